Source: an optimization exercise on an open RTL-to-GDS flow (aim: small area). Production flows keep margins and buffers that such runs may drop. The RTL was checked by simulation tests, not by an equivalence proof against the original design. Runs are listed by start time; runs that overlapped did not see each other's results, and the first one shown may already differ from the original design. Some runs may be left out. An edit can pass the tests and still lose a function that they never use. No driver is modelled on the clock port, so clocking that relies on it looks cheaper here than on a real chip. Power and IR drop assume default switching activity.

File: flow/design.v
module baud_gen #(parameter DVSR = 326)(
    input wire clk,
    input wire reset,
    output reg tick
);
    reg [8:0] count;   
    always @(posedge clk or posedge reset) begin
        if (reset) begin
            count <= 0;
            tick <= 0;
        end else if (count == DVSR - 1) begin
            count <= 0;
            tick <= 1;  
        end else begin
            count <= count + 1;
            tick <= 0;
        end
    end
endmodule
module uart_rx (
    input wire clk,
    input wire reset,
    input wire rx,  
    input wire s_tick,   
    output reg rx_done_tick,  
    output reg [7:0] dout  
);
    reg [3:0] s_reg;  
    reg [2:0] n_reg;  
    reg [7:0] b_reg;  
    reg [1:0] state;  
    localparam [1:0]
        idle  = 2'b00,
        start = 2'b01,
        data  = 2'b10,
        stop  = 2'b11;
    always @(posedge clk or posedge reset) begin
        if (reset) begin
            state <= idle;
            s_reg <= 0;
            n_reg <= 0;
            b_reg <= 0;
            rx_done_tick <= 0;
        end else begin
            rx_done_tick <= 0;
            case (state)
                idle:
                    if (~rx) begin  
                        state <= start;
                        s_reg <= 0;
                    end
                start:
                    if (s_tick) begin
                        s_reg <= s_reg + 1;
                        if (s_reg == 7) begin  
                            state <= data;
                            s_reg <= 0;
                            n_reg <= 0;
                        end
                    end
                data:
                    if (s_tick) begin
                        s_reg <= s_reg + 1;
                        if (s_reg == 15) begin  
                            s_reg <= 0;
                            b_reg <= {rx, b_reg[7:1]};
                            if (n_reg == 7)
                                state <= stop;  
                            else
                                n_reg <= n_reg + 1;
                        end
                    end
                stop:
                    if (s_tick) begin
                        if (s_reg == 15) begin
                            state <= idle;
                            rx_done_tick <= 1;
                            dout <= b_reg;
                        end else
                            s_reg <= s_reg + 1;
                    end
            endcase
        end
    end
endmodule
module uart_tx (
    input wire clk,
    input wire reset,
    input wire tx_start,  
    input wire s_tick,  
    input wire [7:0] din,  
    output reg tx_done_tick,  
    output reg tx  
);
    reg [3:0] s_reg;  
    reg [2:0] n_reg;  
    reg [7:0] b_reg;  
    reg [1:0] state;  
    localparam [1:0]
        idle  = 2'b00,
        start = 2'b01,
        data  = 2'b10,
        stop  = 2'b11;
    always @(posedge clk or posedge reset) begin
        if (reset) begin
            state <= idle;
            tx <= 1'b1;
            tx_done_tick <= 0;
        end else begin
            tx_done_tick <= 0;
            case (state)
                idle:
                    if (tx_start) begin  
                        state <= start;
                        b_reg <= din;
                        s_reg <= 0;
                        tx <= 0;
                    end
                start:
                    if (s_tick) begin
                        if (s_reg == 15) begin
                            s_reg <= 0;
                            n_reg <= 0;
                            state <= data;
                            tx <= b_reg[0];  
                            b_reg <= b_reg >> 1;
                        end else
                            s_reg <= s_reg + 1;
                    end
                data:
                    if (s_tick) begin
                        if (s_reg == 15) begin
                            s_reg <= 0;
                            if (n_reg == 7) begin
                                state <= stop;  
                                tx <= 1;  
                            end else begin
                                n_reg <= n_reg + 1;
                                tx <= b_reg[0];  
                                b_reg <= b_reg >> 1;
                            end
                        end else
                            s_reg <= s_reg + 1;
                    end
                stop:
                    if (s_tick) begin
                        if (s_reg == 15) begin
                            state <= idle;
                            tx <= 1;
                            tx_done_tick <= 1;  
                        end else
                            s_reg <= s_reg + 1;
                    end
            endcase
        end
    end
endmodule
module fifo #(
    parameter DATA_WIDTH = 8,
    parameter ADDR_WIDTH = 4
)(
    input wire clk,
    input wire reset,
    input wire wr,  
    input wire rd,  
    input wire [DATA_WIDTH-1:0] w_data,  
    output wire [DATA_WIDTH-1:0] r_data,  
    output wire empty,  
    output wire full  
);
    reg [DATA_WIDTH-1:0] mem[2**ADDR_WIDTH-1:0];  
    reg [ADDR_WIDTH-1:0] w_ptr, r_ptr;  
    reg [ADDR_WIDTH:0] count;  
    assign full = (count == 2**ADDR_WIDTH);
    assign empty = (count == 0);
    assign r_data = mem[r_ptr];
    always @(posedge clk or posedge reset) begin
        if (reset) begin
            w_ptr <= 0; r_ptr <= 0; count <= 0;
        end else begin
            if (wr && !full) begin  
                mem[w_ptr] <= w_data;
                w_ptr <= w_ptr + 1;
            end
            if (rd && !empty) begin  
                r_ptr <= r_ptr + 1;
            end
            if ((wr && !full) && !(rd && !empty))
                count <= count + 1;
            else if (!(wr && !full) && (rd && !empty))
                count <= count - 1;
        end
    end
endmodule
`timescale 1ns / 1ps
module top_uart (
    input wire clk,
    input wire reset,
    input wire rx,  
    output wire tx,  
    output wire rx_done_tick,  
    output wire tx_done_tick,  
    output wire fifo_full,  
    output wire fifo_empty  
);
    wire tick;  
    wire [7:0] rx_data;  
    wire [7:0] tx_data;  
    wire wr_en;  
    wire rd_en;  
    baud_gen #(27) baud_unit (
        .clk(clk),
        .reset(reset),
        .tick(tick)
    );
    uart_rx rx_unit (
        .clk(clk),
        .reset(reset),
        .rx(rx),
        .s_tick(tick),
        .rx_done_tick(rx_done_tick),
        .dout(rx_data)
    );
    fifo #(8, 4) fifo_unit (
        .clk(clk),
        .reset(reset),
        .wr(rx_done_tick),          
        .rd(rd_en),                 
        .w_data(rx_data),
        .r_data(tx_data),
        .empty(fifo_empty),
        .full(fifo_full)
    );
    reg tx_start_reg;
    reg [1:0] tx_state;
    assign rd_en = tx_start_reg;
    uart_tx tx_unit (
        .clk(clk),
        .reset(reset),
        .tx_start(tx_start_reg),
        .s_tick(tick),
        .din(tx_data),
        .tx_done_tick(tx_done_tick),
        .tx(tx)
    );
    always @(posedge clk or posedge reset) begin
        if (reset) begin
            tx_start_reg <= 0;
            tx_state <= 0;
        end else begin
            case (tx_state)
                0: if (!fifo_empty) tx_state <= 1;
                1: begin
                    tx_start_reg <= 1;
                    tx_state <= 2;
                end
                2: begin
                    tx_start_reg <= 0;
                    if (tx_done_tick)
                        tx_state <= 0;
                end
            endcase
        end
    end
endmodule
File: flow/run.sh
#!/bin/bash
# synth_recipe.tcl (not shown) runs the flow's synth.tcl, then flattens the netlist and writes it again
# the make line also repeats each setting of config.mk as NAME=value (left out here)
make -C /OpenROAD-flow-scripts/flow DESIGN_CONFIG=/design/flow/config.mk WORK_HOME=/design/flow/orfs CLKGATE_MAP_FILE= SYNTH_SCRIPT=/design/flow/synth_recipe.tcl finish
File: flow/config.mk
export PLATFORM = sky130hd
export DESIGN_NAME = top_uart
export DESIGN_NICKNAME = top_uart
export VERILOG_FILES = /design/flow/design.v
export SDC_FILE = /design/flow/constraint.sdc
export NUM_CORES = 4
export LEC_CHECK = 0
export CAP_MARGIN = 20
export CORE_MARGIN = 2
export CORE_UTILIZATION = 40
export SLEW_MARGIN = 20
File: flow/constraint.sdc
create_clock -name core_clock -period 10.0 [get_ports {clk}]
set_input_delay 2.0000 -clock core_clock [delete_from_list [all_inputs] [get_ports {clk}]]
set_output_delay 2.0000 -clock core_clock [all_outputs]
set_load 0.01 [all_outputs]
==> flow_summary_export.csv, run 1 <==
group,metric,value,unit
final_layout,largest_reg_flops,128,
die,die_h,149,um
die,io_pins,8,
clocking,clock_path_buffers,2,
route,drc,0,
route,drt_first_pass_iters,5,
clocking,clock-sinks,199,
sta,worstMarginPinSlew,1030,ps
sta,slew_violations,0,
final_layout,fin_nets,653,
synthesis,yosys-top-cells-area,"edfxtp_1, dfrtp_1, ha_1",
synthesis,async_reset_ff_frac,0.241,
synthesis,yosysUniqueCellTypes,50,
sta,layout_min_cycle_time,4210,ps
clocking,hold_buffers,0,
route,drt_iter0_markers,486,
sta,fin_crit_sh,0.421,
synthesis,synth_top_cell_by_area,"edfxtp_1",
worst_setup_path,crit_required,8000,ps
clocking,htree_levels,4,
worst_setup_path,criticalPathCategory,"reg -> out",
clocking,clkLatencyLatePin,440,ps
worst_setup_path,cp-start-kind,"flip-flop",
route,vias,4970,
worst_setup_path,path_max_fanout,4,
synthesis,ys_warn_count,6,
sta,max_slew_margin,0.310,
route,drt-total-wl,18000,um
worst_setup_path,reg2reg_depth,11,
worst_setup_path,worstSetupEndpointType,"output pin",
synthesis,yosys-top-cells-count,"edfxtp_1, dfrtp_1, nand2_1, nor2_1, a22oi_1",
placed_design,hpwlAfterDp,11900,um
sta,fin_skew,12.5,ps
clocking,cts_setup_buffers,0,
global_routing,grtUsageTotal,0.174,
clocking,cts_tree,"done",
final_layout,antennaDiodeCount,0,
synthesis,synth_area_per_cell,13.7,um^2
sta,rsz0062_at_grt,"false",
synthesis,synth_seq_area_share,0.681,
die,dieArea,22200,um^2
global_routing,grt_pass1_wl,28500,um
placed_design,globalplace.congestion,0.905,
synthesis,syn_nets,649,
synthesis,synth_flop_cell,"edfxtp_1",
sta,hold_violations,0,
global_routing,grt_pass1_vias,5151,
die,core_area,20800,um^2
final_layout,final_layout_size_suffix_gt1_frac,0.0905,
global_routing,grt.overflow.total,0,
job,max_cap_violations,0,
route,ant_nets,0,
clocking,numCtsBuffers,17,
min_path,hold_class,"reg -> reg",
final_layout,largest-register,"fifo_unit.mem",
outcome,run_status,"no timing/DRC/antenna violations",
final_layout,n_fill_cell,1871,
synthesis,netlist_area,8420,um^2
min_path,min_path_cells,0,
route,routedWlPerCell,19.9,um
worst_setup_path,crit_arrival,2210,ps
clocking,ctsResizeCount,0,
sta,setup_tns,0,ps
sta,maxClockFrequency,238,MHz
synthesis,netlist.area_leader.share,0.538,
final_layout,largestRegisters,"fifo_unit.mem: 128 flops, baud_unit.count: 9 flops",
clocking,cts-root-buf,"clkbuf_16",
die,die_x,149,um
die,rows,53,
placed_design,port_buffers,7,
global_routing,grt_start_max_net_pins,53,
sta,setup_viol,0,
synthesis,yosysMostFrequentCell,"edfxtp_1",
synthesis,synth_edf_count,151,
synthesis,ys_ff_latch,199,
route,viasPerCell,5.49,
global_routing,antenna_found_initial,0,
die,initial_core_util,0.404,
synthesis,syn_inst,613,
final_layout,area_delta_synth_final,11.1,%
clocking,cts.clk_slew.worst_paths,70,ps
area by class of cell:
class / count / area, um^2 / share of cell area
Clock buffer: 17 / 425 / 0.0455
Multi-Input combinational cell: 359 / 2460 / 0.263
Timing Repair Buffer: 13 / 115 / 0.0123
Tap cell: 275 / 344 / 0.0368
Sequential cell: 199 / 5740 / 0.613
Inverter: 27 / 101 / 0.0108
Clock inverter: 15 / 169 / 0.0181
worst paths after layout:
| kind | slack, ps | startpoint | end |
|---|---|---|---|
| worst min register to register | 440 | rx_unit.b_reg[0] | rx_unit.dout[0] |
| min in group asynchronous | 2220 | reset | tx_unit.state[0] |
| worst max register to register | 6990 | fifo_unit.count[0] | fifo_unit.count[4] |
| max in group asynchronous | 7310 | reset | fifo_unit.w_ptr[3] |
| worst min-delay path | 440 | rx_unit.b_reg[0] | rx_unit.dout[0] |
| worst max-delay path | 5790 | fifo_unit.count[0] | fifo_empty |
placed cells by master, fill, tap and decap left out, types with 7 or more instances in the layout:
master and n:
a221oi_1 8, xor2_1 8, nand2b_1 8, nor2_1 39, nor2b_1 8, nor3_1 15, nand2_1 44, edfxtp_1 151
nand3_1 13, a21oi_1 30, o21ai_0 21, ha_1 32, o22ai_1 8, inv_1 26, clkbuf_16 17, clkdlybuf4s50_1 7
xnor2_1 12, a22oi_1 33, dfrtp_1 47, mux2_2 12, mux2i_1 7
cell families (layout without fill, tap and decap cells):
kind of cell | after synthesis | after routing | share of synthesized area
XOR/XNOR | 20 | 20 | 0.0208
flip-flops | 199 | 199 | 0.681
adder cells (fa/ha/maj) | 33 | 33 | 0.0499
AND/OR/NAND/NOR | 151 | 151 | 0.0863
AO/OA/AOI/OAI | 136 | 136 | 0.111
multiplexers | 19 | 19 | 0.0244
buffers and inverters | 55 | 72 | 0.0266
per-layer routing:
metal	GRT usage	part of all wire	up-vias	routed length, um
met3	0.0495	0.063	27	1130
met2	0.271	0.47	148	8470
met5	0	0	-	0
met1	0.230	0.44	2482	7930
met4	0.0695	0.028	0	507
li1	-	-	2313	-
stage by stage:
step | hold WS (ps) | utilization | instances | cell area [um^2] | worst slack (ps)
after floorplan | 419 | - | 613 | 8420 | 5830
after global placement | 439 | 0.421 | 873 | 8760 | 5610
after detailed placement | 434 | 0.421 | 873 | 8760 | 5510
after CTS | 449 | 0.449 | 905 | 9350 | 5770
after global routing | 460 | 0.449 | 905 | 9350 | 5600
final | 444 | 0.449 | 905 | 9350 | 5790
critical path, stage by stage (launching register included):
cell and delay [ps]:
dfrtp_1 420, nor4_1 370, nor2b_1 370, clkdlybuf4s50_1 610
Power of run 1 is not shown: the default activity estimate is doubtful for this run.
==> run 2, diff against run 1 <==
==> flow/design.v (replaced) <==
`timescale 1ns / 1ps
module top_uart (
    input wire clk,
    input wire reset,
    input wire rx,  
    output wire tx,  
    output wire rx_done_tick,  
    output wire tx_done_tick,  
    output wire fifo_full,  
    output wire fifo_empty  
);
    reg [4:0] bc;
    wire tick = (bc == 5'd27);
    always @(posedge clk or posedge reset)
        if (reset) bc <= 5'd0;
        else bc <= tick ? 5'd1 : bc + 5'd1;
    reg [7:0] rc;
    reg [7:0] rb;
    wire r_data = rc[7];
    wire r_ctrl = ~rc[7] & ~rc[6] & rc[4];
    assign rx_done_tick = r_ctrl & ~rc[0];
    always @(posedge clk or posedge reset)
        if (reset) rc <= 8'h11;
        else if (r_ctrl) rc <= rx ? 8'h11 : 8'h78;
        else if (tick) rc <= rc + 8'd1;
    always @(posedge clk)
        if (tick & r_data & (rc[3:0] == 4'hF)) rb <= {rx, rb[7:1]};
    reg [7:0] tc;
    reg [7:0] tb;
    wire t_ctrl = ~tc[7] & ~tc[6] & tc[4];
    wire t_start = ~tc[7] & tc[6];
    wire pop = t_ctrl & tc[1] & tc[0];
    assign tx_done_tick = t_ctrl & ~tc[1] & ~tc[0];
    assign tx = tc[7] ? tb[tc[6:4]] : ~tc[6];
    always @(posedge clk or posedge reset)
        if (reset) tc <= 8'h11;
        else if (t_ctrl) begin
            case (tc[1:0])
                2'd0: tc <= 8'h11;
                2'd1: if (!fifo_empty) tc <= 8'h12;
                2'd2: tc <= 8'h13;
                2'd3: tc <= 8'h70;
            endcase
        end else if (tick) tc <= tc + 8'd1;
    reg [4:0] wp, rp;      
    reg pend;              
    reg [7:0] ring [0:15];
    wire [4:0] diff = wp - rp;
    assign fifo_empty = (wp == rp);
    assign fifo_full = diff[4];
    wire wr = rx_done_tick & ~fifo_full;
    wire wr_now = pend & (wp[3:0] == 4'd1) & ~(fifo_full & t_start);
    wire [7:0] ring_in = wr_now ? rb : ring[0];
    always @(posedge clk or posedge reset)
        if (reset) begin
            wp <= 5'd0;
            rp <= 5'd0;
            pend <= 1'b0;
        end else begin
            wp <= wp - {4'd0, ~wr};
            rp <= rp - {4'd0, ~pop};
            pend <= wr | (pend & ~wr_now);
        end
    integer i;
    always @(posedge clk) begin
        for (i = 0; i < 15; i = i + 1) ring[i] <= ring[i + 1];
        ring[15] <= ring_in;
    end
    always @(posedge clk)
        if (t_start & (rp[3:0] == 4'd1)) tb <= ring_in;
endmodule
==> flow_summary_export.csv, run 2 <==
group,metric,value,unit
min_path,min-delay-start,"ring[6][3]",
worst_setup_path,path_max_fanout,4,
final_layout,design_area,5810,um^2
worst_setup_path,reg2reg_depth,7,
min_path,hold_class,"reg -> reg",
synthesis,netlist_area,4930,um^2
clocking,cts-root-buf,"clkbuf_16",
final_layout,area_delta_synth_final,17.8,%
sta,max_slew_margin,0.508,
synthesis,syn_nets,350,
placed_design,port_buffers,7,
die,die_x,115,um
route,drt-total-wl,6340,um
placed_design,place_area,5180,um^2
final_layout,layout_commonest_cell,"dfxtp_1",
die,die_h,115,um
worst_setup_path,crit_arrival,2330,ps
clocking,numCtsBuffers,17,
synthesis,yosysUniqueCellTypes,37,
synthesis,syn_inst,333,
die,io_pins,8,
worst_setup_path,cp_slowest_cell,"clkdlybuf4s50_1",
global_routing,use_met2,0.152,
sta,rsz0062_at_grt,"false",
global_routing,top_usage_layer,"met2",
route,viasPerCell,4.43,
global_routing,grtUsageTotal,0.110,
die,initial_core_util,0.410,
clocking,hold_buffers,0,
worst_setup_path,crit_required,8000,ps
final_layout,final_cell_mix,"dfxtp_1, dfrtp_1, nand2_1",
synthesis,yosys-top-cells-area,"dfxtp_1, dfrtp_1, edfxtp_1",
route,routedWlPerCell,12.2,um
sta,hold_violations,0,
placed_design,hpwlAfterDp,3900,um
final_layout,largest-register,"ring",
sta,worstMarginPinSlew,735,ps
global_routing,grt_pass1_vias,2226,
clocking,clock_path_buffers,2,
global_routing,met1_usage,0.141,
worst_setup_path,cp_top_family,"buffers and inverters",
route,drt_first_pass_iters,4,
die,rows,40,
final_layout,fin_nets,375,
clocking,cts_setup_buffers,0,
global_routing,use_met3,0.0490,
route,ant_nets,0,
sta,slew_violations,0,
worst_setup_path,r2r_slack,7700,ps
worst_setup_path,r2r-start,"wp[2]",
sta,maxClockFrequency,231,MHz
worst_setup_path,worst_r2r_endpoint,"tb[6]",
synthesis,synth_edf_count,16,
sta,fin_crit_sh,0.433,
route,drt_iter0_markers,100,
synthesis,ys_ff_latch,176,
clocking,clock-sinks,176,
final_layout,final_layout_size_suffix_gt1_frac,0.146,
synthesis,synth_flop_cell,"dfxtp_1",
job,max_cap_violations,0,
placed_design,globalplace.congestion,0.829,
route,vias,2297,
synthesis,yosysMostFrequentCell,"dfxtp_1",
global_routing,grt.overflow.total,0,
global_routing,grt_start_max_net_pins,33,
die,dieArea,13200,um^2
clocking,cts.clk_slew.worst_paths,60,ps
min_path,min_path_cells,0,
worst_setup_path,crit_chain,"ha_1 -> o21ai_0 -> a21oi_1 -> nor2_1 -> xor2_2 -> clkdlybuf4s50_1",
worst_setup_path,criticalPathCategory,"reg -> out",
synthesis,synth_seq_area_share,0.781,
sta,hold_ws,322,ps
sta,fin_skew,7.23,ps
synthesis,netlist.area_leader.share,0.520,
synthesis,ys_warn_count,2,
synthesis,async_reset_ff_frac,0.182,
worst_setup_path,cpPeakStageDelay,580,ps
final_layout,antennaDiodeCount,0,
sta,layout_min_cycle_time,4330,ps
synthesis,yosys-top-cells-count,"dfxtp_1, dfrtp_1, nand2_1, nor2_1, inv_1",
clocking,ctsResizeCount,0,
final_layout,largest_reg_flops,128,
min_path,worstHoldEndpoint,"ring[5][3]",
worst_setup_path,cp_num_cells,6,
outcome,run_status,"no timing/DRC/antenna violations",
worst_setup_path,cp_num_buf_inv,1,
worst_setup_path,cp-start-kind,"flip-flop",
sta,setup_tns,0,ps
die,core_area,12000,um^2
global_routing,grt_pass1_wl,10800,um
clocking,cts_tree,"done",
synthesis,synth_top_cell_by_area,"dfxtp_1",
global_routing,antenna_found_initial,0,
clocking,htree_levels,4,
clocking,clkLatencyLatePin,410,ps
worst_setup_path,worstSetupEndpointType,"output pin",
synthesis,synth_area_per_cell,14.8,um^2
route,drc,0,
sta,setup_viol,0,
## run 2: cell families (layout without fill, tap and decap cells)
logic type                 after synthesis  after routing  share of synthesized area
AOI/OAI and AO/OA                       21             21                     0.0300
and+or+nand+nor                         73             73                     0.0709
xor gates and xnor gates                17             17                     0.0333
adders and majority gates               14             14                     0.0356
buffers and inverters                   19             57                     0.0147
muxes                                   13             13                     0.0345
DFF                                    176            176                      0.781
## run 2: cell type report
cell class	instances	area, um^2
Sequential cell	176	3850
Clock inverter	11	139
Tap cell	147	184
Fill cell	1037	6210
Inverter	17	63.8
Timing Repair Buffer	8	77.6
Clock buffer	21	482
Multi-Input combinational cell	138	1010
## run 2: metrics by stage
step                      std cells  setup WS (ps)  utilization
after floorplan                 333           6500            -
after global placement          486           6100        0.431
after detailed placement        486           6100        0.431
after CTS                       518           5640        0.483
after global routing            518           5480        0.483
final                           518           5670        0.483
## run 2: worst max path at each step
| stage | startpoint | end | slack (ps) |
|---|---|---|---|
| floorplan | tc[4] | tx | 6500 |
| global placement | wp[2] | fifo_full | 6100 |
| detailed placement | wp[2] | fifo_full | 6100 |
| CTS | wp[2] | fifo_full | 5640 |
| global route | wp[2] | fifo_full | 5480 |
| finish | wp[2] | fifo_full | 5670 |
## run 2: metal layers
metal	part of all wire	vias up	routed length [um]
met5	0	-	0
met4	0.021	0	136
met3	0.043	13	270
met2	0.42	29	2630
met1	0.52	1101	3300
li1	-	1154	-
Power of run 2 is not shown: the default activity estimate is doubtful for this run.
==> run 3, diff against run 2 <==
--- a/flow/config.mk
+++ b/flow/config.mk
@@ -9,3 +9,6 @@
 export CORE_MARGIN = 2
 export CORE_UTILIZATION = 40
+export CTS_BUF_LIST = sky130_fd_sc_hd__clkbuf_8
+export CTS_CLUSTER_DIAMETER = 200
+export CTS_CLUSTER_SIZE = 40
 export SLEW_MARGIN = 20
==> flow_summary_export.csv, run 3 <==
group,metric,value,unit
synthesis,synth_compound_area_frac,0.0300,
synthesis,synth_top_family_by_area,"simple AND/OR/NAND/NOR gates",
final_layout,multi_input_comb_area,1010,um^2
die,die_x,115,um
sta,hold_violations,0,
placed_design,globalplace.congestion,0.829,
worst_setup_path,reg2reg_depth,7,
route,viasPerCell,4.45,
synthesis,syn_nets,350,
final_layout,antennaDiodeCount,0,
global_routing,grtUsageTotal,0.109,
synthesis,synth_top_cell_by_area,"dfxtp_1",
job,max_cap_violations,0,
synthesis,yosysMostFrequentCell,"dfxtp_1",
clocking,cts.clk_slew.worst_paths,90,ps
final_layout,fin_nets,375,
worst_setup_path,cp-start-kind,"flip-flop",
placed_design,port_buffers,7,
clocking,clock-sinks,176,
synthesis,yosysUniqueCellTypes,37,
synthesis,synth_flop_cell,"dfxtp_1",
sta,fin_crit_sh,0.437,
global_routing,grt_pass1_wl,10700,um
clocking,hold_buffers,0,
global_routing,grt.overflow.total,0,
clocking,cts_setup_buffers,0,
final_layout,layout_commonest_cell,"dfxtp_1",
die,dieArea,13200,um^2
route,routedWlPerCell,12.0,um
die,io_pins,8,
synthesis,yosys-top-cells-area,"dfxtp_1, dfrtp_1, edfxtp_1",
synthesis,ys_ff_latch,176,
final_layout,n_fill_cell,1061,
global_routing,antenna_found_initial,0,
synthesis,yosys.area_share.simple,0.0708,
clocking,clkLatencyLatePin,440,ps
synthesis,netlist_area,4930,um^2
worst_setup_path,crit_arrival,2370,ps
clocking,clock_path_buffers,2,
final_layout,regArea,3850,um^2
outcome,run_status,"no timing/DRC/antenna violations",
final_layout,final_layout_size_suffix_gt1_frac,0.146,
clocking,htree_levels,4,
synthesis,netlist.area_leader.share,0.520,
route,ant_nets,0,
clocking,ctsResizeCount,0,
worst_setup_path,path_max_fanout,4,
sta,max_slew_margin,0.512,
final_layout,final_cell_mix,"dfxtp_1, dfrtp_1, nand2_1",
global_routing,grt_pass1_vias,2212,
final_layout,largest-register,"ring",
synthesis,synthMuxAreaShare,0.0345,
sta,setup_tns,0,ps
worst_setup_path,worstSetupEndpointType,"output pin",
global_routing,grt_start_max_net_pins,33,
synthesis,synthXorXnorAreaFrac,0.0333,
route,drt-total-wl,6240,um
min_path,hold_class,"reg -> reg",
sta,rsz0062_at_grt,"false",
die,core_area,12000,um^2
sta,slew_violations,0,
sta,fin_skew,8.35,ps
sta,layout_min_cycle_time,4370,ps
sta,setup_viol,0,
route,drt_first_pass_iters,4,
die,initial_core_util,0.410,
route,drc,0,
final_layout,area_delta_synth_final,14.0,%
placed_design,hpwlAfterDp,3900,um
sta,maxClockFrequency,229,MHz
route,drt_iter0_markers,122,
die,die_h,115,um
synthesis,syn_inst,333,
synthesis,yosys-top-cells-count,"dfxtp_1, dfrtp_1, nand2_1, nor2_1, inv_1",
die,rows,40,
final_layout,largest_reg_flops,128,
min_path,min_path_cells,0,
worst_setup_path,crit_required,8000,ps
synthesis,async_reset_ff_frac,0.182,
synthesis,synth_edf_count,16,
synthesis,ys_warn_count,2,
route,vias,2307,
clocking,cts_tree,"done",
clocking,cts-root-buf,"clkbuf_8",
synthesis,synth_seq_area_share,0.781,
synthesis,synth_area_per_cell,14.8,um^2
synthesis,synth_fa_ha_area_frac,0.0356,
sta,worstMarginPinSlew,729,ps
worst_setup_path,criticalPathCategory,"reg -> out",
clocking,numCtsBuffers,17,
[run 3: cell count changes in the layout (fill, tap and decap cells not counted), sizes merged]
| cell | delta |
|---|---|
| inv | +1 |
| bufinv | +1 |
| clkbuf | -2 |
[run 3: stage by stage]
stage,instances,setup WS [ps],util,hold slack [ps],area (um^2)
floorplan,333,6500,-,310,4930
global placement,486,6100,0.431,310,5180
detailed placement,486,6100,0.431,312,5180
CTS,518,5590,0.467,330,5610
global route,518,5420,0.468,328,5620
finish,518,5630,0.468,325,5620
[run 3: logic make-up after synthesis]
group           after synthesis
buf+inv                      19
fa+ha+maj                    14
mux                          13
flops                       176
compound gates               21
simple gates                 73
xor+xnor                     17
[run 3: per-layer routing]
layer	GRT usage	wire length, um	vias up
met5	0	0	-
met4	0.0586	132	0
met3	0.0538	267	15
met2	0.149	2610	30
met1	0.142	3230	1108
li1	-	-	1154
[run 3: worst max-delay path, cell delays in order, from the launching register on]
cell and delay [ps]:
dfrtp_1 420, ha_1 320, o21ai_0 140, a21oi_1 50, nor2_1 160, xor2_2 250, clkdlybuf4s50_1 580
[run 3: worst paths after layout]
| kind | startpoint | to | slack, ps |
|---|---|---|---|
| worst min-delay path | ring[6][3] | ring[5][3] | 320 |
| worst max register to register | wp[2] | tb[6] | 7700 |
| worst max-delay path | wp[2] | fifo_full | 5630 |
| max in group asynchronous | reset | rc[0] | 7730 |
| min in group asynchronous | reset | bc[4] | 1930 |
| worst min register to register | ring[6][3] | ring[5][3] | 320 |
[run 3: area by class of cell]
| class | instances | share of cell area |
|---|---|---|
| clock inverters | 13 | 0.0307 |
| repair buffers | 8 | 0.0138 |
| multi-input cells | 138 | 0.180 |
| flip-flops and latches | 176 | 0.685 |
| clock buffers | 19 | 0.0465 |
| well taps | 147 | 0.0327 |
| inverters | 17 | 0.0114 |
Power of run 3 is not shown: the default activity estimate is doubtful for this run.
==> run 4, diff against run 3 <==
==> flow/flow/run.sh (new file) <==
#!/bin/bash
# Standard ORFS layout, with smaller port buffers and a clock tree without dummy loads.
set -euo pipefail
bash standard.sh \
  "BUFFER_PORTS_ARGS=-buffer_cell sky130_fd_sc_hd__buf_1" \
  "CTS_ARGS=-sink_clustering_enable -repair_clock_nets -buf_list sky130_fd_sc_hd__clkbuf_8 -dont_use_dummy_load" \
  finish > make_finish.log 2>&1
==> flow/standard.sh (new file) <==
#!/bin/bash
# synth_recipe.tcl (not shown) runs the flow's synth.tcl, then flattens the netlist and writes it again
# the make line also repeats each setting of config.mk as NAME=value (left out here)
make -C /OpenROAD-flow-scripts/flow DESIGN_CONFIG=/design/flow/config.mk WORK_HOME=/design/flow/orfs CLKGATE_MAP_FILE= SYNTH_SCRIPT=/design/flow/synth_recipe.tcl "${@:-finish}"
--- a/flow/config.mk
+++ b/flow/config.mk
@@ -9,6 +9,3 @@
 export CORE_MARGIN = 2
 export CORE_UTILIZATION = 40
-export CTS_BUF_LIST = sky130_fd_sc_hd__clkbuf_8
-export CTS_CLUSTER_DIAMETER = 200
-export CTS_CLUSTER_SIZE = 40
 export SLEW_MARGIN = 20
removed: flow/run.sh
==> flow_summary_export.csv, run 4 <==
group,metric,value,unit
clocking,clkLatencyLatePin,430,ps
clocking,htree_levels,4,
synthesis,netlist_area,4930,um^2
synthesis,async_reset_ff_frac,0.182,
synthesis,yosys-top-cells-area,"dfxtp_1, dfrtp_1, edfxtp_1",
worst_setup_path,crit_arrival,1970,ps
route,drc,0,
min_path,min-delay-start,"ring[7][3]",
final_layout,largest_reg_flops,128,
die,die_h,115,um
route,viasPerCell,4.44,
job,max_cap_violations,0,
final_layout,area_delta_synth_final,8.99,%
die,die_x,115,um
synthesis,synth_area_per_cell,14.8,um^2
die,initial_core_util,0.410,
sta,setup_viol,0,
clocking,cts_tree,"done",
synthesis,syn_inst,333,
global_routing,antenna_found_initial,0,
outcome,run_status,"no timing/DRC/antenna violations",
clocking,cts-root-buf,"clkbuf_8",
worst_setup_path,r2r-start,"wp[2]",
sta,worstMarginPinSlew,1010,ps
sta,rsz0062_at_grt,"false",
final_layout,antennaDiodeCount,0,
synthesis,synth_edf_count,16,
placed_design,globalplace.congestion,0.815,
clocking,hold_buffers,0,
synthesis,yosysMostFrequentCell,"dfxtp_1",
placed_design,hpwlAfterDp,3950,um
sta,fin_ws,6030,ps
die,rows,40,
placed_design,pre_cts_slack,6460,ps
final_layout,largest-register,"ring",
clocking,clock-sinks,176,
clocking,cts.clk_slew.worst_paths,90,ps
worst_setup_path,cpPeakStageDelay,420,ps
clocking,cts_setup_buffers,0,
sta,max_slew_margin,0.318,
route,vias,2233,
clocking,ctsResizeCount,0,
sta,hold_violations,0,
synthesis,yosysUniqueCellTypes,37,
sta,hold_ws,313,ps
worst_setup_path,cp_top_family,"flip-flops",
clocking,numCtsBuffers,17,
min_path,hold_class,"reg -> reg",
worst_setup_path,cp_slowest_cell,"dfrtp_1",
route,drt_iter0_markers,121,
worst_setup_path,worstSetupEndpointType,"output pin",
route,drt_first_pass_iters,4,
die,dieArea,13200,um^2
sta,setup_tns,0,ps
global_routing,grt_pass1_vias,2308,
worst_setup_path,crit_start,"wp[2]",
placed_design,port_buffers,7,
worst_setup_path,crit_chain,"ha_1 -> o21ai_0 -> a21oi_1 -> nor2_1 -> xor2_2 -> buf_1",
worst_setup_path,crit_required,8000,ps
sta,slew_violations,0,
synthesis,ys_warn_count,2,
sta,fin_crit_sh,0.397,
global_routing,grt_pass1_wl,10700,um
synthesis,synth_top_cell_by_area,"dfxtp_1",
die,core_area,12000,um^2
final_layout,n_fill_cell,1090,
worst_setup_path,criticalPathCategory,"reg -> out",
synthesis,ys_ff_latch,176,
worst_setup_path,path_max_fanout,4,
route,drt-total-wl,6240,um
synthesis,syn_nets,350,
sta,fin_skew,31.5,ps
final_layout,fin_nets,375,
final_layout,final_cell_mix,"dfxtp_1, dfrtp_1, nand2_1",
final_layout,final_layout_size_suffix_gt1_frac,0.110,
sta,layout_min_cycle_time,3970,ps
worst_setup_path,cp-start-kind,"flip-flop",
sta,maxClockFrequency,252,MHz
final_layout,layout_commonest_cell,"dfxtp_1",
synthesis,synth_flop_cell,"dfxtp_1",
synthesis,synth_seq_area_share,0.781,
global_routing,grt.overflow.total,0,
worst_setup_path,cp_num_buf_inv,1,
synthesis,netlist.area_leader.share,0.520,
global_routing,grt_start_max_net_pins,33,
clocking,clock_path_buffers,2,
global_routing,grtUsageTotal,0.109,
die,io_pins,8,
route,ant_nets,0,
route,routedWlPerCell,12.4,um
synthesis,yosys-top-cells-count,"dfxtp_1, dfrtp_1, nand2_1, nor2_1, inv_1",
## run 4: logic make-up after synthesis
family                   synth area share
AND/OR/NAND/NOR                    0.0709
AO/OA/AOI/OAI                      0.0300
flip-flops                          0.781
buffers and inverters              0.0147
adder cells (fa/ha/maj)            0.0356
XOR/XNOR                           0.0333
multiplexers                       0.0345
## run 4: area by class of cell
| cell class | count | area [um^2] | area share |
|---|---|---|---|
| tap | 147 | 184 | 0.0342 |
| multi-input combinational | 138 | 1010 | 0.187 |
| inverter | 17 | 63.8 | 0.0119 |
| sequential | 176 | 3850 | 0.717 |
| timing repair buffer | 8 | 33.8 | 0.00629 |
| clock buffer | 17 | 234 | 0.0436 |
## run 4: routing by layer
metal | GRT usage | up-vias | wire (um)
met5 | 0 | - | 0
met4 | 0.0586 | 0 | 129
met3 | 0.0522 | 14 | 236
met2 | 0.156 | 23 | 2680
met1 | 0.138 | 1060 | 3200
li1 | - | 1136 | -
## run 4: final timing paths
path | to | cells after the start | slack [ps]
max | fifo_full | 6 | 6030
min | ring[6][3] | 0 | 310
max reg2reg | tb[6] | 7 | 7670
min reg2reg | ring[6][3] | 0 | 310
max in group asynchronous | tc[4] | 3 | 8010
min in group asynchronous | bc[2] | 3 | 1640
## run 4: stage by stage
step | cells | util | area (um^2)
after global placement | 486 | 0.428 | 5140
after floorplan | 333 | - | 4930
after global routing | 503 | 0.447 | 5370
final | 503 | 0.447 | 5370
after CTS | 503 | 0.447 | 5370
after detailed placement | 486 | 0.428 | 5140
Power of run 4 is not shown: the default activity estimate is doubtful for this run.
==> run 5, diff against run 4 <==
==> flow/flow/run.sh (replaced) <==
#!/bin/bash
# Standard ORFS layout, with smaller port buffers and a clock tree without dummy loads.
set -euo pipefail
bash standard.sh \
  "BUFFER_PORTS_ARGS=-buffer_cell sky130_fd_sc_hd__buf_1" \
  "CTS_ARGS=-sink_clustering_enable -repair_clock_nets -buf_list sky130_fd_sc_hd__clkbuf_8 -dont_use_dummy_load -sink_clustering_size 30 -sink_clustering_max_diameter 150 -sink_buffer_max_cap_derate 1.0" \
  finish > make_finish.log 2>&1
==> flow_summary_export.csv, run 5 <==
group,metric,value,unit
route,drc,0,
worst_setup_path,reg2reg_depth,7,
worst_setup_path,r2r_slack,7670,ps
route,viasPerCell,4.44,
global_routing,grt.overflow.total,0,
synthesis,netlist_area,4930,um^2
synthesis,ys_ff_latch,176,
outcome,run_status,"no timing/DRC/antenna violations",
final_layout,layout_commonest_cell,"dfxtp_1",
worst_setup_path,cpPeakStageDelay,420,ps
die,dieArea,13200,um^2
synthesis,yosysMostFrequentCell,"dfxtp_1",
worst_setup_path,crit_chain,"ha_1 -> o21ai_0 -> a21oi_1 -> nor2_1 -> xor2_2 -> buf_1",
sta,hold_violations,0,
final_layout,final_layout_size_suffix_gt1_frac,0.110,
synthesis,synth_seq_area_share,0.781,
worst_setup_path,worst_r2r_endpoint,"tb[6]",
synthesis,ys_warn_count,2,
worst_setup_path,cp_slowest_cell,"dfrtp_1",
min_path,hold_class,"reg -> reg",
die,initial_core_util,0.410,
synthesis,netlist.area_leader.share,0.520,
worst_setup_path,cp-start-kind,"flip-flop",
route,drt_first_pass_iters,4,
route,ant_nets,0,
synthesis,syn_nets,350,
sta,setup_tns,0,ps
synthesis,synth_flop_cell,"dfxtp_1",
synthesis,yosys-top-cells-count,"dfxtp_1, dfrtp_1, nand2_1, nor2_1, inv_1",
clocking,clkLatencyLatePin,430,ps
die,rows,40,
worst_setup_path,r2r-start,"wp[2]",
final_layout,n_fill_cell,1090,
global_routing,grt_pass1_wl,10700,um
placed_design,port_buffers,7,
route,vias,2233,
route,routedWlPerCell,12.4,um
worst_setup_path,worstSetupEndpointType,"output pin",
clocking,htree_levels,4,
sta,maxClockFrequency,252,MHz
final_layout,fin_nets,375,
global_routing,grt_pass1_vias,2308,
synthesis,async_reset_ff_frac,0.182,
min_path,min_path_cells,0,
final_layout,final_cell_mix,"dfxtp_1, dfrtp_1, nand2_1",
placed_design,hpwlAfterDp,3950,um
clocking,cts_setup_buffers,0,
worst_setup_path,crit_arrival,1970,ps
synthesis,synth_area_per_cell,14.8,um^2
sta,slew_violations,0,
route,drt-total-wl,6240,um
clocking,hold_buffers,0,
die,io_pins,8,
sta,fin_skew,31.5,ps
final_layout,largest_reg_flops,128,
synthesis,synth_top_cell_by_area,"dfxtp_1",
clocking,clock_path_buffers,2,
clocking,numCtsBuffers,17,
global_routing,grt_start_max_net_pins,33,
clocking,cts-root-buf,"clkbuf_8",
global_routing,grtUsageTotal,0.109,
sta,layout_min_cycle_time,3970,ps
sta,fin_crit_sh,0.397,
final_layout,area_delta_synth_final,8.99,%
clocking,ctsResizeCount,0,
sta,rsz0062_at_grt,"false",
global_routing,antenna_found_initial,0,
min_path,worstHoldEndpoint,"ring[6][3]",
worst_setup_path,crit_required,8000,ps
clocking,cts.clk_slew.worst_paths,90,ps
placed_design,globalplace.congestion,0.815,
clocking,clock-sinks,176,
worst_setup_path,criticalPathCategory,"reg -> out",
final_layout,largest-register,"ring",
die,core_area,12000,um^2
die,die_h,115,um
final_layout,antennaDiodeCount,0,
worst_setup_path,path_max_fanout,4,
clocking,cts_tree,"done",
job,max_cap_violations,0,
sta,max_slew_margin,0.318,
synthesis,yosys-top-cells-area,"dfxtp_1, dfrtp_1, edfxtp_1",
synthesis,yosysUniqueCellTypes,37,
die,die_x,115,um
sta,worstMarginPinSlew,1010,ps
sta,setup_viol,0,
route,drt_iter0_markers,121,
synthesis,synth_edf_count,16,
min_path,min-delay-start,"ring[7][3]",
synthesis,syn_inst,333,
run 5: final cells by class:
cell class	count	area (um^2)	area share
Timing Repair Buffer	8	33.8	0.00629
Tap cell	147	184	0.0342
Clock buffer	17	234	0.0436
Inverter	17	63.8	0.0119
Multi-Input combinational cell	138	1010	0.187
Sequential cell	176	3850	0.717
run 5: metrics by stage:
stage               cell area [um^2]  utilization  hold WS, ps  setup WS (ps)  std cells
global placement                5140        0.428          310           6500        486
floorplan                       4930            -          310           6500        333
CTS                             5370        0.447          318           5990        503
detailed placement              5140        0.428          312           6460        486
finish                          5370        0.447          313           6030        503
global route                    5370        0.447          317           5840        503
run 5: worst max-delay path by stage:
stage / startpoint / to / depth (start not counted)
2_1_floorplan: tc[4] / tx / 4
3_3_place_gp: wp[2] / fifo_full / 6
3_5_place_dp: wp[2] / fifo_full / 6
4_1_cts: wp[2] / fifo_full / 6
5_1_grt: wp[2] / fifo_full / 6
6_report: wp[2] / fifo_full / 6
run 5: cells by family (layout without fill, tap and decap cells):
logic type / after synthesis / after routing / share of synthesized area
xor+xnor: 17 / 17 / 0.0333
fa+ha+maj: 14 / 14 / 0.0356
mux: 13 / 13 / 0.0345
simple gates: 73 / 73 / 0.0709
flops: 176 / 176 / 0.781
buf+inv: 19 / 42 / 0.0147
compound gates: 21 / 21 / 0.0300
run 5: layer usage:
layer | vias to the layer above | track usage | wire length (um)
met5 | - | 0 | 0
li1 | 1136 | - | -
met2 | 23 | 0.156 | 2680
met3 | 14 | 0.0522 | 236
met1 | 1060 | 0.138 | 3200
met4 | 0 | 0.0586 | 129
run 5: critical path: cells and delay by family (launching register included):
kind,cells,cell delay (ps)
simple gates,1,160
compound gates,2,210
xor+xnor,1,250
buf+inv,1,180
flops,1,420
fa+ha+maj,1,330
Power of run 5 is not shown: the default activity estimate is doubtful for this run.
==> run 6, diff against run 5 <==
==> flow/flow/run.sh (replaced) <==
#!/bin/bash
# Standard ORFS layout, with smaller port buffers and a clock tree without dummy loads.
set -euo pipefail
bash standard.sh \
  "BUFFER_PORTS_ARGS=-buffer_cell sky130_fd_sc_hd__buf_1" \
  "CTS_ARGS=-sink_clustering_enable -repair_clock_nets -root_buf sky130_fd_sc_hd__clkbuf_8 -buf_list {sky130_fd_sc_hd__clkbuf_4 sky130_fd_sc_hd__clkbuf_8} -dont_use_dummy_load" \
  finish > make_finish.log 2>&1
--- a/flow/config.mk
+++ b/flow/config.mk
@@ -8,4 +8,4 @@
 export CAP_MARGIN = 20
 export CORE_MARGIN = 2
-export CORE_UTILIZATION = 40
+export CORE_UTILIZATION = 65
 export SLEW_MARGIN = 20
==> flow_summary_export.csv, run 6 <==
group,metric,value,unit
final_layout,area_delta_synth_final,7.77,%
route,viasPerCell,5.02,
route,drc,0,
synthesis,yosys.area_share.simple,0.0708,
route,drt_first_pass_iters,4,
die,dieArea,8290,um^2
synthesis,ys_ff_latch,176,
final_layout,antennaDiodeCount,0,
die,core_area,7290,um^2
sta,fin_crit_sh,0.399,
clocking,clock-sinks,176,
route,routedWlPerCell,14.1,um
sta,fin_ws,6010,ps
synthesis,synth_compound_area_frac,0.0300,
placed_design,hpwlAfterDp,4140,um
synthesis,syn_nets,350,
sta,hold_violations,0,
job,max_cap_violations,0,
synthesis,ys_warn_count,2,
placed_design,placedCellCount,438,
die,die_h,91.1,um
worst_setup_path,reg2reg_depth,8,
worst_setup_path,crit_arrival,1990,ps
synthesis,syn_inst,333,
worst_setup_path,cp-start-kind,"flip-flop",
min_path,min_path_cells,0,
sta,worstMarginPinSlew,1020,ps
synthesis,yosysUniqueCellTypes,37,
clocking,numCtsBuffers,17,
clocking,cts.clk_slew.worst_paths,100,ps
die,initial_core_util,0.676,
final_layout,fin_nets,375,
worst_setup_path,r2r-start,"rp[2]",
sta,slew_violations,0,
route,drt-total-wl,6440,um
clocking,cts_setup_buffers,0,
synthesis,synth_flop_cell,"dfxtp_1",
global_routing,grtUsageTotal,0.182,
worst_setup_path,path_max_fanout,3,
sta,fin_skew,31.8,ps
global_routing,grt_pass1_wl,11200,um
global_routing,grt.overflow.total,0,
synthesis,netlist_area,4930,um^2
worst_setup_path,criticalPathCategory,"reg -> out",
synthesis,yosysMostFrequentCell,"dfxtp_1",
final_layout,final_cell_mix,"dfxtp_1, dfrtp_1, nand2_1",
synthesis,yosys-top-cells-area,"dfxtp_1, dfrtp_1, edfxtp_1",
min_path,min-delay-start,"ring[6][2]",
route,vias,2285,
clocking,cts-root-buf,"clkbuf_8",
synthesis,netlist.area_leader.share,0.520,
clocking,clock_path_buffers,2,
synthesis,async_reset_ff_frac,0.182,
final_layout,largest_reg_flops,128,
die,die_x,91.1,um
global_routing,antenna_found_initial,0,
synthesis,synth_edf_count,16,
final_layout,regArea,3850,um^2
synthesis,synth_fa_ha_area_frac,0.0356,
route,ant_nets,0,
sta,setup_viol,0,
final_layout,multi_input_comb_area,1010,um^2
sta,max_slew_margin,0.314,
sta,setup_tns,0,ps
die,io_pins,8,
worst_setup_path,crit_start,"rp[2]",
synthesis,synth_top_cell_by_area,"dfxtp_1",
clocking,cts_tree,"done",
synthesis,synth_area_per_cell,14.8,um^2
sta,rsz0062_at_grt,"false",
placed_design,port_buffers,7,
route,drt_iter0_markers,128,
synthesis,yosys-top-cells-count,"dfxtp_1, dfrtp_1, nand2_1, nor2_1, inv_1",
synthesis,synthMuxAreaShare,0.0345,
die,rows,31,
sta,layout_min_cycle_time,3990,ps
sta,maxClockFrequency,251,MHz
min_path,hold_class,"reg -> reg",
final_layout,n_fill_cell,507,
placed_design,globalplace.congestion,0.826,
global_routing,grt_pass1_vias,2300,
synthesis,synth_top_family_by_area,"simple AND/OR/NAND/NOR gates",
final_layout,layout_commonest_cell,"dfxtp_1",
synthesis,synthXorXnorAreaFrac,0.0333,
outcome,run_status,"no timing/DRC/antenna violations",
final_layout,finalNonFillerCells,455,
global_routing,grt_start_max_net_pins,33,
placed_design,pre_cts_slack,6460,ps
sta,hold_ws,293,ps
final_layout,final_layout_size_suffix_gt1_frac,0.110,
clocking,ctsResizeCount,0,
worst_setup_path,worstSetupEndpointType,"output pin",
final_layout,largest-register,"ring",
clocking,clkLatencyLatePin,440,ps
clocking,hold_buffers,0,
clocking,htree_levels,4,
synthesis,synth_seq_area_share,0.781,
worst_setup_path,crit_required,8000,ps
==> run 6: cell counts in the layout (fill, tap and decap cells not counted) <==
Identical to the previous run, type by type.
==> run 6: through the flow <==
| stage | utilization | area (um^2) |
|---|---|---|
| floorplan | - | 4930 |
| global placement | 0.696 | 5080 |
| detailed placement | 0.696 | 5080 |
| CTS | 0.728 | 5310 |
| global route | 0.728 | 5310 |
| finish | 0.728 | 5310 |
==> run 6: cell type report <==
type,instances,share of cell area
Clock buffer,17,0.0441
Timing Repair Buffer,8,0.00636
Inverter,17,0.0120
Sequential cell,176,0.725
Tap cell,99,0.0233
Multi-Input combinational cell,138,0.189
==> run 6: logic make-up (layout without fill, tap and decap cells) <==
kind of cell | after synthesis | after routing
adder cells (fa/ha/maj) | 14 | 14
buffers and inverters | 19 | 42
flip-flops | 176 | 176
AND/OR/NAND/NOR | 73 | 73
multiplexers | 13 | 13
XOR/XNOR | 17 | 17
AO/OA/AOI/OAI | 21 | 21
==> run 6: critical path: stages, from the launching register on <==
cell     delay, ps
dfrtp_1        400
inv_1           70
ha_1           290
o21ai_0        160
a21oi_1         60
nor2_1         160
xor2_2         250
buf_1          180
==> run 6: path summary, 6_finish.rpt <==
path / slack [ps] / end
hold / removal: 290 / ring[5][2]
max in group asynchronous: 8030 / tc[4]
setup / recovery: 6010 / fifo_full
hold reg to reg: 290 / ring[5][2]
setup reg to reg: 7640 / tb[2]
min in group asynchronous: 1620 / bc[1]
==> run 6: layer usage <==
metal | routed length [um] | share of wire | track usage | vias up
met1 | 3210 | 0.50 | 0.246 | 1105
li1 | - | - | - | 1136
met4 | 76 | 0.012 | 0.0720 | 0
met3 | 218 | 0.034 | 0.0672 | 8
met5 | 0 | 0 | 0 | -
met2 | 2930 | 0.45 | 0.268 | 36
Power of run 6 is not shown: the default activity estimate is doubtful for this run.
==> run 7, diff against run 6 <==
--- a/flow/design.v
+++ b/flow/design.v
@@ -43,21 +43,24 @@
             endcase
         end else if (tick) tc <= tc + 8'd1;
-    reg [4:0] wp, rp;      
+    reg [3:0] wp, rp;      
+    reg last_wr;           
     reg pend;              
     reg [7:0] ring [0:15];
-    wire [4:0] diff = wp - rp;
-    assign fifo_empty = (wp == rp);
-    assign fifo_full = diff[4];
+    wire eq = (wp == rp);
+    assign fifo_empty = eq & ~last_wr;
+    assign fifo_full = eq & last_wr;
     wire wr = rx_done_tick & ~fifo_full;
-    wire wr_now = pend & (wp[3:0] == 4'd1) & ~(fifo_full & t_start);
+    wire wr_now = pend & (wp == 4'd1) & ~(fifo_full & t_start);
     wire [7:0] ring_in = wr_now ? rb : ring[0];
     always @(posedge clk or posedge reset)
         if (reset) begin
-            wp <= 5'd0;
-            rp <= 5'd0;
+            wp <= 4'd0;
+            rp <= 4'd0;
+            last_wr <= 1'b0;
             pend <= 1'b0;
         end else begin
-            wp <= wp - {4'd0, ~wr};
-            rp <= rp - {4'd0, ~pop};
+            wp <= wp - {3'd0, ~wr};
+            rp <= rp - {3'd0, ~pop};
+            if (wr != pop) last_wr <= wr;
             pend <= wr | (pend & ~wr_now);
         end
@@ -68,4 +71,4 @@
     end
     always @(posedge clk)
-        if (t_start & (rp[3:0] == 4'd1)) tb <= ring_in;
+        if (t_start & (rp == 4'd1)) tb <= ring_in;
 endmodule
==> flow/flow/run.sh (replaced) <==
#!/bin/bash
# The standard layout (standard.sh, ORFS from synthesis to the final layout) with:
#  - synthesis: the standard flow's script with a different ABC mapping script (flow/synth_own.tcl);
#  - port buffers: sky130_fd_sc_hd__buf_1 on every input and output;
#  - clock tree: clkbuf_8 buffers and no dummy loads.
# make's full output goes to make_finish.log; each ORFS step keeps its own log under orfs/logs.
set -euo pipefail
W=$(pwd)
export OWN_ABC_SCRIPT="$W/flow/abc_area.script"
bash standard.sh \
  "SYNTH_SCRIPT=$W/flow/synth_own.tcl" \
  "BUFFER_PORTS_ARGS=-buffer_cell sky130_fd_sc_hd__buf_1" \
  "CTS_ARGS=-sink_clustering_enable -repair_clock_nets -buf_list sky130_fd_sc_hd__clkbuf_8 -dont_use_dummy_load" \
  finish > make_finish.log 2>&1
==> flow/flow/abc_area.script (new file) <==
&get -n
&st
&dch
&nf
&st
&syn2
&if -g -K 6
&synch2
&nf
&st
&syn2
&if -g -K 6
&synch2
&nf
&st
&syn2
&if -g -K 6
&synch2
&nf
&st
&syn2
&if -g -K 6
&synch2
&nf
&st
&syn2
&if -g -K 6
&synch2
&nf
&st
&dch -f
&nf -a
&put
==> flow/flow/synth_own.tcl (new file) <==
# The standard synthesis script (synth_recipe.tcl), with one change: ABC maps the logic with
# flow/abc_area.script (ORFS's speed-script steps followed by an area-recovery mapping, without
# the speed script's final buffering and gate resizing) in place of ORFS's abc_speed.script.
proc synth {args} { yosys synth -nofsm -noshare {*}$args }
proc abc {args} {
  set i [lsearch -exact $args -script]
  if { $i >= 0 } { lset args [expr {$i + 1}] $::env(OWN_ABC_SCRIPT) }
  yosys abc {*}$args
}
source $::env(SCRIPTS_DIR)/synth.tcl
# left out here: clear keep_hierarchy, flatten, clean up, hide names made inside functions, write 1_2_yosys.v
--- a/flow/config.mk
+++ b/flow/config.mk
@@ -8,4 +8,4 @@
 export CAP_MARGIN = 20
 export CORE_MARGIN = 2
-export CORE_UTILIZATION = 65
+export CORE_UTILIZATION = 40
 export SLEW_MARGIN = 20
==> flow_summary_export.csv, run 7 <==
group,metric,value,unit
worst_setup_path,cp-start-kind,"flip-flop",
global_routing,grt_pass1_wl,10600,um
route,drc,0,
route,drt_iter0_markers,102,
sta,worstMarginPinSlew,844,ps
die,die_x,114,um
route,vias,2218,
die,die_h,114,um
synthesis,yosys-top-cells-area,"dfxtp_1, dfrtp_1, edfxtp_1",
sta,fin_skew,24.1,ps
synthesis,netlist_area,4800,um^2
synthesis,synthMuxAreaShare,0.0373,
final_layout,final_cell_mix,"dfxtp_1, dfrtp_1, clkinv_1",
route,drt_first_pass_iters,4,
synthesis,yosysUniqueCellTypes,38,
sta,hold_violations,0,
sta,max_slew_margin,0.432,
worst_setup_path,worstSetupEndpointType,"output pin",
clocking,cts-root-buf,"clkbuf_8",
synthesis,synth_seq_area_share,0.796,
clocking,cts_tree,"done",
synthesis,yosys-top-cells-count,"dfxtp_1, dfrtp_1, clkinv_1, nand2_1, edfxtp_1",
final_layout,final_layout_size_suffix_gt1_frac,0.0729,
placed_design,hpwlAfterDp,3840,um
placed_design,port_buffers,7,
final_layout,layout_commonest_cell,"dfxtp_1",
route,viasPerCell,4.53,
clocking,numCtsBuffers,17,
worst_setup_path,crit_required,8000,ps
final_layout,area_delta_synth_final,9.43,%
global_routing,grt_pass1_vias,2221,
worst_setup_path,crit_arrival,2190,ps
clocking,ctsResizeCount,0,
final_layout,n_fill_cell,1070,
sta,maxClockFrequency,239,MHz
outcome,run_status,"no timing/DRC/antenna violations",
global_routing,antenna_found_initial,0,
synthesis,netlist.area_leader.share,0.534,
synthesis,yosysMostFrequentCell,"dfxtp_1",
final_layout,antennaDiodeCount,0,
die,dieArea,12900,um^2
die,rows,40,
worst_setup_path,worst_r2r_endpoint,"tb[2]",
sta,setup_viol,0,
min_path,min_path_cells,0,
clocking,clock-sinks,175,
synthesis,synth_fa_ha_area_frac,0.0261,
job,max_cap_violations,0,
route,ant_nets,0,
min_path,hold_class,"reg -> reg",
worst_setup_path,r2r_slack,7450,ps
worst_setup_path,timing.critical_path.to,"fifo_full",
sta,layout_min_cycle_time,4190,ps
die,initial_core_util,0.405,
worst_setup_path,crit_start,"wp[1]",
synthesis,synthXorXnorAreaFrac,0.0274,
clocking,cts_setup_buffers,0,
global_routing,grt.overflow.total,0,
clocking,clkLatencyLatePin,440,ps
sta,rsz0062_at_grt,"false",
placed_design,globalplace.congestion,0.806,
synthesis,synth_top_cell_by_area,"dfxtp_1",
synthesis,synth_flop_cell,"dfxtp_1",
synthesis,ys_ff_latch,175,
synthesis,syn_nets,331,
sta,fin_crit_sh,0.419,
route,routedWlPerCell,12.6,um
clocking,hold_buffers,0,
synthesis,synth_edf_count,16,
sta,slew_violations,0,
route,drt-total-wl,6150,um
global_routing,grtUsageTotal,0.112,
synthesis,yosys.area_share.simple,0.0599,
sta,setup_tns,0,ps
synthesis,syn_inst,318,
synthesis,synth_top_family_by_area,"simple AND/OR/NAND/NOR gates",
final_layout,fin_nets,358,
final_layout,largest_reg_flops,128,
final_layout,largest-register,"ring",
worst_setup_path,r2r-start,"wp[1]",
global_routing,grt_start_max_net_pins,32,
worst_setup_path,path_max_fanout,5,
clocking,cts.clk_slew.worst_paths,90,ps
synthesis,synth_compound_area_frac,0.0381,
synthesis,async_reset_ff_frac,0.177,
worst_setup_path,criticalPathCategory,"reg -> out",
die,io_pins,8,
die,core_area,11900,um^2
synthesis,synth_area_per_cell,15.1,um^2
clocking,htree_levels,4,
clocking,clock_path_buffers,2,
worst_setup_path,reg2reg_depth,6,
synthesis,ys_warn_count,2,
-- run 7: cell families (layout without fill, tap and decap cells) --
kind of cell | after synthesis | after routing
AO/OA/AOI/OAI | 29 | 29
buffers and inverters | 19 | 44
XOR/XNOR | 15 | 15
multiplexers | 14 | 14
flip-flops | 175 | 175
AND/OR/NAND/NOR | 56 | 56
adder cells (fa/ha/maj) | 10 | 10
-- run 7: per-stage QoR --
step / area (um^2) / setup WS [ps] / utilization / instances / hold slack, ps
3_3_place_gp: 5020 / 6280 / 0.423 / 473 / 310
4_1_cts: 5250 / 5730 / 0.443 / 490 / 305
6_report: 5250 / 5810 / 0.443 / 490 / 300
3_5_place_dp: 5020 / 6260 / 0.423 / 473 / 312
5_1_grt: 5250 / 5630 / 0.443 / 490 / 308
2_1_floorplan: 4800 / 6670 / - / 318 / 310
-- run 7: worst min-delay path by stage --
| stage | slack, ps | endpoint | start |
|---|---|---|---|
| 6_report | 300 | ring[12][6] | ring[13][6] |
| 3_3_place_gp | 310 | ring[0][6] | ring[1][6] |
| 4_1_cts | 300 | ring[12][6] | ring[13][6] |
| 2_1_floorplan | 310 | ring[0][0] | ring[1][0] |
| 5_1_grt | 310 | ring[8][2] | ring[9][2] |
| 3_5_place_dp | 310 | ring[1][7] | ring[2][7] |
-- run 7: cell type report --
cell class	instances	area [um^2]	share of cell area
flip-flops and latches	175	3820	0.728
multi-input cells	124	906	0.172
clock buffers	17	234	0.0445
well taps	147	184	0.0350
inverters	19	72.6	0.0138
repair buffers	8	33.8	0.00643
-- run 7: metal layers --
layer / track usage / routed length [um] / up-vias
li1: - / - / 1116
met1: 0.143 / 3220 / 1061
met2: 0.149 / 2520 / 29
met3: 0.0600 / 291 / 12
met4: 0.0642 / 121 / 0
met5: 0 / 0 / -
-- run 7: critical path, cell delays in order, from the launching register on --
cell,delay [ps]
dfrtp_1,400
xor2_1,170
nor4_1,750
and2_0,280
buf_1,170
Power of run 7 is not shown: the default activity estimate is doubtful for this run.
==> run 8, diff against run 7 <==
--- a/flow/design.v
+++ b/flow/design.v
@@ -28,19 +28,14 @@
     reg [7:0] tc;
     reg [7:0] tb;
-    wire t_ctrl = ~tc[7] & ~tc[6] & tc[4];
-    wire t_start = ~tc[7] & tc[6];
+    wire t_ctrl = tc[7] & tc[5];
+    wire t_start = (tc[7:4] == 4'h0);
     wire pop = t_ctrl & tc[1] & tc[0];
     assign tx_done_tick = t_ctrl & ~tc[1] & ~tc[0];
-    assign tx = tc[7] ? tb[tc[6:4]] : ~tc[6];
+    assign tx = t_start ? 1'b0 : (tc[7] & (tc[5] | tc[4])) ? 1'b1 : tb[tc[6:4]];
+    wire t_inc = t_ctrl ? (tc[1] | ~tc[0] | ~fifo_empty) : tick;
     always @(posedge clk or posedge reset)
-        if (reset) tc <= 8'h11;
-        else if (t_ctrl) begin
-            case (tc[1:0])
-                2'd0: tc <= 8'h11;
-                2'd1: if (!fifo_empty) tc <= 8'h12;
-                2'd2: tc <= 8'h13;
-                2'd3: tc <= 8'h70;
-            endcase
-        end else if (tick) tc <= tc + 8'd1;
+        if (reset) tc <= 8'hA1;
+        else if (pop) tc <= 8'h00;
+        else if (t_inc) tc <= tc + 8'd1;
     reg [3:0] wp, rp;      
     reg last_wr;           
@@ -71,4 +66,4 @@
     end
     always @(posedge clk)
-        if (t_start & (rp == 4'd1)) tb <= ring_in;
+        if (t_start & (rp == 4'd1)) tb <= {ring_in[6:0], ring_in[7]};
 endmodule
==> flow/flow/run.sh (replaced) <==
#!/bin/bash
# The standard layout (standard.sh: ORFS from synthesis to the final layout) with:
#  - synthesis: the standard flow's script (flow/synth_own.tcl), but ABC maps the logic once with each
#    script in flow/abc/ and keeps the smallest mapping, and Yosys does not map adders to
#    half/full-adder cells first (ADDER_MAP_FILE empty), which leaves that logic to ABC too;
#  - port buffers: sky130_fd_sc_hd__buf_1 on every input and output;
#  - clock tree: clkbuf_8 buffers and no dummy loads.
# make's full output goes to make_finish.log; each ORFS step keeps its own log under orfs/logs.
set -euo pipefail
W=$(pwd)
OWN_ABC_SCRIPTS=""
for f in "$W"/flow/abc/*.script; do OWN_ABC_SCRIPTS="$OWN_ABC_SCRIPTS $f"; done
export OWN_ABC_SCRIPTS
bash standard.sh \
  "SYNTH_SCRIPT=$W/flow/synth_own.tcl" \
  "ADDER_MAP_FILE=" \
  "BUFFER_PORTS_ARGS=-buffer_cell sky130_fd_sc_hd__buf_1" \
  "CTS_ARGS=-sink_clustering_enable -repair_clock_nets -buf_list sky130_fd_sc_hd__clkbuf_8 -dont_use_dummy_load" \
  finish > make_finish.log 2>&1
==> flow/flow/abc/a12.script (new file) <==
strash
dc2
dc2
dch -f
amap
topo
==> flow/flow/abc/a13.script (new file) <==
strash
ifraig
dc2
dch -f
amap
topo
==> flow/flow/abc/a14.script (new file) <==
&get -n
&st
&syn2
&synch2
&put
dch -f
amap
topo
==> flow/flow/abc/a16.script (new file) <==
strash
dc2
dch -f
amap
strash
dch -f
amap
topo
==> flow/flow/abc/a2.script (new file) <==
&get -n
&st
&dch
&nf
&st
&syn2
&if -g -K 6
&synch2
&nf
&st
&syn2
&if -g -K 6
&synch2
&nf
&st
&syn2
&if -g -K 6
&synch2
&nf
&st
&syn2
&if -g -K 6
&synch2
&nf
&st
&syn2
&if -g -K 6
&synch2
&nf
&st
&dch -f
&nf -a
&put
==> flow/flow/abc/a8.script (new file) <==
&get -n
&st
&dch -f
&nf -a -R 1000
&st
&syn3
&dch -f
&nf -a -R 1000
&put
==> flow/flow/abc/a9.script (new file) <==
strash
dc2
dch -f
amap
topo
==> flow/flow/synth_own.tcl (replaced) <==
# The standard synthesis script (synth_recipe.tcl), with one change: the logic is mapped by
# ABC once with each of the scripts in OWN_ABC_SCRIPTS, and the mapping with the smallest cell
# area is kept (ORFS's own script maps it once with abc_speed.script).
proc synth {args} { yosys synth -nofsm -noshare {*}$args }
proc my_own_area {} {
  set f $::env(RESULTS_DIR)/own_abc_stat.txt
  yosys tee -q -o $f stat -liberty [lindex $::env(LIB_FILES) 0]
  set fh [open $f r]; set t [read $fh]; close $fh
  if { ![regexp {Chip area for module[^:]*:\s*([0-9.]+)} $t -> a] } { error "no area in stat output" }
  return $a
}
proc abc {args} {
  set i [lsearch -exact $args -script]
  if { $i < 0 } { yosys abc {*}$args; return }
  yosys design -save own_pre_abc
  set best ""
  set best_area 0
  foreach sc $::env(OWN_ABC_SCRIPTS) {
    yosys design -load own_pre_abc
    lset args [expr {$i + 1}] $sc
    if { [catch { yosys abc {*}$args } msg] } {
      puts "OWN_ABC: $sc failed: $msg"
      continue
    }
    set a [my_own_area]
    puts "OWN_ABC: $sc area $a"
    if { $best eq "" || $a < $best_area } { set best $sc; set best_area $a }
  }
  puts "OWN_ABC: keeping $best (area $best_area)"
  yosys design -load own_pre_abc
  lset args [expr {$i + 1}] $best
  yosys abc {*}$args
}
source $::env(SCRIPTS_DIR)/synth.tcl
# left out here: clear keep_hierarchy, flatten, clean up, hide names made inside functions, write 1_2_yosys.v
removed: flow/flow/abc_area.script
==> flow_summary_export.csv, run 8 <==
group,metric,value,unit
outcome,run_status,"no timing/DRC/antenna violations",
die,dieArea,12200,um^2
route,drt_iter0_markers,117,
worst_setup_path,r2r-start,"rp[3]",
final_layout,layout_commonest_cell,"dfxtp_1",
synthesis,ys_ff_latch,175,
route,ant_nets,0,
worst_setup_path,crit_required,8000,ps
worst_setup_path,cp-start-kind,"flip-flop",
global_routing,grt_pass1_vias,2134,
sta,maxClockFrequency,233,MHz
min_path,min_path_cells,0,
die,die_x,111,um
synthesis,yosys-top-cells-area,"dfxtp_1, dfrtp_1, edfxtp_1",
clocking,cts_tree,"done",
job,max_cap_violations,0,
clocking,cts_setup_buffers,0,
global_routing,antenna_found_initial,0,
synthesis,synth_seq_area_share,0.843,
placed_design,hpwlAfterDp,3650,um
worst_setup_path,crit_arrival,2280,ps
synthesis,synth_top_cell_by_area,"dfxtp_1",
sta,layout_min_cycle_time,4280,ps
final_layout,n_fill_cell,991,
die,io_pins,8,
worst_setup_path,r2r_slack,6710,ps
synthesis,synth_flop_cell,"dfxtp_1",
synthesis,async_reset_ff_frac,0.177,
clocking,clock_path_buffers,2,
worst_setup_path,criticalPathCategory,"reg -> out",
synthesis,netlist.area_leader.share,0.564,
clocking,ctsResizeCount,0,
synthesis,netlist_area,4540,um^2
sta,rsz0062_at_grt,"false",
die,core_area,10900,um^2
clocking,hold_buffers,0,
clocking,cts-root-buf,"clkbuf_8",
die,die_h,111,um
worst_setup_path,worst_r2r_endpoint,"tb[2]",
global_routing,grtUsageTotal,0.105,
synthesis,yosysUniqueCellTypes,27,
clocking,htree_levels,4,
global_routing,grt_pass1_wl,9890,um
final_layout,final_layout_size_suffix_gt1_frac,0.0698,
sta,setup_tns,0,ps
sta,setup_viol,0,
final_layout,antennaDiodeCount,0,
final_layout,final_cell_mix,"dfxtp_1, nor2_1, dfrtp_1",
synthesis,yosys-top-cells-count,"dfxtp_1, nor2_1, dfrtp_1, clkinv_1, edfxtp_1",
synthesis,syn_nets,322,
clocking,numCtsBuffers,17,
route,routedWlPerCell,11.8,um
clocking,clkLatencyLatePin,430,ps
final_layout,largest_reg_flops,128,
final_layout,largest-register,"ring",
synthesis,yosysMostFrequentCell,"dfxtp_1",
min_path,min-delay-start,"ring[8][2]",
min_path,hold_class,"reg -> reg",
die,initial_core_util,0.415,
clocking,cts.clk_slew.worst_paths,90,ps
global_routing,grt.overflow.total,0,
min_path,worstHoldEndpoint,"ring[7][2]",
route,viasPerCell,4.51,
synthesis,syn_inst,319,
synthesis,synth_edf_count,16,
die,rows,38,
sta,worstMarginPinSlew,847,ps
worst_setup_path,reg2reg_depth,8,
sta,slew_violations,0,
worst_setup_path,path_max_fanout,7,
sta,max_slew_margin,0.435,
sta,fin_skew,28.5,ps
placed_design,port_buffers,7,
route,drt_first_pass_iters,4,
placed_design,globalplace.congestion,0.786,
route,vias,2185,
sta,fin_crit_sh,0.428,
final_layout,area_delta_synth_final,10.3,%
final_layout,multi_input_comb_area,626,um^2
sta,hold_violations,0,
final_layout,regArea,3820,um^2
synthesis,synth_area_per_cell,14.2,um^2
clocking,clock-sinks,175,
worst_setup_path,worstSetupEndpointType,"output pin",
synthesis,ys_warn_count,2,
final_layout,fin_nets,349,
route,drt-total-wl,5730,um
route,drc,0,
global_routing,grt_start_max_net_pins,21,
run 8: changes by cell type after synthesis, moves of 4 or more:
cell | before | now
mux2_1 | 11 | 0
nor2_1 | 9 | 37
xor2_1 | 10 | 0
o22ai_1 | 0 | 4
ha_1 | 10 | 0
xnor2_1 | 5 | 0
o21ai_0 | 7 | 12
nand4_1 | 5 | 0
clkinv_1 | 19 | 25
o22a_1 | 0 | 8
run 8: worst max-delay path by stage:
stage,start,slack [ps],cells past startpoint,end
3_5_place_dp,rc[4],6130,5,rx_done_tick
3_3_place_gp,rc[4],6200,5,rx_done_tick
6_report,rc[4],5720,5,rx_done_tick
2_1_floorplan,rc[4],6500,4,rx_done_tick
4_1_cts,rc[4],5620,5,rx_done_tick
5_1_grt,rc[4],5440,5,rx_done_tick
run 8: per-stage QoR:
step / cells / setup WS [ps] / util / hold slack, ps / area, um^2
floorplan: 319 / 6500 / - / 310 / 4540
global placement: 466 / 6200 / 0.434 / 310 / 4740
detailed placement: 467 / 6130 / 0.436 / 312 / 4770
CTS: 484 / 5620 / 0.457 / 318 / 5000
global route: 484 / 5440 / 0.458 / 319 / 5010
finish: 484 / 5720 / 0.458 / 314 / 5010
run 8: kinds of logic after synthesis:
logic type	after synthesis	share of synthesized area
buffers and inverters	25	0.0207
and+or+nand+nor	75	0.0714
AOI/OAI and AO/OA	44	0.0653
DFF	175	0.843
run 8: per-layer routing:
layer,share of wire,wire (um),global-route usage,vias up
li1,-,-,-,1103
met1,0.53,3050,0.142,1050
met2,0.42,2390,0.138,26
met3,0.036,205,0.0450,6
met4,0.015,84,0.0600,0
met5,0,0,0,-
run 8: worst max-delay path: stages (launching register included):
cell and delay [ps]:
dfstp_2 510, clkinv_1 80, nor3_1 610, clkinv_1 240
nor2_1 250, buf_1 180
run 8: area by class of cell:
type | instances | share of cell area
clock buffer | 17 | 0.0467
tap | 140 | 0.0350
inverter | 25 | 0.0187
sequential | 175 | 0.764
timing repair buffer | 8 | 0.0107
multi-input combinational | 119 | 0.125
Power of run 8 is not shown: the default activity estimate is doubtful for this run.
==> run 9, diff against run 8 <==
--- a/flow/flow/run.sh
+++ b/flow/flow/run.sh
@@ -5,5 +5,7 @@
 #    half/full-adder cells first (ADDER_MAP_FILE empty), which leaves that logic to ABC too;
 #  - port buffers: sky130_fd_sc_hd__buf_1 on every input and output;
-#  - clock tree: clkbuf_8 buffers and no dummy loads.
+#  - clock tree: clkbuf_8 buffers and no dummy loads; then (flow/downsize_clock.tcl, run at the
+#    end of the CTS step) each clock buffer is made as small as it can be while every flip-flop
+#    clock pin's slew, estimated from placement, stays at or under 120 ps.
 # make's full output goes to make_finish.log; each ORFS step keeps its own log under orfs/logs.
 set -euo pipefail
@@ -12,4 +14,5 @@
 for f in "$W"/flow/abc/*.script; do OWN_ABC_SCRIPTS="$OWN_ABC_SCRIPTS $f"; done
 export OWN_ABC_SCRIPTS
+export OWN_CLK_SLEW=0.120
 bash standard.sh \
   "SYNTH_SCRIPT=$W/flow/synth_own.tcl" \
@@ -17,3 +20,4 @@
   "BUFFER_PORTS_ARGS=-buffer_cell sky130_fd_sc_hd__buf_1" \
   "CTS_ARGS=-sink_clustering_enable -repair_clock_nets -buf_list sky130_fd_sc_hd__clkbuf_8 -dont_use_dummy_load" \
+  "POST_CTS_TCL=$W/flow/downsize_clock.tcl" \
   finish > make_finish.log 2>&1
==> flow/flow/downsize_clock.tcl (new file) <==
# Clock-tree buffer downsizing, run after CTS (POST_CTS_TCL): each clock buffer is set to the
# smallest of clkbuf_2, clkbuf_4 and its own cell with which every flip-flop clock pin's
# slew, estimated from placement, stays under OWN_CLK_SLEW (ns).
set own_limit [expr {[info exists ::env(OWN_CLK_SLEW)] ? $::env(OWN_CLK_SLEW) : 0.120}]
proc own_clk_max_slew {} {
  set m 0
  foreach p [get_pins -hierarchical */CLK] {
    foreach prop {slew_max_rise slew_max_fall} {
      set s [get_property $p $prop]
      if { $s > $m } { set m $s }
    }
  }
  return $m
}
estimate_parasitics -placement
puts "OWN_CTS: max flip-flop clock slew before [own_clk_max_slew]"
set own_bufs {}
foreach inst [get_cells *] {
  set ref [get_property $inst ref_name]
  if { [string match sky130_fd_sc_hd__clkbuf_* $ref] } { lappend own_bufs $inst }
}
# leaves first (they drive flip-flops), the root last
set own_bufs [lsort -command {apply {{a b} {
  set ra [string match *clkbuf_0_* [get_full_name $a]]
  set rb [string match *clkbuf_0_* [get_full_name $b]]
  expr {$ra - $rb}
}}} $own_bufs]
foreach inst $own_bufs {
  set orig [get_property $inst ref_name]
  foreach cand {sky130_fd_sc_hd__clkbuf_2 sky130_fd_sc_hd__clkbuf_4} {
    if { $cand eq $orig } { break }
    replace_cell $inst $cand
    estimate_parasitics -placement
    if { [own_clk_max_slew] <= $own_limit } {
      puts "OWN_CTS: [get_full_name $inst] $orig -> $cand"
      set orig ""
      break
    }
    replace_cell $inst $orig
    estimate_parasitics -placement
  }
}
puts "OWN_CTS: max flip-flop clock slew after [own_clk_max_slew]"
==> flow_summary_export.csv, run 9 <==
group,metric,value,unit
global_routing,grt_pass1_wl,9890,um
synthesis,ys_warn_count,2,
global_routing,grt.overflow.total,0,
die,io_pins,8,
worst_setup_path,path_max_fanout,7,
final_layout,final_layout_size_suffix_gt1_frac,0.0698,
synthesis,async_reset_ff_frac,0.177,
synthesis,yosys-top-cells-count,"dfxtp_1, nor2_1, dfrtp_1, clkinv_1, edfxtp_1",
route,viasPerCell,4.47,
worst_setup_path,path_common_cell,"clkinv_1",
sta,setup_viol,0,
min_path,min_path_cells,0,
sta,worstMarginPinSlew,850,ps
placed_design,port_buffers,7,
synthesis,synth_top_cell_by_area,"dfxtp_1",
die,die_x,111,um
worst_setup_path,cpPeakStageDelay,620,ps
final_layout,layout_commonest_cell,"dfxtp_1",
job,max_cap_violations,0,
worst_setup_path,r2r_slack,6670,ps
synthesis,netlist.area_leader.share,0.564,
synthesis,synth_fa_ha_area_frac,0,
worst_setup_path,crit_chain,"clkinv_1 -> nor3_1 -> clkinv_1 -> nor2_1 -> buf_1",
route,ant_nets,0,
worst_setup_path,criticalPathCategory,"reg -> out",
sta,hold_ws,300,ps
synthesis,ys_ff_latch,175,
sta,hold_violations,0,
route,drc,0,
route,drt_iter0_markers,92,
synthesis,yosys.area_share.simple,0.0714,
final_layout,antennaDiodeCount,0,
worst_setup_path,cp_slowest_cell,"nor3_1",
placed_design,hpwlAfterDp,3650,um
global_routing,grtUsageTotal,0.105,
synthesis,synth_top_family_by_area,"simple AND/OR/NAND/NOR gates",
final_layout,n_fill_cell,1008,
synthesis,synth_compound_area_frac,0.0653,
sta,slew_violations,0,
worst_setup_path,worstSetupEndpointType,"output pin",
final_layout,largest_reg_flops,128,
sta,rsz0062_at_grt,"false",
synthesis,synth_flop_cell,"dfxtp_1",
clocking,cts.clk_slew.worst_paths,120,ps
global_routing,antenna_found_initial,0,
worst_setup_path,reg2reg_depth,8,
die,core_area,10900,um^2
sta,setup_tns,0,ps
worst_setup_path,cp-start-kind,"flip-flop",
sta,fin_crit_sh,0.440,
placed_design,globalplace.congestion,0.786,
final_layout,fin_nets,349,
synthesis,yosys-top-cells-area,"dfxtp_1, dfrtp_1, edfxtp_1",
synthesis,synthMuxAreaShare,0,
sta,fin_skew,47.5,ps
synthesis,syn_inst,319,
min_path,worstHoldEndpoint,"ring[5][1]",
min_path,min-delay-start,"ring[6][1]",
clocking,clock-sinks,175,
worst_setup_path,r2r-start,"wp[3]",
sta,maxClockFrequency,227,MHz
sta,layout_min_cycle_time,4400,ps
final_layout,largest-register,"ring",
synthesis,netlist_area,4540,um^2
synthesis,yosysUniqueCellTypes,27,
route,routedWlPerCell,11.8,um
die,die_h,111,um
global_routing,grt_start_max_net_pins,21,
die,rows,38,
synthesis,synth_seq_area_share,0.843,
outcome,run_status,"no timing/DRC/antenna violations",
synthesis,synth_edf_count,16,
worst_setup_path,crit_arrival,2400,ps
die,initial_core_util,0.415,
synthesis,synth_area_per_cell,14.2,um^2
die,dieArea,12200,um^2
global_routing,grt_pass1_vias,2120,
route,drt-total-wl,5730,um
synthesis,yosysMostFrequentCell,"dfxtp_1",
clocking,cts_tree,"done",
final_layout,area_delta_synth_final,8.46,%
clocking,clkLatencyLatePin,520,ps
worst_setup_path,crit_required,8000,ps
synthesis,syn_nets,322,
route,drt_first_pass_iters,4,
worst_setup_path,worst_r2r_endpoint,"tb[3]",
sta,max_slew_margin,0.433,
route,vias,2162,
synthesis,synthXorXnorAreaFrac,0,
final_layout,final_cell_mix,"dfxtp_1, nor2_1, dfrtp_1",
min_path,hold_class,"reg -> reg",
-- run 9: cell counts after synthesis --
No cell type changed its count.
-- run 9: metal layers --
| layer | global-route usage | share of wire | up-vias |
|---|---|---|---|
| met5 | 0 | 0 | - |
| met4 | 0.0600 | 0.019 | 0 |
| met3 | 0.0467 | 0.038 | 9 |
| met2 | 0.137 | 0.40 | 22 |
| met1 | 0.143 | 0.54 | 1027 |
| li1 | - | - | 1104 |
-- run 9: cell type report --
class	instances	area [um^2]	area share
sequential	175	3820	0.777
multi-input combinational	119	626	0.127
tap	140	175	0.0356
clock buffer	17	150	0.0305
inverter	25	93.8	0.0191
timing repair buffer	8	53.8	0.0109
-- run 9: cell families after synthesis --
| group | Yosys count |
|---|---|
| DFF | 175 |
| and+or+nand+nor | 75 |
| AOI/OAI and AO/OA | 44 |
| buffers and inverters | 25 |
-- run 9: worst max path at each step --
| stage | cells past startpoint | from | slack (ps) | end |
|---|---|---|---|---|
| 2_1_floorplan | 4 | rc[4] | 6500 | rx_done_tick |
| 6_report | 5 | rc[4] | 5600 | rx_done_tick |
| 3_3_place_gp | 5 | rc[4] | 6200 | rx_done_tick |
| 3_5_place_dp | 5 | rc[4] | 6130 | rx_done_tick |
| 5_1_grt | 5 | rc[4] | 5300 | rx_done_tick |
-- run 9: critical path, delay by kind of cell (launching register included) --
kind	cells	cell delay (ps)
and+or+nand+nor	2	870
DFF	1	520
buffers and inverters	3	500
-- run 9: stage by stage --
| stage | utilization | std cells | area (um^2) | setup slack [ps] |
|---|---|---|---|---|
| 2_1_floorplan | - | 319 | 4540 | 6500 |
| 3_3_place_gp | 0.434 | 466 | 4740 | 6200 |
| 3_5_place_dp | 0.436 | 467 | 4770 | 6130 |
| 5_1_grt | 0.450 | 484 | 4920 | 5300 |
| 6_report | 0.450 | 484 | 4920 | 5600 |
Power of run 9 is not shown: the default activity estimate is doubtful for this run.
==> run 10, diff against run 9 <==
--- a/flow/design.v
+++ b/flow/design.v
@@ -11,8 +11,8 @@
 );
     reg [4:0] bc;
-    wire tick = (bc == 5'd27);
+    wire tick = (bc == 5'd6);
     always @(posedge clk or posedge reset)
         if (reset) bc <= 5'd0;
-        else bc <= tick ? 5'd1 : bc + 5'd1;
+        else bc <= tick ? 5'd1 : {bc[3:0], ~(bc[4] ^ bc[2])};
     reg [7:0] rc;
     reg [7:0] rb;
--- a/flow/flow/run.sh
+++ b/flow/flow/run.sh
@@ -5,4 +5,6 @@
 #    half/full-adder cells first (ADDER_MAP_FILE empty), which leaves that logic to ABC too;
 #  - port buffers: sky130_fd_sc_hd__buf_1 on every input and output;
+#  - before the post-placement repair, high-fanout inv_1 cells become inv_2 (same size, twice
+#    the drive; flow/upsize_inverters.tcl);
 #  - clock tree: clkbuf_8 buffers and no dummy loads; then (flow/downsize_clock.tcl, run at the
 #    end of the CTS step) each clock buffer is made as small as it can be while every flip-flop
@@ -20,4 +22,5 @@
   "BUFFER_PORTS_ARGS=-buffer_cell sky130_fd_sc_hd__buf_1" \
   "CTS_ARGS=-sink_clustering_enable -repair_clock_nets -buf_list sky130_fd_sc_hd__clkbuf_8 -dont_use_dummy_load" \
+  "PRE_RESIZE_TCL=$W/flow/upsize_inverters.tcl" \
   "POST_CTS_TCL=$W/flow/downsize_clock.tcl" \
   finish > make_finish.log 2>&1
==> flow/flow/upsize_inverters.tcl (new file) <==
# Run before the post-placement repair (PRE_RESIZE_TCL): an inv_1 or clkinv_1 that drives more
# than 12 pins (the inverted reset, for one) becomes an inv_2, a cell of the same size with twice
# the drive, so that repair_design does not need a large buffer on its net.
foreach inst [get_cells *] {
  set ref [get_property $inst ref_name]
  if { $ref ne "sky130_fd_sc_hd__inv_1" && $ref ne "sky130_fd_sc_hd__clkinv_1" } { continue }
  set out [get_pins -of_objects $inst -filter "direction == output"]
  set net [get_nets -of_objects $out]
  set fanout [llength [get_pins -of_objects $net -filter "direction == input"]]
  if { $fanout > 12 } {
    puts "OWN_INV: [get_full_name $inst] $ref -> sky130_fd_sc_hd__inv_2 (fanout $fanout)"
    replace_cell $inst sky130_fd_sc_hd__inv_2
  }
}
==> flow_summary_export.csv, run 10 <==
group,metric,value,unit
outcome,run_status,"no timing/DRC/antenna violations",
worst_setup_path,crit_start,"rc[4]",
global_routing,grt_pass1_wl,10200,um
die,die_x,110,um
worst_setup_path,worstSetupEndpointType,"output pin",
global_routing,antenna_found_initial,0,
sta,slew_violations,0,
pwr,p_clk_frac,0.282,
worst_setup_path,criticalPathCategory,"reg -> out",
global_routing,grt.overflow.total,0,
sta,layout_min_cycle_time,4230,ps
clocking,clkLatencyLatePin,520,ps
pwr,p_leak,1.84,nW
placed_design,hpwlAfterDp,3750,um
sta,max_slew_margin,0.463,
min_path,hold_class,"reg -> reg",
job,max_cap_violations,0,
worst_setup_path,crit_required,8000,ps
route,drc,0,
placed_design,placedCellCount,458,
synthesis,yosysMostFrequentCell,"dfxtp_1",
synthesis,synth_flop_cell,"dfxtp_1",
die,die_h,110,um
route,drt-total-wl,5850,um
sta,fin_skew,44.3,ps
synthesis,netlist.area_leader.share,0.566,
placed_design,globalplace.congestion,0.761,
global_routing,grt_pass1_vias,2143,
route,drt_iter0_markers,185,
pwr,combPwrFrac,0.005,
final_layout,area_delta_synth_final,7.71,%
pwr,seq_power_share,0.713,
sta,hold_violations,0,
clocking,clock-sinks,175,
synthesis,yosys-top-cells-area,"dfxtp_1, dfrtp_1, edfxtp_1",
sta,fin_ws,5770,ps
worst_setup_path,crit_arrival,2230,ps
synthesis,netlist_area,4530,um^2
worst_setup_path,path_max_fanout,6,
route,ant_nets,0,
sta,worstMarginPinSlew,805,ps
route,viasPerCell,4.56,
route,vias,2167,
min_path,min-delay-start,"ring[6][6]",
final_layout,regArea,3820,um^2
synthesis,synth_top_cell_by_area,"dfxtp_1",
synthesis,ys_ff_latch,175,
final_layout,final_layout_size_suffix_gt1_frac,0.0716,
pwr,power_density,204,nW/um^2
worst_setup_path,r2r-start,"wp[3]",
die,rows,38,
sta,setup_tns,0,ps
clocking,cts_tree,"done",
synthesis,syn_nets,316,
final_layout,multi_input_comb_area,594,um^2
pwr,power.total,0.000994,W
final_layout,final_cell_mix,"dfxtp_1, nor2_1, clkinv_1",
die,initial_core_util,0.414,
die,dieArea,12200,um^2
route,routedWlPerCell,12.3,um
pwr,switching_share,0.193,
synthesis,synth_area_per_cell,14.5,um^2
clocking,cts.clk_slew.worst_paths,120,ps
sta,maxClockFrequency,236,MHz
sta,hold_ws,304,ps
synthesis,syn_inst,313,
sta,setup_viol,0,
final_layout,antennaDiodeCount,0,
synthesis,synth_seq_area_share,0.844,
global_routing,grt_start_max_net_pins,32,
die,io_pins,8,
final_layout,layout_commonest_cell,"dfxtp_1",
final_layout,finalNonFillerCells,475,
pwr,internal_power,0.000803,W
synthesis,synth_edf_count,16,
sta,rsz0062_at_grt,"false",
pwr,power_switching,0.000192,W
synthesis,ys_warn_count,2,
placed_design,pre_cts_slack,6310,ps
route,drt_first_pass_iters,4,
pwr,max-vdd-ir-drop,98.2,uV
synthesis,yosys-top-cells-count,"dfxtp_1, nor2_1, clkinv_1, dfrtp_1, edfxtp_1",
synthesis,yosysUniqueCellTypes,28,
worst_setup_path,cp-start-kind,"flip-flop",
synthesis,async_reset_ff_frac,0.177,
final_layout,largest-register,"ring",
final_layout,largest_reg_flops,128,
placed_design,port_buffers,7,
sta,fin_crit_sh,0.423,
global_routing,grtUsageTotal,0.108,
final_layout,n_fill_cell,977,
final_layout,fin_nets,340,
die,core_area,10900,um^2
==> run 10: through the flow <==
step	utilization	instance area [um^2]
3_5_place_dp	0.432	4720
3_3_place_gp	0.432	4720
6_report	0.446	4880
2_1_floorplan	-	4530
5_1_grt	0.446	4880
==> run 10: power by group through the flow <==
stage | combinational (W) | sequential [W] | clock (W)
2_1_floorplan | 0.00000333 | 0.000725 | 0
3_3_place_gp | 0.00000460 | 0.000725 | 0
3_5_place_dp | 0.00000477 | 0.000725 | 0
5_1_grt | 0.00000544 | 0.000710 | 0.000325
6_report | 0.00000448 | 0.000709 | 0.000281
==> run 10: worst paths after layout <==
path	end	depth (start not counted)	slack, ps
setup / recovery	rx_done_tick	5	5770
hold / removal	ring[5][6]	0	300
setup reg to reg	tb[7]	10	6670
hold reg to reg	ring[5][6]	0	300
max in group asynchronous	wp[2]	2	8010
min in group asynchronous	rp[0]	2	1550
==> run 10: per-layer routing <==
layer | share of wire | global-route usage | routed length, um | up-vias
li1 | - | - | - | 1080
met1 | 0.53 | 0.147 | 3080 | 1034
met2 | 0.41 | 0.145 | 2420 | 36
met3 | 0.038 | 0.0335 | 221 | 17
met4 | 0.023 | 0.0767 | 134 | 0
met5 | 0 | 0 | 0 | -
==> run 10: area by class of cell <==
cell class	count	share of cell area
Sequential cell	175	0.784
Multi-Input combinational cell	107	0.122
Tap cell	140	0.0359
Clock buffer	17	0.0308
Inverter	29	0.0223
Timing Repair Buffer	7	0.00538
==> run 10: kinds of logic (layout without fill, tap and decap cells) <==
family | count (synthesis) | in the layout | share of synthesized area
flip-flops | 175 | 175 | 0.844
AND/OR/NAND/NOR | 65 | 65 | 0.0641
AO/OA/AOI/OAI | 42 | 42 | 0.0660
buffers and inverters | 31 | 53 | 0.0257
==> run 10: critical path, cell delays in order, from the launching register on <==
cell	delay [ps]
dfstp_2	530
clkinv_1	80
nor3_1	420
clkinv_1	280
nor2_1	240
buf_1	180

what the ideal ports hide:
How much do the figures lean on ideal ports? The routed layouts below were timed once more, with nothing changed but the port constraints. Step 1 assumes that a clkbuf_16 drives the clock port and a buf_2 every other input. Step 2, shift: input delay + t, output delay - t, t = (earliest + latest rising clock arrival at the registers) / 2. This alone moves slack from input paths to output paths. Slacks: no drivers / after step 1 / after step 2; pairs: no drivers / after step 1.
| run | shift t [ns] | setup slack, ns | hold slack, ns | latest minus earliest clock arrival (ns) | worst data-port slew with drivers (ns) |
|---|---|---|---|---|---|
| run 1 | 0.480 | 5.791 / 5.747 / 5.512 | 0.444 / 0.444 / 0.444 | 0.013 / 0.013 | 0.03 |
| run 2 | 0.449 | 5.665 / 5.628 / 6.077 | 0.322 / 0.322 / 0.322 | 0.009 / 0.008 | 0.03 |
| run 3 | 0.466 | 5.634 / 5.604 / 6.070 | 0.325 / 0.325 / 0.325 | 0.009 / 0.009 | 0.03 |
| run 4 | 0.447 | 6.029 / 5.998 / 6.445 | 0.313 / 0.313 / 0.313 | 0.033 / 0.033 | 0.03 |
| run 5 | 0.447 | 6.029 / 5.998 / 6.445 | 0.313 / 0.313 / 0.313 | 0.033 / 0.033 | 0.03 |
| run 6 | 0.445 | 6.009 / 5.980 / 6.425 | 0.293 / 0.293 / 0.293 | 0.047 / 0.046 | 0.03 |
| run 7 | 0.457 | 5.811 / 5.780 / 6.237 | 0.300 / 0.300 / 0.300 | 0.026 / 0.026 | 0.04 |
| run 8 | 0.445 | 5.717 / 5.685 / 6.130 | 0.314 / 0.314 / 0.314 | 0.031 / 0.031 | 0.03 |
| run 9 | 0.529 | 5.604 / 5.575 / 6.104 | 0.300 / 0.300 / 0.300 | 0.048 / 0.048 | 0.03 |
| run 10 | 0.525 | 5.768 / 5.739 / 6.264 | 0.304 / 0.304 / 0.304 | 0.044 / 0.044 | 0.03 |
After both steps every run listed still meets setup and hold. The setup slack of run 1, which loses most, moves by -0.044 ns with the drivers and by -0.279 ns with both steps.
